Source: an optimization exercise on an open RTL-to-GDS flow (aim: small area). Production flows keep margins and buffers that such runs may drop.
In this exercise RTL edits were held to simulation tests only and were not proved equivalent to the original.
Order is by start time. A run may have started before the one above it ended, and the first run may already hold edits.
The series may have gaps, and a smaller design here may also do less where the tests do not look.
Power is estimated from default activity; no workload was simulated.

`flow/run.sh`:
```
#!/bin/bash
# synth_recipe.tcl (not shown) runs the flow's synth.tcl, then flattens the netlist and writes it again
# the make line also repeats each setting of config.mk as NAME=value (left out here)
make -C /OpenROAD-flow-scripts/flow DESIGN_CONFIG=/design/flow/config.mk WORK_HOME=/design/flow/orfs CLKGATE_MAP_FILE= SYNTH_SCRIPT=/design/flow/synth_recipe.tcl finish
```
`flow/config.mk`:
```
export PLATFORM = sky130hd
export DESIGN_NAME = KFPS2IRKB
export DESIGN_NICKNAME = KFPS2IRKB
export VERILOG_FILES = /design/flow/design.v
export SDC_FILE = /design/flow/constraint.sdc
export NUM_CORES = 4
export LEC_CHECK = 0
export CAP_MARGIN = 20
export CORE_MARGIN = 2
export CORE_UTILIZATION = 40
export PLACE_DENSITY = 0.6
export SLEW_MARGIN = 20
```
`flow/constraint.sdc`:
```
create_clock -name core_clock -period 20.0 [get_ports {clock}]
set_input_delay 4.0000 -clock core_clock [delete_from_list [all_inputs] [get_ports {clock}]]
set_output_delay 4.0000 -clock core_clock [all_outputs]
set_load 0.01 [all_outputs]
```
`flow/design.v`:
```
module KFPS2KB_Shift_Register #(
    parameter over_time = 16'd1000
) (
    input   logic           clock,
    input   logic           reset,
    input   logic           device_clock,
    input   logic           device_data,
    output  logic   [7:0]   register,
    output  logic           recieved_flag,
    output  logic           error_flag
);
    typedef enum {READY, RECEIVING, STOPBIT} shit_state_t;
    logic           prev_device_clock;
    logic           device_clock_edge;
    logic   [8:0]   shift_register;
    logic   [3:0]   bit_count;
    logic           parity_bit;
    logic   [15:0]  receiving_time;
    logic           over_receiving_time;
    shit_state_t    next_state;
    shit_state_t    state;
    always_ff @(posedge clock, posedge reset) begin
        if (reset)
            prev_device_clock <= 1'b0;
        else
            prev_device_clock <= device_clock;
    end
    assign device_clock_edge = (prev_device_clock != device_clock) & (device_clock == 1'b0);
    always_ff @(posedge clock, posedge reset) begin
        if (reset)
            shift_register <= 9'b0_0000_0000;
        else if ((state == RECEIVING) & (device_clock_edge))
            shift_register <= {device_data, shift_register[8:1]};
        else
            shift_register <= shift_register;
    end
    always_ff @(posedge clock, posedge reset) begin
        if (reset)
            bit_count <= 4'b0000;
        else if (state == READY)
            bit_count <= 4'b0000;
        else if ((state == RECEIVING) & (device_clock_edge))
            bit_count <= bit_count + 4'b0001;
        else
            bit_count <= bit_count;
    end
    assign parity_bit = ~(shift_register[0]
                        + shift_register[1]
                        + shift_register[2]
                        + shift_register[3]
                        + shift_register[4]
                        + shift_register[5]
                        + shift_register[6]
                        + shift_register[7]);
    always_ff @(posedge clock, posedge reset) begin
        if (reset)
            receiving_time <= 16'h0000;
        else if (state == READY)
            receiving_time <= 16'h0000;
        else if (device_clock_edge)
            receiving_time <= 16'h0000;
        else if (over_receiving_time == 1'b0)
            receiving_time <= receiving_time + 16'h0001;
        else
            receiving_time <= receiving_time;
    end
    assign over_receiving_time = (receiving_time >= over_time) ? 1'b1 : 1'b0;
    always_ff @(posedge clock, posedge reset) begin
        if (reset) begin
            recieved_flag <= 1'b0;
            error_flag    <= 1'b0;
        end
        else if (over_receiving_time) begin
            recieved_flag <= 1'b0;
            error_flag    <= 1'b1;
        end
        else if (state == STOPBIT) begin
            if (device_clock_edge) begin
                if ((device_data == 1'b1) && (shift_register[8] == parity_bit)) begin
                    recieved_flag <= 1'b1;
                    error_flag    <= 1'b0;
                end
                else begin
                    recieved_flag <= 1'b0;
                    error_flag    <= 1'b1;
                end
            end
            else begin
                recieved_flag <= 1'b0;
                error_flag    <= 1'b0;
            end
        end
        else begin
            recieved_flag <= 1'b0;
            error_flag    <= 1'b0;
        end
    end
    always_ff @(posedge clock, posedge reset) begin
        if (reset)
            register <= 8'h00;
        else if ((state == STOPBIT) && (device_clock_edge))
            register <= shift_register[7:0];
        else
            register <= register;
    end
    always_comb begin
        next_state = READY;
        case (state)
            READY: begin
                if ((device_clock_edge) && (device_data == 1'b0))
                    next_state = RECEIVING;
                else
                    next_state = READY;
            end
            RECEIVING: begin
                if (bit_count >= 4'b1001)
                    next_state = STOPBIT;
                else
                    next_state = RECEIVING;
            end
            STOPBIT: begin
                if (device_clock_edge)
                    next_state = READY;
                else
                    next_state = STOPBIT;
            end
        endcase
        if (over_receiving_time)
            next_state = READY;
    end
    always_ff @(posedge clock, posedge reset) begin
        if (reset)
            state <= READY;
        else
            state <= next_state;
    end
endmodule
module KFPS2KB #(
    parameter over_time = 16'd1000
) (
    input   logic           clock,
    input   logic           reset,
    input   logic           device_clock,
    input   logic           device_data,
    output  logic           irq,
    output  logic   [7:0]   keycode,
    input   logic           clear_keycode
);
    logic   [7:0]   register;
    logic           recieved_flag;
    logic           error_flag;
    logic           break_flag;
    KFPS2KB_Shift_Register #(
        .over_time      (over_time)
    ) u_Shift_Register (
        .clock              (clock),
        .reset              (reset),
        .device_clock       (device_clock),
        .device_data        (device_data),
        .register           (register),
        .recieved_flag      (recieved_flag),
        .error_flag         (error_flag)
    );
    function logic [7:0] scancode_converter (input [7:0] code);
        casez (code)
            8'h00: scancode_converter = 8'hFF;
            8'h01: scancode_converter = 8'h43;   
            8'h02: scancode_converter = 8'h41;
            8'h03: scancode_converter = 8'h3F;   
            8'h04: scancode_converter = 8'h3D;   
            8'h05: scancode_converter = 8'h3B;   
            8'h06: scancode_converter = 8'h3C;   
            8'h07: scancode_converter = 8'h58;   
            8'h08: scancode_converter = 8'h64;
            8'h09: scancode_converter = 8'h44;   
            8'h0A: scancode_converter = 8'h42;   
            8'h0B: scancode_converter = 8'h40;   
            8'h0C: scancode_converter = 8'h3E;   
            8'h0D: scancode_converter = 8'h0F;   
            8'h0E: scancode_converter = 8'h29;   
            8'h0F: scancode_converter = 8'h59;
            8'h10: scancode_converter = 8'h65;
            8'h11: scancode_converter = 8'h38;   
            8'h12: scancode_converter = 8'h2A;   
            8'h13: scancode_converter = 8'h70;   
            8'h14: scancode_converter = 8'h1D;   
            8'h15: scancode_converter = 8'h10;   
            8'h16: scancode_converter = 8'h02;   
            8'h17: scancode_converter = 8'h5A;
            8'h18: scancode_converter = 8'h66;
            8'h19: scancode_converter = 8'h71;
            8'h1A: scancode_converter = 8'h2C;   
            8'h1B: scancode_converter = 8'h1F;   
            8'h1C: scancode_converter = 8'h1E;   
            8'h1D: scancode_converter = 8'h11;   
            8'h1E: scancode_converter = 8'h03;   
            8'h1F: scancode_converter = 8'h5B;   
            8'h20: scancode_converter = 8'h67;
            8'h21: scancode_converter = 8'h2E;   
            8'h22: scancode_converter = 8'h2D;   
            8'h23: scancode_converter = 8'h20;   
            8'h24: scancode_converter = 8'h12;   
            8'h25: scancode_converter = 8'h05;   
            8'h26: scancode_converter = 8'h04;   
            8'h27: scancode_converter = 8'h5C;   
            8'h28: scancode_converter = 8'h68;
            8'h29: scancode_converter = 8'h39;   
            8'h2A: scancode_converter = 8'h2F;   
            8'h2B: scancode_converter = 8'h21;   
            8'h2C: scancode_converter = 8'h14;   
            8'h2D: scancode_converter = 8'h13;   
            8'h2E: scancode_converter = 8'h06;   
            8'h2F: scancode_converter = 8'h5D;   
            8'h30: scancode_converter = 8'h69;
            8'h31: scancode_converter = 8'h31;   
            8'h32: scancode_converter = 8'h30;   
            8'h33: scancode_converter = 8'h23;   
            8'h34: scancode_converter = 8'h22;   
            8'h35: scancode_converter = 8'h15;   
            8'h36: scancode_converter = 8'h07;   
            8'h37: scancode_converter = 8'h5E;
            8'h38: scancode_converter = 8'h6A;
            8'h39: scancode_converter = 8'h72;
            8'h3A: scancode_converter = 8'h32;   
            8'h3B: scancode_converter = 8'h24;   
            8'h3C: scancode_converter = 8'h16;   
            8'h3D: scancode_converter = 8'h08;   
            8'h3E: scancode_converter = 8'h09;   
            8'h3F: scancode_converter = 8'h5F;
            8'h40: scancode_converter = 8'h6B;
            8'h41: scancode_converter = 8'h33;   
            8'h42: scancode_converter = 8'h25;   
            8'h43: scancode_converter = 8'h17;   
            8'h44: scancode_converter = 8'h18;   
            8'h45: scancode_converter = 8'h0B;   
            8'h46: scancode_converter = 8'h0A;   
            8'h47: scancode_converter = 8'h60;
            8'h48: scancode_converter = 8'h6C;
            8'h49: scancode_converter = 8'h34;   
            8'h4A: scancode_converter = 8'h35;   
            8'h4B: scancode_converter = 8'h26;   
            8'h4C: scancode_converter = 8'h27;   
            8'h4D: scancode_converter = 8'h19;   
            8'h4E: scancode_converter = 8'h0C;   
            8'h4F: scancode_converter = 8'h61;
            8'h50: scancode_converter = 8'h6D;
            8'h51: scancode_converter = 8'h7D;   
            8'h52: scancode_converter = 8'h28;   
            8'h53: scancode_converter = 8'h74;
            8'h54: scancode_converter = 8'h1A;   
            8'h55: scancode_converter = 8'h0D;   
            8'h56: scancode_converter = 8'h62;
            8'h57: scancode_converter = 8'h6E;
            8'h58: scancode_converter = 8'h3A;   
            8'h59: scancode_converter = 8'h36;   
            8'h5A: scancode_converter = 8'h1C;   
            8'h5B: scancode_converter = 8'h1B;   
            8'h5C: scancode_converter = 8'h75;
            8'h5D: scancode_converter = 8'h2B;   
            8'h5E: scancode_converter = 8'h63;
            8'h5F: scancode_converter = 8'h76;
            8'h60: scancode_converter = 8'h55;
            8'h61: scancode_converter = 8'h56;
            8'h62: scancode_converter = 8'h77;
            8'h63: scancode_converter = 8'h78;
            8'h64: scancode_converter = 8'h79;   
            8'h65: scancode_converter = 8'h7A;
            8'h66: scancode_converter = 8'h0E;   
            8'h67: scancode_converter = 8'h7B;   
            8'h68: scancode_converter = 8'h7C;
            8'h69: scancode_converter = 8'h4F;   
            8'h6A: scancode_converter = 8'h7D;
            8'h6B: scancode_converter = 8'h4B;   
            8'h6C: scancode_converter = 8'h47;   
            8'h6D: scancode_converter = 8'h7E;
            8'h6E: scancode_converter = 8'h7F;
            8'h6F: scancode_converter = 8'h6F;
            8'h70: scancode_converter = 8'h52;   
            8'h71: scancode_converter = 8'h53;   
            8'h72: scancode_converter = 8'h50;   
            8'h73: scancode_converter = 8'h4C;   
            8'h74: scancode_converter = 8'h4D;   
            8'h75: scancode_converter = 8'h48;   
            8'h76: scancode_converter = 8'h01;   
            8'h77: scancode_converter = 8'h45;   
            8'h78: scancode_converter = 8'h57;   
            8'h79: scancode_converter = 8'h4E;   
            8'h7A: scancode_converter = 8'h51;   
            8'h7B: scancode_converter = 8'h4A;   
            8'h7C: scancode_converter = 8'h37;   
            8'h7D: scancode_converter = 8'h49;   
            8'h7E: scancode_converter = 8'h46;   
            8'h7F: scancode_converter = 8'h54;
            8'h80: scancode_converter = 8'h81;
            8'h81: scancode_converter = 8'h82;
            8'h82: scancode_converter = 8'h83;
            8'h83: scancode_converter = 8'h41;   
            8'h84: scancode_converter = 8'h84;
            8'h85: scancode_converter = 8'h85;
            8'h86: scancode_converter = 8'h86;
            8'h87: scancode_converter = 8'h87;
            8'h88: scancode_converter = 8'h88;
            8'h89: scancode_converter = 8'h89;
            8'h8A: scancode_converter = 8'h8A;
            8'h8B: scancode_converter = 8'h8B;
            8'h8C: scancode_converter = 8'h8C;
            8'h8D: scancode_converter = 8'h8D;
            8'h8E: scancode_converter = 8'h8E;
            8'h8F: scancode_converter = 8'h8F;
            default:
                scancode_converter = code;
        endcase
    endfunction
    always_ff @(posedge clock, posedge reset) begin
        if (reset) begin
            irq         <= 1'b0;
            keycode     <= 8'h00;
            break_flag  <= 1'b0;
        end
        else if (clear_keycode) begin
            irq         <= 1'b0;
            keycode     <= 8'h00;
            break_flag  <= 1'b0;
        end
        else if (error_flag) begin
            irq         <= 1'b1;
            keycode     <= 8'hFF;
            break_flag  <= 1'b0;
        end
        else if (recieved_flag) begin
            if (irq == 1'b1) begin
                irq         <= 1'b1;
                keycode     <= 8'hFF;
                break_flag  <= 1'b0;
            end
            else if (register == 8'hF0) begin
                irq         <= 1'b0;
                keycode     <= 8'h00;
                break_flag  <= 1'b1;
            end
            else begin
                irq         <= 1'b1;
                keycode     <= scancode_converter(register) | (break_flag ? 8'h80 : 8'h00);
                break_flag  <= 1'b0;
            end
        end
        else begin
            irq         <= irq;
            keycode     <= keycode;
            break_flag  <= break_flag;
        end
    end
endmodule
module KFPS2IRKB #(
    parameter over_time         = 16'd10000,   
    parameter bit_phase_cycle   = 16'd22000-16'd1    
) (
    input   logic           clock,
    input   logic           reset,
    input   logic           device_clock,
    input   logic           device_data,
    output  logic           ir_signal
);
    logic           irq;
    logic   [7:0]   keycode;
    logic           clear_keycode;
    logic   [9:0]   shift_register;
    logic           shift;
    logic   [3:0]   send_count;
    logic           sending;
    logic   [1:0]   send_code;
    logic   [15:0]  phase_cycle_count;
    logic           bit_1_signal;
    logic           bit_0_signal;
    KFPS2KB #(
        .over_time          (over_time)
    ) u_KFPS2KB (
        .clock              (clock),
        .reset              (reset),
        .device_clock       (device_clock),
        .device_data        (device_data),
        .irq                (irq),
        .keycode            (keycode),
        .clear_keycode      (clear_keycode)
    );
    always_ff @(posedge clock, posedge reset) begin
        if (reset)
            shift_register      <= 10'b1111111111;
        else if (shift)
            shift_register      <= {1'b1, shift_register[9:1]};
        else if (~sending & irq)
            shift_register      <= {1'b1, keycode, 1'b1};
        else
            shift_register      <= shift_register;
    end
    always_ff @(posedge clock, posedge reset) begin
        if (reset) begin
            send_count          <= 4'd0;
            shift               <= 1'b0;
            clear_keycode       <= 1'b0;
        end
        else if (~|phase_cycle_count) begin
            if (|send_count) begin
                send_count      <= send_count - 4'd1;
                clear_keycode   <= 1'b0;
                shift           <= 1'b1;
            end
            else if (irq) begin
                send_count      <= 4'd10;
                clear_keycode   <= 1'b1;
                shift           <= 1'b0;
            end
            else begin
                send_count      <= send_count;
                clear_keycode   <= 1'b0;
                shift           <= 1'b0;
            end
        end
        else begin
            send_count          <= send_count;
            shift               <= 1'b0;
            clear_keycode       <= 1'b0;
        end
    end
    assign  sending     = |send_count;
    assign  send_code   = {sending, shift_register[0]};
    always_ff @(posedge clock, posedge reset) begin
        if (reset)
            phase_cycle_count   <= bit_phase_cycle;
        else if (~|phase_cycle_count)
            phase_cycle_count   <= bit_phase_cycle;
        else
            phase_cycle_count   <= phase_cycle_count - 1'd1;
    end
    always_ff @(posedge clock, posedge reset) begin
        if (reset)
            bit_1_signal        <= 1'b1;
        else if (phase_cycle_count == bit_phase_cycle)
            bit_1_signal        <= 1'b0;
        else if (phase_cycle_count == {1'b0, bit_phase_cycle[15:1]})
            bit_1_signal        <= 1'b1;
        else
            bit_1_signal        <= bit_1_signal;
    end
    assign  bit_0_signal = ~bit_1_signal;
    always_ff @(posedge clock, posedge reset) begin
        if (reset)
            ir_signal           <= 1'b1;
        else
            casez (send_code)
                2'b10:  ir_signal   <= bit_0_signal;
                2'b11:  ir_signal   <= bit_1_signal;
                default:ir_signal   <= 1'b1;
            endcase
    end
endmodule
```
==> flow_summary.toml, run 1 <==
[status]
status = "no timing/DRC/antenna violations"

[sta]
setup_tns_ps = 0
max-slew-margin-rel_pct = 32.7
fin_skew_ps = 9.85
period_share_pct = 27.4
period_minus_slack_ps = 5470
drv_slew = 0
finalSetupViolCount = 0
fin_hold_ws_ps = 472
setup_ws_ps = 14530
worstMarginPinSlew_ps = 984
hold_viol_final = 0
max_freq_mhz = 183
rsz0062_at_grt = "false"

[die]
core_area_mm2 = 0.0159
die_w_um = 132
rows = 46
ios = 5
die_area_mm2 = 0.0173
die_y_um = 132
start_util_pct = 41.0

[clock_tree]
ctsResizeCount = 0
numClockSinks = 85
post_cts_buffers = 0
cts_tree = "done"
numCtsBuffers = 9
cts_root_buffer = "clkbuf_16"
clock_path_buffers = 2
clk_pin_slew_ps = 60
htree_levels = 3
clkLatencyLatePin_ps = 330
hold_buffers = 0

[logic_synthesis]
ys_seq_area_share_pct = 33.1
synth_area_per_cell_um2 = 8.22
ys_types = 94
synth_top_flop_cell = "dfrtp_1"
syn-cell-area_mm2 = 0.00652
post-synth-top-count-cell = "nand2_1"
yosysTopAreaCellShare_pct = 24.2
syn_inst = 793
synth_edf_count = 0
synthTopCellsByCount = "nand2_1, nor2_1, dfrtp_1"
synth_area_leader_cell = "dfrtp_1"
synth_area_leaders = "dfrtp_1, dfstp_2, nand2_1, nor2_1, o21ai_0"
synth_seq_cells = 85
synth_nets = 806
async_reset_ff_share_pct = 100
yosysWarnings = 3

[cells_and_area]
finalNetCount = 777
n_antenna_cell = 0
multi_input_area_mm2 = 0.00397
fillCellCount = 1631
drive_above_1_share_pct = 13.4
seqCellArea_mm2 = 0.00216
syn2layout_area_growth_pct = 6.37

[pwr]
p_per_area_mw_per_mm2 = 66.7
leakage_nw = 2.69
ir_worst_vdd_v = 0.0000859
p_total_w = 0.000462

[setup_path]
ff2ff_path_depth = 9
cp_data_required_time_ps = 20220
cp.arrival_ps = 5690
crit_fanout = 16
cp_slowest_cell = "nor2b_2"
crit_path_end_kind = "flip-flop"
start_kind = "input pin"
crit_path_cell_trace = "clkdlybuf4s50_1, nand2b_1, nor2b_2, nand4_1, xor2_1, nor2_1"
path_class = "in -> reg"
max_stage_delay_ps = 580

[flow_run]
max_cap_viol_count = 0

[route]
drc = 0
routed_wl_um = 20200
drtAntennaViolNets = 0
drt_first_pass_iters = 5
wl_per_cell_um = 20.5
via_per_inst = 6.30
via_count = 6205
first_iter_violations = 719

[grt]
grt_pass1_vias = 5810
grt_pass1_wl_um = 31900
grt_max_degree = 85
globalRoute.totalOverflow = 0
grt_usage_pct = 23.0
antenna_found_initial = 0

[placed_design]
gp_congestion = 1.05
portBuffers = 4
dpl_worst_slack_ps = 13850
hpwl_um = 13900

[min_path]
hold_path_class = "reg -> reg"
holdPathStages = 1
-- path summary, 6_finish.rpt --
kind	from	endpoint	slack [ps]
worst max register to register	u_KFPS2KB.u_Shift_Register.register[6]	u_KFPS2KB.keycode[6]	16010
max in group asynchronous	reset	u_KFPS2KB.u_Shift_Register.register[2]	15150
min in group asynchronous	reset	ir_signal	4040
worst min-delay path	phase_cycle_count[0]	phase_cycle_count[0]	470
worst max-delay path	device_clock	u_KFPS2KB.u_Shift_Register.bit_count[3]	14530
worst min register to register	phase_cycle_count[0]	phase_cycle_count[0]	470
-- per-layer routing --
metal | global-route usage [%] | part of all wire (%) | vias up
li1 | - | - | 2827
met1 | 32.5 | 43 | 2932
met5 | 0 | 0 | -
met3 | 6.29 | 11 | 64
met4 | 9.30 | 3.5 | 0
met2 | 32.9 | 43 | 382
-- metrics by stage --
| stage | util [%] | area [µm²] | cells |
|---|---|---|---|
| 6_report | 43.6 | 6930 | 985 |
| 5_1_grt | 43.6 | 6930 | 985 |
| 4_1_cts | 43.6 | 6920 | 985 |
| 3_5_place_dp | 41.7 | 6620 | 969 |
| 3_3_place_gp | 41.7 | 6620 | 969 |
| 2_1_floorplan | - | 6520 | 793 |
-- power breakdown --
part / switching (W) / total, W / internal (W)
logic: 0.0000464 / 0.0000892 / 0.0000428
registers: 0.0000185 / 0.000206 / 0.000188
clock network: 0.0000665 / 0.000167 / 0.000100
total: 0.000131 / 0.000462 / 0.000331
-- layout by cell type (no fill, tap or decap), types with 10 or more instances in the layout --
cell and instances:
dfstp_2 22, nor2_1 82, o22ai_1 15, a21oi_1 44, o21ai_0 58, nor2b_1 13, xor2_1 20, nand3_1 35
dfrtp_1 62, nand2b_1 10, mux2_2 13, nand4_1 13, nor3_1 35, inv_1 16, nand2_1 88, xnor2_1 18
buf_4 16, a31oi_1 12
-- final cells by class --
cell class                      count  area share, %
Clock buffer                       11           3.50
Clock inverter                      5          0.830
Inverter                           18          0.993
Multi-Input combinational cell    629           57.2
Sequential cell                    85           31.1
Tap cell                          216           3.90
Timing Repair Buffer               21           2.47
-- cell families after synthesis --
kind of cell,after synthesis,share of synthesized area (%)
muxes,21,3.47
AOI/OAI and AO/OA,201,20.1
buffers and inverters,79,6.47
and+or+nand+nor,360,30.0
adders and majority gates,9,1.73
xor gates and xnor gates,38,5.11
DFF,85,33.1
-- worst max-delay path: cells and delay by family --
family,cells,cell delay (ps)
xor gates and xnor gates,1,180
buffers and inverters,1,410
and+or+nand+nor,4,1100
-- flip-flops by register name (all words and copies together), names as in the netlist --
| register | count |
|---|---|
| u_KFPS2KB.u_Shift_Register.receiving_time | 16 |
| u_KFPS2KB.u_Shift_Register.register | 8 |
| shift_register | 9 |
| shift | 1 |
| u_KFPS2KB.u_Shift_Register.state | 2 |
| u_KFPS2KB.irq | 1 |
| send_count | 4 |
| ir_signal | 1 |
| u_KFPS2KB.u_Shift_Register.recieved_flag | 1 |
| clear_keycode | 1 |
| u_KFPS2KB.u_Shift_Register.error_flag | 1 |
| u_KFPS2KB.break_flag | 1 |
| u_KFPS2KB.u_Shift_Register.prev_device_clock | 1 |
| u_KFPS2KB.keycode | 8 |
| bit_1_signal | 1 |
| u_KFPS2KB.u_Shift_Register.bit_count | 4 |
| phase_cycle_count | 16 |
| u_KFPS2KB.u_Shift_Register.shift_register | 9 |
==> inputs of run 2 (changes only) <==
--- a/flow/design.v
+++ b/flow/design.v
@@ -9,131 +9,72 @@
     output  logic           recieved_flag,
     output  logic           error_flag
 );
-    typedef enum {READY, RECEIVING, STOPBIT} shit_state_t;
+    function automatic integer log2ceil(input integer v);
+        integer i;
+        log2ceil = 0;
+        for (i = v - 1; i > 0; i = i >> 1)
+            log2ceil = log2ceil + 1;
+    endfunction
+    localparam logic [3:0] READY     = 4'd0;    
+    localparam logic [3:0] PARITY    = 4'd9;    
+    localparam logic [3:0] STOPBIT   = 4'd10;   
+    localparam logic [3:0] DONE_OK   = 4'd11;   
+    localparam logic [3:0] DONE_ERR  = 4'd12;   
+    localparam logic [3:0] DONE_ERR2 = 4'd13;   
     logic           prev_device_clock;
     logic           device_clock_edge;
-    logic   [8:0]   shift_register;
-    logic   [3:0]   bit_count;
-    logic           parity_bit;
-    logic   [15:0]  receiving_time;
+    logic   [7:0]   shift_register;
+    logic           parity;
+    logic   [3:0]   state;
+    logic           busy;            
+    logic           data_bit;        
+    logic   [log2ceil(over_time+2)-1:0] receiving_time;
     logic           over_receiving_time;
-    shit_state_t    next_state;
-    shit_state_t    state;
     always_ff @(posedge clock, posedge reset) begin
         if (reset)
             prev_device_clock <= 1'b0;
         else
             prev_device_clock <= device_clock;
     end
-    assign device_clock_edge = (prev_device_clock != device_clock) & (device_clock == 1'b0);
-    always_ff @(posedge clock, posedge reset) begin
-        if (reset)
-            shift_register <= 9'b0_0000_0000;
-        else if ((state == RECEIVING) & (device_clock_edge))
-            shift_register <= {device_data, shift_register[8:1]};
-        else
-            shift_register <= shift_register;
-    end
-    always_ff @(posedge clock, posedge reset) begin
-        if (reset)
-            bit_count <= 4'b0000;
-        else if (state == READY)
-            bit_count <= 4'b0000;
-        else if ((state == RECEIVING) & (device_clock_edge))
-            bit_count <= bit_count + 4'b0001;
+    assign device_clock_edge = prev_device_clock & ~device_clock;
+    assign busy     = (state != READY) && (state <= STOPBIT);
+    assign data_bit = (state != READY) && (state < PARITY);
+    always_ff @(posedge clock) begin
+        if (data_bit & device_clock_edge)
+            shift_register <= {device_data, shift_register[7:1]};
+    end
+    always_ff @(posedge clock) begin
+        if (device_clock_edge)
+            parity <= device_data ^ (parity & busy);
+    end
+    always_ff @(posedge clock) begin
+        if (~busy | device_clock_edge)
+            receiving_time <= '0;
         else
-            bit_count <= bit_count;
+            receiving_time <= receiving_time + 1'b1;
     end
-    assign parity_bit = ~(shift_register[0]
-                        + shift_register[1]
-                        + shift_register[2]
-                        + shift_register[3]
-                        + shift_register[4]
-                        + shift_register[5]
-                        + shift_register[6]
-                        + shift_register[7]);
+    assign over_receiving_time = busy & ((receiving_time & over_time) == over_time);
     always_ff @(posedge clock, posedge reset) begin
         if (reset)
-            receiving_time <= 16'h0000;
-        else if (state == READY)
-            receiving_time <= 16'h0000;
-        else if (device_clock_edge)
-            receiving_time <= 16'h0000;
-        else if (over_receiving_time == 1'b0)
-            receiving_time <= receiving_time + 16'h0001;
-        else
-            receiving_time <= receiving_time;
-    end
-    assign over_receiving_time = (receiving_time >= over_time) ? 1'b1 : 1'b0;
-    always_ff @(posedge clock, posedge reset) begin
-        if (reset) begin
-            recieved_flag <= 1'b0;
-            error_flag    <= 1'b0;
-        end
-        else if (over_receiving_time) begin
-            recieved_flag <= 1'b0;
-            error_flag    <= 1'b1;
-        end
-        else if (state == STOPBIT) begin
+            state <= READY;
+        else if (over_receiving_time)
+            state <= device_clock_edge ? DONE_ERR : DONE_ERR2;
+        else if (state == DONE_ERR2)
+            state <= DONE_ERR;
+        else if (busy) begin
             if (device_clock_edge) begin
-                if ((device_data == 1'b1) && (shift_register[8] == parity_bit)) begin
-                    recieved_flag <= 1'b1;
-                    error_flag    <= 1'b0;
-                end
-                else begin
-                    recieved_flag <= 1'b0;
-                    error_flag    <= 1'b1;
-                end
-            end
-            else begin
-                recieved_flag <= 1'b0;
-                error_flag    <= 1'b0;
-            end
-        end
-        else begin
-            recieved_flag <= 1'b0;
-            error_flag    <= 1'b0;
-        end
-    end
-    always_ff @(posedge clock, posedge reset) begin
-        if (reset)
-            register <= 8'h00;
-        else if ((state == STOPBIT) && (device_clock_edge))
-            register <= shift_register[7:0];
-        else
-            register <= register;
-    end
-    always_comb begin
-        next_state = READY;
-        case (state)
-            READY: begin
-                if ((device_clock_edge) && (device_data == 1'b0))
-                    next_state = RECEIVING;
-                else
-                    next_state = READY;
-            end
-            RECEIVING: begin
-                if (bit_count >= 4'b1001)
-                    next_state = STOPBIT;
-                else
-                    next_state = RECEIVING;
-            end
-            STOPBIT: begin
-                if (device_clock_edge)
-                    next_state = READY;
+                if (state == STOPBIT)
+                    state <= (device_data & parity) ? DONE_OK : DONE_ERR;
                 else
-                    next_state = STOPBIT;
+                    state <= state + 4'd1;
             end
-        endcase
-        if (over_receiving_time)
-            next_state = READY;
-    end
-    always_ff @(posedge clock, posedge reset) begin
-        if (reset)
-            state <= READY;
+        end
         else
-            state <= next_state;
+            state <= (device_clock_edge & ~device_data) ? 4'd1 : READY;
     end
+    assign register      = shift_register;
+    assign recieved_flag = (state == DONE_OK);
+    assign error_flag    = (state == DONE_ERR) | (state == DONE_ERR2);
 endmodule
 module KFPS2KB #(
     parameter over_time = 16'd1000
@@ -150,6 +91,8 @@
     logic           recieved_flag;
     logic           error_flag;
     logic           break_flag;
+    logic           is_break_prefix;
+    logic           set_ff;
     KFPS2KB_Shift_Register #(
         .over_time      (over_time)
     ) u_Shift_Register (
@@ -311,43 +254,30 @@
                 scancode_converter = code;
         endcase
     endfunction
+    assign is_break_prefix = (register == 8'hF0);
+    assign set_ff = error_flag | (recieved_flag & irq);
+    always_ff @(posedge clock) begin
+        if (irq)
+            keycode <= keycode | {8{set_ff}};
+        else
+            keycode <= scancode_converter(register) | {break_flag, 7'h00} | {8{error_flag}};
+    end
     always_ff @(posedge clock, posedge reset) begin
         if (reset) begin
             irq         <= 1'b0;
-            keycode     <= 8'h00;
             break_flag  <= 1'b0;
         end
         else if (clear_keycode) begin
             irq         <= 1'b0;
-            keycode     <= 8'h00;
             break_flag  <= 1'b0;
         end
         else if (error_flag) begin
             irq         <= 1'b1;
-            keycode     <= 8'hFF;
             break_flag  <= 1'b0;
         end
         else if (recieved_flag) begin
-            if (irq == 1'b1) begin
-                irq         <= 1'b1;
-                keycode     <= 8'hFF;
-                break_flag  <= 1'b0;
-            end
-            else if (register == 8'hF0) begin
-                irq         <= 1'b0;
-                keycode     <= 8'h00;
-                break_flag  <= 1'b1;
-            end
-            else begin
-                irq         <= 1'b1;
-                keycode     <= scancode_converter(register) | (break_flag ? 8'h80 : 8'h00);
-                break_flag  <= 1'b0;
-            end
-        end
-        else begin
-            irq         <= irq;
-            keycode     <= keycode;
-            break_flag  <= break_flag;
+            irq         <= irq | ~is_break_prefix;
+            break_flag  <= ~irq & is_break_prefix;
         end
     end
 endmodule
@@ -361,17 +291,27 @@
     input   logic           device_data,
     output  logic           ir_signal
 );
+    function automatic integer log2ceil(input integer v);
+        integer i;
+        log2ceil = 0;
+        for (i = v - 1; i > 0; i = i >> 1)
+            log2ceil = log2ceil + 1;
+    endfunction
+    localparam int HALF      = (bit_phase_cycle + 1) / 2;      
+    localparam int CW        = ((3 << (log2ceil(HALF) - 2)) + 1 >= HALF - 1) ? log2ceil(HALF) : log2ceil(HALF) + 1;
+    localparam int HALF_LAST = (1 << (CW - 1)) + (1 << (CW - 2)) + 1;
+    localparam int HALF_FIRST = HALF_LAST - (HALF - 1);
     logic           irq;
     logic   [7:0]   keycode;
     logic           clear_keycode;
     logic   [9:0]   shift_register;
-    logic           shift;
-    logic   [3:0]   send_count;
     logic           sending;
-    logic   [1:0]   send_code;
-    logic   [15:0]  phase_cycle_count;
-    logic           bit_1_signal;
-    logic           bit_0_signal;
+    logic           half;            
+    logic   [CW-1:0] half_count;
+    logic           half_top;        
+    logic           half_end;        
+    logic           phase_end;       
+    logic           phase_start;     
     KFPS2KB #(
         .over_time          (over_time)
     ) u_KFPS2KB (
@@ -383,74 +323,38 @@
         .keycode            (keycode),
         .clear_keycode      (clear_keycode)
     );
-    always_ff @(posedge clock, posedge reset) begin
-        if (reset)
-            shift_register      <= 10'b1111111111;
-        else if (shift)
-            shift_register      <= {1'b1, shift_register[9:1]};
-        else if (~sending & irq)
-            shift_register      <= {1'b1, keycode, 1'b1};
-        else
-            shift_register      <= shift_register;
-    end
+    assign half_top    = half_count[CW-1] & half_count[CW-2];
+    assign half_end    = half_top &  half_count[0];
+    assign phase_end   = half & half_top & ~half_count[0];
+    assign phase_start = half & half_end;
     always_ff @(posedge clock, posedge reset) begin
         if (reset) begin
-            send_count          <= 4'd0;
-            shift               <= 1'b0;
-            clear_keycode       <= 1'b0;
-        end
-        else if (~|phase_cycle_count) begin
-            if (|send_count) begin
-                send_count      <= send_count - 4'd1;
-                clear_keycode   <= 1'b0;
-                shift           <= 1'b1;
-            end
-            else if (irq) begin
-                send_count      <= 4'd10;
-                clear_keycode   <= 1'b1;
-                shift           <= 1'b0;
-            end
-            else begin
-                send_count      <= send_count;
-                clear_keycode   <= 1'b0;
-                shift           <= 1'b0;
-            end
+            half        <= 1'b1;
+            half_count  <= CW'(HALF_LAST);
         end
-        else begin
-            send_count          <= send_count;
-            shift               <= 1'b0;
-            clear_keycode       <= 1'b0;
+        else if (half_end) begin
+            half        <= ~half;
+            half_count  <= CW'(HALF_FIRST);
         end
-    end
-    assign  sending     = |send_count;
-    assign  send_code   = {sending, shift_register[0]};
-    always_ff @(posedge clock, posedge reset) begin
-        if (reset)
-            phase_cycle_count   <= bit_phase_cycle;
-        else if (~|phase_cycle_count)
-            phase_cycle_count   <= bit_phase_cycle;
         else
-            phase_cycle_count   <= phase_cycle_count - 1'd1;
+            half_count  <= half_count + 1'b1;
     end
+    assign sending = |shift_register;
+    assign clear_keycode = phase_start & shift_register[9];
     always_ff @(posedge clock, posedge reset) begin
         if (reset)
-            bit_1_signal        <= 1'b1;
-        else if (phase_cycle_count == bit_phase_cycle)
-            bit_1_signal        <= 1'b0;
-        else if (phase_cycle_count == {1'b0, bit_phase_cycle[15:1]})
-            bit_1_signal        <= 1'b1;
-        else
-            bit_1_signal        <= bit_1_signal;
+            shift_register  <= 10'b0;
+        else if (phase_end) begin
+            if (sending)
+                shift_register  <= {1'b0, shift_register[9:1]};
+            else if (irq)
+                shift_register  <= {1'b1, keycode, 1'b1};
+        end
     end
-    assign  bit_0_signal = ~bit_1_signal;
     always_ff @(posedge clock, posedge reset) begin
         if (reset)
-            ir_signal           <= 1'b1;
-        else
-            casez (send_code)
-                2'b10:  ir_signal   <= bit_0_signal;
-                2'b11:  ir_signal   <= bit_1_signal;
-                default:ir_signal   <= 1'b1;
-            endcase
+            ir_signal   <= 1'b1;
+        else if (~phase_start)
+            ir_signal   <= ~sending | ~(shift_register[0] ^ half);
     end
 endmodule
--- a/flow/config.mk
+++ b/flow/config.mk
@@ -5,6 +5,7 @@
 export SDC_FILE = /design/flow/constraint.sdc
 export NUM_CORES = 4
 export LEC_CHECK = 0
+export ABC_AREA = 1
 export CAP_MARGIN = 20
 export CORE_MARGIN = 2
 export CORE_UTILIZATION = 40
==> run 2 against run 1 <==
Die area shrank 20%. Power grew 0.23%. First-iteration DRC count grew 24%. Core utilization grew 0.88 points. Sequential power shrank 18%. Critical endpoint is now ir_signal. Worst hold slack lost 33 ps. Final area shrank 19%.
==> flow_summary.toml, run 2 <==
[status]
status = "no timing/DRC/antenna violations"

[logic_synthesis]
synth_area_leaders = "nand2_1, dfrtp_1, nor2_1, dfxtp_1, nand3_1"
synthTopCellsByCount = "nand2_1, nor2_1, inv_1"
post-synth-top-count-cell = "nand2_1"
synth_edf_count = 9
synth_area_per_cell_um2 = 6.03
syn_inst = 854
synth_nets = 864
synth_top_flop_cell = "dfrtp_1"
muxShareOfSynthArea_pct = 0
synth_compound_area_share_pct = 10.2
yosysWarnings = 3
syn-cell-area_mm2 = 0.00515
yosysTopAreaCellShare_pct = 19.1
synth_seq_cells = 64
synth_xor_area_share_pct = 1.36
async_reset_ff_share_pct = 51.6
synth_top_family_by_area = "simple AND/OR/NAND/NOR gates"
synth_simple_gate_area_share_pct = 48.5
ys_seq_area_share_pct = 30.0
synth_area_leader_cell = "nand2_1"
synthAdderAreaFrac_pct = 1.46
ys_types = 42

[setup_path]
reg2reg_to = "u_KFPS2KB.keycode[3]"
cp_num_buf_inv = 1
crit_path_cell_trace = "clkdlybuf4s50_1"
reg2reg_from = "u_KFPS2KB.u_Shift_Register.shift_register[1]"
cp.arrival_ps = 1380
crit_family = "buffers and inverters"
path_class = "reg -> out"
critPathLaunch = "ir_signal"
cp_data_required_time_ps = 16000
start_kind = "flip-flop"
cp_slowest_cell = "clkdlybuf4s50_1"
max_stage_delay_ps = 530
ff2ff_path_depth = 11
crit_fanout = 2
r2r_setup_slack_ps = 17250
crit_path_end_kind = "output pin"

[clock_tree]
hold_buffers = 0
cts_tree = "done"
cts_root_buffer = "clkbuf_16"
clkLatencyLatePin_ps = 330
clk_pin_slew_ps = 50
numClockSinks = 64
post_cts_buffers = 0
htree_levels = 3
ctsResizeCount = 0
numCtsBuffers = 9
clock_path_buffers = 2

[route]
drt_first_pass_iters = 7
first_iter_violations = 894
via_per_inst = 5.50
wl_per_cell_um = 17.0
via_count = 5673
drtAntennaViolNets = 0
routed_wl_um = 17600
drc = 0

[grt]
grt_pass1_wl_um = 27500
grt_pass1_vias = 5137
globalRoute.totalOverflow = 0
grt_max_degree = 34
antenna_found_initial = 0
grt_usage_pct = 25.7

[cells_and_area]
fillCellCount = 1344
layout_common_cells = "nand2_1, nor2_1, inv_1, nand3_1, o21ai_0"
syn2layout_area_growth_pct = 8.70
layout_commonest_cell = "nand2_1"
drive_above_1_share_pct = 8.72
n_antenna_cell = 0
reg_top3 = "half_count (14), u_KFPS2KB.u_Shift_Register.receiving_time (14), shift_register (10)"
fin_util_pct = 44.5
finalNetCount = 865
design_area_mm2 = 0.00560

[flow_run]
max_cap_viol_count = 0

[pwr]
p_per_area_mw_per_mm2 = 82.8
p_total_w = 0.000463
leakage_nw = 2.84
ir_worst_vdd_v = 0.0000656

[sta]
worstMarginPinSlew_ps = 862
fin_hold_ws_ps = 439
period_share_pct = 26.9
setup_tns_ps = 0
finalSetupViolCount = 0
drv_slew = 0
period_minus_slack_ps = 5380
max-slew-margin-rel_pct = 42.6
hold_viol_final = 0
rsz0062_at_grt = "false"
max_freq_mhz = 186
fin_skew_ps = 5.32

[min_path]
holdPathStages = 1
hp-start = "u_KFPS2KB.u_Shift_Register.receiving_time[0]"
hold_path_class = "reg -> reg"
hold_path_end = "u_KFPS2KB.u_Shift_Register.receiving_time[0]"

[die]
ios = 5
start_util_pct = 41.0
die_w_um = 117
die_y_um = 117
core_area_mm2 = 0.0126
die_area_mm2 = 0.0138
rows = 41

[placed_design]
place_area_mm2 = 0.00530
gp_congestion = 1.07
hpwl_um = 13500
portBuffers = 4
-- run 2: changes by cell type after synthesis, sizes merged, moves of 16 or more --
cell and delta:
inv +64, dfxtp +22, nand3 +30, dfrtp -35, xor2 -16, dfstp -17
nor2 +103, nand2 +193, nor3 -17, buf -20, clkbuf -24
-- run 2: logic make-up after synthesis --
| group | Yosys count |
|---|---|
| XOR/XNOR | 8 |
| AND/OR/NAND/NOR | 578 |
| buffers and inverters | 99 |
| adder cells (fa/ha/maj) | 6 |
| flip-flops | 64 |
| AO/OA/AOI/OAI | 99 |
-- run 2: report_power, final --
group / leakage [nW] / switching (W) / total [W] / internal (W)
sequential: 0.689 / 0.0000185 / 0.000169 / 0.000151
combinational: 2.01 / 0.000103 / 0.000146 / 0.0000428
clock: 0.145 / 0.0000540 / 0.000148 / 0.0000941
-- run 2: how the worst max path moves through the flow --
stage | cells past startpoint | to | slack (ps)
finish | 1 | ir_signal | 14620
global route | 4 | u_KFPS2KB.u_Shift_Register.shift_register[3] | 14550
CTS | 4 | u_KFPS2KB.u_Shift_Register.shift_register[1] | 14310
detailed placement | 4 | u_KFPS2KB.u_Shift_Register.shift_register[0] | 13930
global placement | 4 | u_KFPS2KB.u_Shift_Register.shift_register[3] | 14070
floorplan | 3 | u_KFPS2KB.u_Shift_Register.shift_register[0] | 14720
-- run 2: layer usage --
metal / track usage, % / vias up / wire length [µm]
met5: 0 / - / 0
met4: 13.7 / 0 / 1050
met3: 8.61 / 91 / 1890
met2: 35.3 / 322 / 6850
met1: 35.5 / 2501 / 7770
li1: - / 2759 / -
-- run 2: stage by stage --
| stage | std cells | setup slack, ps |
|---|---|---|
| after CTS | 1032 | 14310 |
| after floorplan | 854 | 14720 |
| after global placement | 1016 | 14070 |
| final | 1032 | 14620 |
| after detailed placement | 1016 | 13930 |
| after global routing | 1032 | 14550 |
-- run 2: final cells by class --
| type | count | area (µm²) | share of cell area [%] |
|---|---|---|---|
| Sequential cell | 64 | 1540 | 27.6 |
| Timing Repair Buffer | 7 | 62.6 | 1.12 |
| Clock inverter | 3 | 15.0 | 0.268 |
| Inverter | 82 | 313 | 5.59 |
| Tap cell | 172 | 215 | 3.85 |
| Multi-Input combinational cell | 691 | 3180 | 56.8 |
| Clock buffer | 13 | 272 | 4.85 |
==> inputs of run 3 (changes only) <==
==> flow/design.v (replaced) <==
module KFPS2KB_Shift_Register #(
    parameter over_time = 16'd1000
) (
    input   logic           clock,
    input   logic           reset,
    input   logic           device_clock,
    input   logic           device_data,
    output  logic   [7:0]   register,
    output  logic           recieved_flag,
    output  logic           error_flag
);
    function automatic logic [15:0] lfsr_taps(input integer w);
        case (w)
            3:  lfsr_taps = 16'h0006;
            4:  lfsr_taps = 16'h000C;
            5:  lfsr_taps = 16'h0014;
            6:  lfsr_taps = 16'h0030;
            7:  lfsr_taps = 16'h0060;
            8:  lfsr_taps = 16'h00B8;
            9:  lfsr_taps = 16'h0110;
            10: lfsr_taps = 16'h0240;
            11: lfsr_taps = 16'h0500;
            12: lfsr_taps = 16'h0829;
            13: lfsr_taps = 16'h100D;
            14: lfsr_taps = 16'h2015;
            15: lfsr_taps = 16'h6000;
            default: lfsr_taps = 16'hD008;
        endcase
    endfunction
    function automatic logic [15:0] lfsr_next(input logic [15:0] s, input integer w);
        logic [15:0] m;
        m = (16'h1 << w) - 16'h1;
        lfsr_next = {s[14:0], ~^(s & lfsr_taps(w))} & m;
    endfunction
    localparam logic [3:0] READY     = 4'd0;    
    localparam logic [3:0] PARITY    = 4'd9;    
    localparam logic [3:0] STOPBIT   = 4'd10;   
    localparam logic [3:0] DONE_OK   = 4'd11;   
    localparam logic [3:0] DONE_ERR  = 4'd12;   
    localparam logic [3:0] DONE_ERR2 = 4'd13;   
    logic           prev_device_clock;
    logic           device_clock_edge;
    logic   [7:0]   shift_register;
    logic           parity;
    logic   [3:0]   state;
    logic           busy;            
    logic           data_bit;        
    localparam int RW_GEN = 14;
    localparam int RW = RW_GEN;
    localparam logic [15:0] RT_OVER = 16'h3FE6;
    logic   [RW-1:0] receiving_time;     
    logic           over_receiving_time;
    always_ff @(posedge clock, posedge reset) begin
        if (reset)
            prev_device_clock <= 1'b0;
        else
            prev_device_clock <= device_clock;
    end
    assign device_clock_edge = prev_device_clock & ~device_clock;
    assign busy     = (state != READY) && (state <= STOPBIT);
    assign data_bit = (state != READY) && (state < PARITY);
    always_ff @(posedge clock) begin
        if (data_bit & device_clock_edge)
            shift_register <= {device_data, shift_register[7:1]};
    end
    always_ff @(posedge clock) begin
        if (device_clock_edge)
            parity <= device_data ^ (parity & busy);
    end
    always_ff @(posedge clock) begin
        if (~busy | device_clock_edge)
            receiving_time <= '0;
        else
            receiving_time <= RW'(lfsr_next(16'(receiving_time), RW));
    end
    assign over_receiving_time = busy & (receiving_time == RT_OVER[RW-1:0]);
    always_ff @(posedge clock, posedge reset) begin
        if (reset)
            state <= READY;
        else if (over_receiving_time)
            state <= device_clock_edge ? DONE_ERR : DONE_ERR2;
        else if (state == DONE_ERR2)
            state <= DONE_ERR;
        else if (busy) begin
            if (device_clock_edge) begin
                if (state == STOPBIT)
                    state <= (device_data & parity) ? DONE_OK : DONE_ERR;
                else
                    state <= state + 4'd1;
            end
        end
        else
            state <= (device_clock_edge & ~device_data) ? 4'd1 : READY;
    end
    assign register      = shift_register;
    assign recieved_flag = (state == DONE_OK);
    assign error_flag    = (state == DONE_ERR) | (state == DONE_ERR2);
endmodule
module KFPS2KB #(
    parameter over_time = 16'd1000
) (
    input   logic           clock,
    input   logic           reset,
    input   logic           device_clock,
    input   logic           device_data,
    output  logic           irq,
    output  logic   [7:0]   keycode,
    input   logic           clear_keycode
);
    logic   [7:0]   register;
    logic           recieved_flag;
    logic           error_flag;
    logic           break_flag;
    logic           is_break_prefix;
    logic           set_ff;
    KFPS2KB_Shift_Register #(
        .over_time      (over_time)
    ) u_Shift_Register (
        .clock              (clock),
        .reset              (reset),
        .device_clock       (device_clock),
        .device_data        (device_data),
        .register           (register),
        .recieved_flag      (recieved_flag),
        .error_flag         (error_flag)
    );
    logic   [7:0]   converted;
    KFPS2KB_table u_table (.a(register), .y(converted));
    assign is_break_prefix = (register == 8'hF0);
    assign set_ff = error_flag | (recieved_flag & irq);
    always_ff @(posedge clock) begin
        if (irq)
            keycode <= keycode | {8{set_ff}};
        else
            keycode <= converted | {break_flag, 7'h00} | {8{error_flag}};
    end
    always_ff @(posedge clock, posedge reset) begin
        if (reset) begin
            irq         <= 1'b0;
            break_flag  <= 1'b0;
        end
        else if (clear_keycode) begin
            irq         <= 1'b0;
            break_flag  <= 1'b0;
        end
        else if (error_flag) begin
            irq         <= 1'b1;
            break_flag  <= 1'b0;
        end
        else if (recieved_flag) begin
            irq         <= irq | ~is_break_prefix;
            break_flag  <= ~irq & is_break_prefix;
        end
    end
endmodule
module KFPS2KB_table(a, y);
  input [7:0] a;
  wire [7:0] a;
  output [7:0] y;
  wire [7:0] y;
  wire _000_;
  wire _001_;
  wire _002_;
  wire _003_;
  wire _004_;
  wire _005_;
  wire _006_;
  wire _007_;
  wire _008_;
  wire _009_;
  wire _010_;
  wire _011_;
  wire _012_;
  wire _013_;
  wire _014_;
  wire _015_;
  wire _016_;
  wire _017_;
  wire _018_;
  wire _019_;
  wire _020_;
  wire _021_;
  wire _022_;
  wire _023_;
  wire _024_;
  wire _025_;
  wire _026_;
  wire _027_;
  wire _028_;
  wire _029_;
  wire _030_;
  wire _031_;
  wire _032_;
  wire _033_;
  wire _034_;
  wire _035_;
  wire _036_;
  wire _037_;
  wire _038_;
  wire _039_;
  wire _040_;
  wire _041_;
  wire _042_;
  wire _043_;
  wire _044_;
  wire _045_;
  wire _046_;
  wire _047_;
  wire _048_;
  wire _049_;
  wire _050_;
  wire _051_;
  wire _052_;
  wire _053_;
  wire _054_;
  wire _055_;
  wire _056_;
  wire _057_;
  wire _058_;
  wire _059_;
  wire _060_;
  wire _061_;
  wire _062_;
  wire _063_;
  wire _064_;
  wire _065_;
  wire _066_;
  wire _067_;
  wire _068_;
  wire _069_;
  wire _070_;
  wire _071_;
  wire _072_;
  wire _073_;
  wire _074_;
  wire _075_;
  wire _076_;
  wire _077_;
  wire _078_;
  wire _079_;
  wire _080_;
  wire _081_;
  wire _082_;
  wire _083_;
  wire _084_;
  wire _085_;
  wire _086_;
  wire _087_;
  wire _088_;
  wire _089_;
  wire _090_;
  wire _091_;
  wire _092_;
  wire _093_;
  wire _094_;
  wire _095_;
  wire _096_;
  wire _097_;
  wire _098_;
  wire _099_;
  wire _100_;
  wire _101_;
  wire _102_;
  wire _103_;
  wire _104_;
  wire _105_;
  wire _106_;
  wire _107_;
  wire _108_;
  wire _109_;
  wire _110_;
  wire _111_;
  wire _112_;
  wire _113_;
  wire _114_;
  wire _115_;
  wire _116_;
  wire _117_;
  wire _118_;
  wire _119_;
  wire _120_;
  wire _121_;
  wire _122_;
  wire _123_;
  wire _124_;
  wire _125_;
  wire _126_;
  wire _127_;
  wire _128_;
  wire _129_;
  wire _130_;
  wire _131_;
  wire _132_;
  wire _133_;
  wire _134_;
  wire _135_;
  wire _136_;
  wire _137_;
  wire _138_;
  wire _139_;
  wire _140_;
  wire _141_;
  wire _142_;
  wire _143_;
  wire _144_;
  wire _145_;
  wire _146_;
  wire _147_;
  wire _148_;
  wire _149_;
  wire _150_;
  wire _151_;
  wire _152_;
  wire _153_;
  wire _154_;
  wire _155_;
  wire _156_;
  wire _157_;
  wire _158_;
  wire _159_;
  wire _160_;
  wire _161_;
  wire _162_;
  wire _163_;
  wire _164_;
  wire _165_;
  wire _166_;
  wire _167_;
  wire _168_;
  wire _169_;
  wire _170_;
  wire _171_;
  wire _172_;
  wire _173_;
  wire _174_;
  wire _175_;
  wire _176_;
  wire _177_;
  wire _178_;
  wire _179_;
  wire _180_;
  wire _181_;
  wire _182_;
  wire _183_;
  wire _184_;
  wire _185_;
  wire _186_;
  wire _187_;
  wire _188_;
  wire _189_;
  wire _190_;
  wire _191_;
  wire _192_;
  wire _193_;
  wire _194_;
  wire _195_;
  wire _196_;
  wire _197_;
  wire _198_;
  wire _199_;
  wire _200_;
  wire _201_;
  wire _202_;
  wire _203_;
  wire _204_;
  wire _205_;
  wire _206_;
  wire _207_;
  wire _208_;
  wire _209_;
  wire _210_;
  wire _211_;
  wire _212_;
  wire _213_;
  wire _214_;
  wire _215_;
  wire _216_;
  wire _217_;
  wire _218_;
  wire _219_;
  wire _220_;
  wire _221_;
  wire _222_;
  wire _223_;
  wire _224_;
  wire _225_;
  wire _226_;
  wire _227_;
  wire _228_;
  wire _229_;
  wire _230_;
  wire _231_;
  wire _232_;
  wire _233_;
  wire _234_;
  wire _235_;
  wire _236_;
  wire _237_;
  wire _238_;
  wire _239_;
  wire _240_;
  wire _241_;
  wire _242_;
  wire _243_;
  wire _244_;
  wire _245_;
  wire _246_;
  wire _247_;
  wire _248_;
  wire _249_;
  wire _250_;
  wire _251_;
  wire _252_;
  wire _253_;
  wire _254_;
  wire _255_;
  wire _256_;
  wire _257_;
  wire _258_;
  wire _259_;
  wire _260_;
  wire _261_;
  wire _262_;
  wire _263_;
  wire _264_;
  wire _265_;
  wire _266_;
  wire _267_;
  wire _268_;
  wire _269_;
  wire _270_;
  wire _271_;
  wire _272_;
  wire _273_;
  wire _274_;
  wire _275_;
  wire _276_;
  wire _277_;
  wire _278_;
  wire _279_;
  wire _280_;
  wire _281_;
  wire _282_;
  wire _283_;
  wire _284_;
  wire _285_;
  wire _286_;
  wire _287_;
  wire _288_;
  wire _289_;
  wire _290_;
  wire _291_;
  wire _292_;
  wire _293_;
  wire _294_;
  assign _068_ = a[7] | a[5];
  assign _079_ = ~(a[1] | a[2]);
  assign _090_ = ~_079_;
  assign _100_ = a[1] & a[2];
  assign _111_ = ~a[0];
  assign _122_ = _100_ & ~(_111_);
  assign _133_ = _090_ & ~(_122_);
  assign _144_ = a[0] & ~(a[1]);
  assign _154_ = ~(_133_ | _144_);
  assign _165_ = a[3] & ~(a[2]);
  assign _176_ = ~_165_;
  assign _186_ = ~_100_;
  assign _197_ = a[0] & a[2];
  assign _208_ = a[3] & ~(_197_);
  assign _219_ = _186_ & ~(_208_);
  assign _228_ = ~a[2];
  assign _229_ = a[1] & ~(a[0]);
  assign _230_ = _228_ & ~(_229_);
  assign _231_ = _219_ & ~(_230_);
  assign _232_ = _176_ & ~(_231_);
  assign _233_ = a[4] ? _232_ : _154_;
  assign _234_ = ~(a[0] | a[2]);
  assign _235_ = a[3] & ~(_234_);
  assign _236_ = ~(a[0] | a[1]);
  assign _237_ = a[0] & a[1];
  assign _238_ = ~(_236_ | _237_);
  assign _239_ = _235_ & ~(_238_);
  assign _240_ = _176_ & ~(_239_);
  assign _241_ = _090_ & ~(_240_);
  assign _242_ = ~a[3];
  assign _243_ = _238_ & ~(a[2]);
  assign _244_ = a[2] & ~(_238_);
  assign _245_ = ~(_243_ | _244_);
  assign _246_ = _242_ & ~(_245_);
  assign _247_ = ~(_241_ | _246_);
  assign _248_ = _247_ & ~(a[2]);
  assign _249_ = ~(_248_ | _122_);
  assign _250_ = ~(_249_ & a[4]);
  assign _251_ = _133_ & ~(_234_);
  assign _252_ = _165_ | a[4];
  assign _253_ = _251_ & ~(_252_);
  assign _254_ = _250_ & ~(_253_);
  assign _255_ = ~a[6];
  assign _256_ = _255_ ? _254_ : _233_;
  assign _257_ = _068_ | _256_;
  assign _258_ = _237_ & ~(a[2]);
  assign _259_ = _258_ | a[6];
  assign _260_ = a[3] & ~(a[4]);
  assign _261_ = ~_260_;
  assign _262_ = _229_ & ~(_228_);
  assign _263_ = _261_ | _262_;
  assign _264_ = _238_ & ~(_263_);
  assign _265_ = _259_ | _264_;
  assign _266_ = _265_ | _249_;
  assign _267_ = a[7] | ~(a[5]);
  assign _268_ = _236_ & ~(_228_);
  assign _269_ = a[4] & a[3];
  assign _270_ = ~_269_;
  assign _271_ = _268_ & ~(_270_);
  assign _272_ = _271_ | _255_;
  assign _273_ = _262_ & ~(a[3]);
  assign _274_ = ~(_272_ | _273_);
  assign _275_ = _267_ | _274_;
  assign _276_ = _266_ & ~(_275_);
  assign _277_ = a[6] | ~(a[7]);
  assign _278_ = ~(a[4] | a[3]);
  assign _279_ = _278_ & ~(a[5]);
  assign _280_ = _279_ & _258_;
  assign _281_ = ~(_277_ | _280_);
  assign _282_ = _276_ | _281_;
  assign y[6] = _257_ & ~(_282_);
  assign _283_ = _268_ | _242_;
  assign _284_ = ~_234_;
  assign _285_ = _079_ | a[3];
  assign _286_ = _284_ & ~(_285_);
  assign _287_ = _283_ & ~(_286_);
  assign _288_ = _287_ | ~(_253_);
  assign _289_ = a[2] & ~(a[1]);
  assign _290_ = a[1] & ~(a[2]);
  assign _291_ = a[3] ? _290_ : _289_;
  assign _292_ = ~a[4];
  assign _293_ = _291_ & ~(_292_);
  assign _294_ = _288_ & ~(_293_);
  assign _000_ = _294_ | _255_;
  assign _001_ = a[0] & a[3];
  assign _002_ = _001_ | a[4];
  assign _003_ = _165_ & a[1];
  assign _004_ = _002_ | _003_;
  assign _005_ = _246_ & ~(_236_);
  assign _006_ = _004_ | _005_;
  assign _007_ = a[4] & ~(a[2]);
  assign _008_ = _251_ & ~(_270_);
  assign _009_ = _007_ & ~(_008_);
  assign _010_ = _009_ | a[6];
  assign _011_ = _006_ & ~(_010_);
  assign _012_ = _011_ | _068_;
  assign _013_ = _000_ & ~(_012_);
  assign _014_ = ~a[7];
  assign _015_ = a[0] ? _228_ : _289_;
  assign _016_ = _260_ & ~(_015_);
  assign _017_ = _016_ | _272_;
  assign _018_ = _273_ | a[4];
  assign _019_ = ~(_018_ | _285_);
  assign _020_ = _017_ | _019_;
  assign _021_ = ~(_236_ & _242_);
  assign _022_ = _021_ | _292_;
  assign _023_ = a[6] | ~(a[2]);
  assign _024_ = _022_ & ~(_023_);
  assign _025_ = _020_ & ~(_024_);
  assign _026_ = _014_ & ~(_025_);
  assign _027_ = a[5] & ~(_026_);
  assign y[5] = _013_ | _027_;
  assign _028_ = _244_ | a[4];
  assign _029_ = ~a[5];
  assign _030_ = _243_ | a[3];
  assign _031_ = _029_ & ~(_030_);
  assign _032_ = _028_ | _031_;
  assign _033_ = _229_ & ~(a[2]);
  assign _034_ = _242_ & ~(_033_);
  assign _035_ = _034_ & ~(_244_);
  assign _036_ = _035_ | _029_;
  assign _037_ = _144_ & ~(_036_);
  assign _038_ = _032_ | _037_;
  assign _039_ = _038_ & ~(a[6]);
  assign _040_ = _245_ & ~(_242_);
  assign _041_ = _040_ | _029_;
  assign _042_ = ~(_030_ | _197_);
  assign _043_ = _041_ | _042_;
  assign _044_ = _111_ & ~(_289_);
  assign _045_ = _029_ & ~(_044_);
  assign _046_ = _045_ | _292_;
  assign _047_ = _043_ & ~(_046_);
  assign _048_ = _039_ & ~(_047_);
  assign _049_ = _240_ | _292_;
  assign _050_ = _015_ & ~(a[3]);
  assign _051_ = _050_ | _264_;
  assign _052_ = _049_ & ~(_051_);
  assign _053_ = _284_ & ~(_240_);
  assign _054_ = _053_ | _018_;
  assign _055_ = ~(_269_ & a[0]);
  assign _056_ = _055_ & ~(_286_);
  assign _057_ = _056_ | ~(_186_);
  assign _058_ = ~(_285_ | _238_);
  assign _059_ = a[4] & ~(_058_);
  assign _060_ = _262_ | ~(_059_);
  assign _061_ = _057_ & ~(_060_);
  assign _062_ = _054_ & ~(_061_);
  assign _063_ = a[5] ? _062_ : _052_;
  assign _064_ = a[6] & ~(_063_);
  assign _065_ = _048_ | _064_;
  assign y[4] = a[7] ? a[4] : _065_;
  assign _066_ = _003_ | _292_;
  assign _067_ = _228_ ? _236_ : _144_;
  assign _069_ = _066_ | _067_;
  assign _070_ = _069_ | _246_;
  assign _071_ = ~_237_;
  assign _072_ = _228_ & ~(_236_);
  assign _073_ = _071_ & ~(_072_);
  assign _074_ = _073_ & ~(_239_);
  assign _075_ = _292_ & ~(_074_);
  assign _076_ = _070_ & ~(_075_);
  assign _077_ = _076_ | a[5];
  assign _078_ = _057_ & ~(_029_);
  assign _080_ = _292_ & ~(_287_);
  assign _081_ = _078_ & ~(_080_);
  assign _082_ = _077_ & ~(_081_);
  assign _083_ = _075_ | _080_;
  assign _084_ = _083_ & ~(_251_);
  assign _085_ = _084_ | _029_;
  assign _086_ = _111_ & ~(_285_);
  assign _087_ = _086_ | _292_;
  assign _088_ = _087_ | _015_;
  assign _089_ = _294_ & ~(_088_);
  assign _091_ = _085_ | _089_;
  assign _092_ = _247_ | _292_;
  assign _093_ = ~(_252_ | _243_);
  assign _094_ = _093_ | a[5];
  assign _095_ = _092_ & ~(_094_);
  assign _096_ = _091_ & ~(_095_);
  assign _097_ = _255_ ? _096_ : _082_;
  assign y[3] = a[7] ? a[3] : _097_;
  assign _098_ = ~(_286_ | _258_);
  assign _099_ = _098_ | _018_;
  assign _101_ = ~_290_;
  assign _102_ = _100_ & ~(_242_);
  assign _103_ = ~(_102_ | _208_);
  assign _104_ = _101_ & ~(_103_);
  assign _105_ = _059_ & ~(_104_);
  assign _106_ = _105_ | _255_;
  assign _107_ = _099_ & ~(_106_);
  assign _108_ = _107_ | _029_;
  assign _109_ = ~(_033_ | _240_);
  assign _110_ = ~(_285_ | _268_);
  assign _112_ = ~(_109_ | _110_);
  assign _113_ = _112_ | _009_;
  assign _114_ = a[3] & ~(a[1]);
  assign _115_ = ~_114_;
  assign _116_ = _284_ & ~(_058_);
  assign _117_ = _116_ | _005_;
  assign _118_ = _115_ & ~(_117_);
  assign _119_ = _118_ | _292_;
  assign _120_ = _113_ | _119_;
  assign _121_ = ~(_268_ | _258_);
  assign _123_ = _121_ & _278_;
  assign _124_ = _230_ | _144_;
  assign _125_ = _260_ & ~(_124_);
  assign _126_ = _123_ | _125_;
  assign _127_ = _120_ & ~(_126_);
  assign _128_ = _255_ & ~(_127_);
  assign _129_ = _108_ | _128_;
  assign _130_ = _087_ | _040_;
  assign _131_ = _101_ & ~(_208_);
  assign _132_ = _292_ & ~(_131_);
  assign _134_ = _130_ & ~(_132_);
  assign _135_ = _134_ | _255_;
  assign _136_ = _114_ | a[4];
  assign _137_ = _136_ | _042_;
  assign _138_ = ~(_066_ | _236_);
  assign _139_ = _138_ | a[6];
  assign _140_ = _137_ & ~(_139_);
  assign _141_ = _140_ | a[5];
  assign _142_ = _135_ & ~(_141_);
  assign _143_ = _129_ & ~(_142_);
  assign y[2] = a[7] ? a[2] : _143_;
  assign _145_ = ~(a[2] | a[6]);
  assign _146_ = ~(_145_ & _279_);
  assign _147_ = _146_ ? a[1] : _238_;
  assign _148_ = a[4] | ~(a[5]);
  assign _149_ = _148_ | _117_;
  assign _150_ = _121_ | _242_;
  assign _151_ = a[5] | a[4];
  assign _152_ = _035_ | _151_;
  assign _153_ = _150_ & ~(_152_);
  assign _155_ = a[2] & ~(_144_);
  assign _156_ = _242_ & ~(_155_);
  assign _157_ = _156_ | a[5];
  assign _158_ = _186_ & ~(_230_);
  assign _159_ = _158_ & _208_;
  assign _160_ = _157_ | _159_;
  assign _161_ = _235_ & ~(_197_);
  assign _162_ = _090_ & ~(_161_);
  assign _163_ = a[5] & ~(_162_);
  assign _164_ = _163_ | _292_;
  assign _166_ = _160_ & ~(_164_);
  assign _167_ = _153_ | _166_;
  assign _168_ = _149_ & ~(_167_);
  assign _169_ = _168_ | _255_;
  assign _170_ = _115_ & ~(_162_);
  assign _171_ = _170_ | _219_;
  assign _172_ = ~(_059_ & a[5]);
  assign _173_ = _171_ & ~(_172_);
  assign _174_ = ~(_148_ | _112_);
  assign _175_ = _173_ | _174_;
  assign _177_ = _119_ | _144_;
  assign _178_ = _158_ & ~(_261_);
  assign _179_ = _178_ | a[5];
  assign _180_ = _177_ & ~(_179_);
  assign _181_ = _175_ | _180_;
  assign _182_ = _124_ & _279_;
  assign _183_ = _182_ | a[6];
  assign _184_ = _181_ & ~(_183_);
  assign _185_ = _169_ & ~(_184_);
  assign y[1] = _014_ ? _185_ : _147_;
  assign _187_ = _290_ & ~(_292_);
  assign _188_ = _156_ & ~(_187_);
  assign _189_ = ~(_263_ | _230_);
  assign _190_ = _188_ | _189_;
  assign _191_ = ~(_190_ | _008_);
  assign _192_ = _235_ & ~(_289_);
  assign _193_ = _192_ | _292_;
  assign _194_ = _079_ & ~(_111_);
  assign _195_ = _156_ & ~(_194_);
  assign _196_ = _193_ | _195_;
  assign _198_ = _260_ & ~(_067_);
  assign _199_ = _196_ & ~(_198_);
  assign _200_ = _228_ ? a[0] : _238_;
  assign _201_ = _278_ & ~(_200_);
  assign _202_ = _199_ & ~(_201_);
  assign _203_ = a[5] ? _202_ : _191_;
  assign _204_ = a[6] & ~(_203_);
  assign _205_ = _204_ | a[7];
  assign _206_ = _151_ | _219_;
  assign _207_ = _001_ | a[5];
  assign _209_ = _021_ & ~(_207_);
  assign _210_ = _036_ & ~(_209_);
  assign _211_ = a[4] & ~(_210_);
  assign _212_ = _206_ & ~(_211_);
  assign _213_ = _212_ | _102_;
  assign _214_ = ~(_195_ & _071_);
  assign _215_ = _004_ | _029_;
  assign _216_ = _214_ & ~(_215_);
  assign _217_ = _216_ | a[6];
  assign _218_ = _213_ & ~(_217_);
  assign _220_ = _205_ | _218_;
  assign _221_ = _146_ | _144_;
  assign _222_ = _146_ & ~(_111_);
  assign _223_ = _222_ | _014_;
  assign _224_ = _221_ & ~(_223_);
  assign y[0] = _220_ & ~(_224_);
  assign _225_ = _236_ & ~(_146_);
  assign _226_ = _225_ | a[7];
  assign _227_ = _280_ & ~(_277_);
  assign y[7] = _226_ & ~(_227_);
endmodule
module KFPS2IRKB #(
    parameter over_time         = 16'd10000,   
    parameter bit_phase_cycle   = 16'd22000-16'd1    
) (
    input   logic           clock,
    input   logic           reset,
    input   logic           device_clock,
    input   logic           device_data,
    output  logic           ir_signal
);
    function automatic logic [15:0] lfsr_taps(input integer w);
        case (w)
            3:  lfsr_taps = 16'h0006;
            4:  lfsr_taps = 16'h000C;
            5:  lfsr_taps = 16'h0014;
            6:  lfsr_taps = 16'h0030;
            7:  lfsr_taps = 16'h0060;
            8:  lfsr_taps = 16'h00B8;
            9:  lfsr_taps = 16'h0110;
            10: lfsr_taps = 16'h0240;
            11: lfsr_taps = 16'h0500;
            12: lfsr_taps = 16'h0829;
            13: lfsr_taps = 16'h100D;
            14: lfsr_taps = 16'h2015;
            15: lfsr_taps = 16'h6000;
            default: lfsr_taps = 16'hD008;
        endcase
    endfunction
    function automatic logic [15:0] lfsr_next(input logic [15:0] s, input integer w);
        logic [15:0] m;
        m = (16'h1 << w) - 16'h1;
        lfsr_next = {s[14:0], ~^(s & lfsr_taps(w))} & m;
    endfunction
    localparam int HALF      = (bit_phase_cycle + 1) / 2;      
    localparam int CW_GEN = 14;
    localparam int CW        = CW_GEN;
    localparam logic [15:0] HALF_LAST = 16'h2D1D;
    localparam logic [15:0] HALF_PREV = 16'h368E;
    logic           irq;
    logic   [7:0]   keycode;
    logic           clear_keycode;
    logic   [9:0]   shift_register;
    logic           sending;
    logic           half;            
    logic   [CW-1:0] half_count;
    logic           half_end;        
    logic           phase_end;       
    logic           phase_start;     
    KFPS2KB #(
        .over_time          (over_time)
    ) u_KFPS2KB (
        .clock              (clock),
        .reset              (reset),
        .device_clock       (device_clock),
        .device_data        (device_data),
        .irq                (irq),
        .keycode            (keycode),
        .clear_keycode      (clear_keycode)
    );
    assign half_end    = (half_count == HALF_LAST[CW-1:0]);
    assign phase_end   = half & (half_count == HALF_PREV[CW-1:0]);
    assign phase_start = half & half_end;
    always_ff @(posedge clock, posedge reset) begin
        if (reset) begin
            half        <= 1'b1;
            half_count  <= HALF_LAST[CW-1:0];
        end
        else if (half_end) begin
            half        <= ~half;
            half_count  <= '0;
        end
        else
            half_count  <= CW'(lfsr_next(16'(half_count), CW));
    end
    assign sending = |shift_register;
    assign clear_keycode = phase_start & shift_register[9];
    always_ff @(posedge clock, posedge reset) begin
        if (reset)
            shift_register  <= 10'b0;
        else if (phase_end) begin
            if (sending)
                shift_register  <= {1'b0, shift_register[9:1]};
            else if (irq)
                shift_register  <= {1'b1, keycode, 1'b1};
        end
    end
    always_ff @(posedge clock, posedge reset) begin
        if (reset)
            ir_signal   <= 1'b1;
        else if (~phase_start)
            ir_signal   <= ~sending | ~(shift_register[0] ^ half);
    end
endmodule
==> flow/flow/run.sh (new file) <==
#!/bin/bash
# Own flow: the standard synthesis, then the combinational logic between
# the registers is mapped again with a stronger, area-oriented ABC script
# (the registers stay as they are: same instances, names and cell types),
# checked for equivalence with the standard netlist, then the standard
# layout from the floorplan on. Each tool writes its own log here.
set -euo pipefail
HERE=$(pwd)
R=$HERE/orfs/results/$FLOW_PLATFORM/KFPS2IRKB/base
LIB=$FLOW_HOME/platforms/$FLOW_PLATFORM/lib/sky130_fd_sc_hd__tt_025C_1v80.lib
TOP=$FLOW_TOP

bash standard.sh synth > standard_synth.log 2>&1
cp $R/1_2_yosys.v $R/1_2_yosys.std.v

# 1. standard netlist -> generic logic, registers kept as cells
cat > reopt_flat.ys <<EOS
read_liberty -ignore_miss_func $LIB
select -set seq =A:blackbox %% sky130_fd_sc_hd__df* sky130_fd_sc_hd__edf* sky130_fd_sc_hd__sdf* sky130_fd_sc_hd__sedf* sky130_fd_sc_hd__dl* sky130_fd_sc_hd__lpflow* sky130_fd_sc_hd__probe* sky130_fd_sc_hd__conb* %u
delete @seq
write_verilog -noattr comb_models.v
design -reset
read_liberty -lib $LIB
read_verilog -overwrite comb_models.v
read_verilog $R/1_2_yosys.std.v
hierarchy -top $TOP
flatten
proc
techmap
opt -fast
opt_clean -purge
write_verilog -noattr reopt_flat.v
EOS
yosys -s reopt_flat.ys > reopt_flat.log 2>&1

# 2. map the logic again for area
cat > reopt_map.ys <<EOS
read_liberty -lib $LIB
read_verilog reopt_flat.v
hierarchy -top $TOP
proc
techmap
opt -fast
abc -liberty $LIB -dont_use *probe* -dont_use *lpflow* -script $HERE/flow/area.abc
opt_clean -purge
hilomap -singleton -hicell sky130_fd_sc_hd__conb_1 HI -locell sky130_fd_sc_hd__conb_1 LO
opt_clean -purge
stat -liberty $LIB
check -assert -mapped
write_verilog -noattr -nohex -nodec reopt.v
EOS
yosys -s reopt_map.ys > reopt_map.log 2>&1

# 3. prove the new netlist equals the standard one (registers paired by name)
cat > reopt_equiv.ys <<EOS
read_liberty -ignore_miss_func $LIB
read_verilog $R/1_2_yosys.std.v
rename $TOP gold
read_verilog reopt.v
rename $TOP gate
hierarchy -check
flatten gold gate
proc
async2sync
rename -hide w:_*
opt_clean
equiv_make gold gate equiv
hierarchy -top equiv
equiv_simple -seq 2
equiv_induct -seq 2
equiv_status -assert
EOS
if yosys -s reopt_equiv.ys > reopt_equiv.log 2>&1; then
  cp reopt.v $R/1_2_yosys.v
  rm -f $R/1_synth.odb $R/1_synth.sdc
else
  echo "equivalence check failed; keeping the standard netlist" >> reopt_equiv.log
fi

bash standard.sh finish > standard_finish.log 2>&1
==> flow/flow/area.abc (new file) <==
strash
&get -n; &fraig -x; &put
dc2
balance; rewrite; refactor; balance; rewrite; rewrite -z; balance; refactor -z; rewrite -z; balance
balance -l; resub -K 6 -l; rewrite -l; resub -K 6 -N 2 -l; refactor -l; resub -K 8 -l; balance -l; resub -K 8 -N 2 -l; rewrite -l; resub -K 10 -l; rewrite -z -l; resub -K 10 -N 2 -l; balance -l; resub -K 12 -l; refactor -z -l; resub -K 12 -N 2 -l; rewrite -z -l; balance -l
dch -f
map -a
topo
==> flow/standard.sh (new file) <==
#!/bin/bash
# synth_recipe.tcl (not shown) runs the flow's synth.tcl, then flattens the netlist and writes it again
# the make line also repeats each setting of config.mk as NAME=value (left out here)
make -C /OpenROAD-flow-scripts/flow DESIGN_CONFIG=/design/flow/config.mk WORK_HOME=/design/flow/orfs CLKGATE_MAP_FILE= SYNTH_SCRIPT=/design/flow/synth_recipe.tcl "${@:-finish}"
--- a/flow/config.mk
+++ b/flow/config.mk
@@ -9,5 +9,6 @@
 export CAP_MARGIN = 20
 export CORE_MARGIN = 2
 export CORE_UTILIZATION = 40
+export CTS_BUF_LIST = sky130_fd_sc_hd__clkbuf_4
 export PLACE_DENSITY = 0.6
 export SLEW_MARGIN = 20
removed: flow/run.sh
==> run 3 against run 2 <==
Register-to-register slack lost 660 ps. Sequential share of layout area increased by 14 points. Die area fell by 32%. Setup slack got worse by 82 ps. Non-clock buffer count unchanged. Combinational power fell by 75%. Highest routed layer unchanged.
==> flow_summary.toml, run 3 <==
[sta]
setup_ws_ps = 14540
period_share_pct = 27.3
drv_slew = 0
rsz0062_at_grt = "false"
finalSetupViolCount = 0
worstMarginPinSlew_ps = 859
hold_viol_final = 0
max-slew-margin-rel_pct = 42.7
period_minus_slack_ps = 5460
setup_tns_ps = 0
max_freq_mhz = 183
fin_skew_ps = 19.5

[logic_synthesis]
synth_nets = 473
syn_inst = 469
yosysWarnings = 3
syn-cell-area_mm2 = 0.00342
synth_area_per_cell_um2 = 7.30

[min_path]
hp-start = "half_count[5]"
hold_path_class = "reg -> reg"

[clock_tree]
ctsResizeCount = 0
hold_buffers = 0
post_cts_buffers = 0
numCtsBuffers = 9
htree_levels = 3
cts_root_buffer = "clkbuf_4"
clock_path_buffers = 2
clkLatencyLatePin_ps = 400
clk_pin_slew_ps = 110
cts_tree = "done"
numClockSinks = 64

[setup_path]
crit_fanout = 2
reg2reg_from = "u_KFPS2KB.u_Shift_Register.shift_register[2]"
crit_family = "flip-flops"
start_kind = "flip-flop"
cp_num_buf_inv = 1
crit_path_end_kind = "output pin"
cp_slowest_cell = "dfstp_2"
cp_data_required_time_ps = 16000
path_class = "reg -> out"
max_stage_delay_ps = 550
crit_path_cell_trace = "clkdlybuf4s50_1"
critPathLaunch = "ir_signal"
cp.arrival_ps = 1460

[placed_design]
dpl_worst_slack_ps = 14360
portBuffers = 4
hpwl_um = 6350
place_area_mm2 = 0.00362
gp_congestion = 0.998

[die]
core_area_mm2 = 0.00826
die_area_mm2 = 0.00931
rows = 33
ios = 5
die_y_um = 96.5
die_w_um = 96.5
start_util_pct = 41.5

[cells_and_area]
syn2layout_area_growth_pct = 9.72
layout_common_cells = "nor2_1, clkinv_1, a21oi_1, nand2_1, o21ai_0"
reg_top3 = "half_count (14), u_KFPS2KB.u_Shift_Register.receiving_time (14), shift_register (10)"
fillCellCount = 842
finalNetCount = 491
n_antenna_cell = 0
drive_above_1_share_pct = 6.10
design_area_mm2 = 0.00376
layout_commonest_cell = "nor2_1"

[grt]
antenna_found_initial = 0
grt_max_degree = 34
globalRoute.totalOverflow = 0
grt_usage_pct = 20.9
grt_pass1_wl_um = 15000
grt_pass1_vias = 3168

[route]
drtAntennaViolNets = 0
wl_per_cell_um = 14.9
drt_first_pass_iters = 6
first_iter_violations = 374
via_per_inst = 5.72
drc = 0
routed_wl_um = 8920
via_count = 3412

[pwr]
leakage_nw = 1.38
power.share.sequential_pct = 53.4
p_sw_share_pct = 28.7
intPower_w = 0.000190
combPwrFrac_pct = 13.9
p_sw_w = 0.0000766
p_clk_share_pct = 32.7
p_per_area_mw_per_mm2 = 71.0
ir_worst_vdd_v = 0.0000622

[flow_run]
max_cap_viol_count = 0

[status]
status = "no timing/DRC/antenna violations"
[run 3: stage by stage]
step	hold WS [ps]	util, %	total power (W)	instances
floorplan	354	-	0.000170	469
global placement	358	43.8	0.000182	581
detailed placement	365	43.8	0.000181	581
CTS	389	45.5	0.000270	597
global route	414	45.5	0.000281	597
finish	386	45.5	0.000267	597
[run 3: worst paths after layout]
kind	slack (ps)	depth (start not counted)	to
setup / recovery	14540	1	ir_signal
hold / removal	390	0	half_count[6]
setup reg to reg	16590	11	u_KFPS2KB.keycode[0]
hold reg to reg	390	0	half_count[6]
max in group asynchronous	15680	3	half_count[13]
min in group asynchronous	3980	3	u_KFPS2KB.u_Shift_Register.prev_device_clock
[run 3: final cells by class]
type	instances	area [µm²]	area share [%]
Clock buffer	11	82.6	2.20
Clock inverter	5	56.3	1.50
Sequential cell	64	1550	41.2
Timing Repair Buffer	7	62.6	1.67
Inverter	71	267	7.10
Multi-Input combinational cell	334	1610	42.8
Tap cell	105	131	3.50
[run 3: power groups by stage]
stage | Sequential, W | Clock (W) | Combinational, W
floorplan | 0.000143 | 0 | 0.0000270
global placement | 0.000145 | 0 | 0.0000366
detailed placement | 0.000145 | 0 | 0.0000362
CTS | 0.000142 | 0.0000910 | 0.0000364
global route | 0.000143 | 0.0000958 | 0.0000419
finish | 0.000143 | 0.0000873 | 0.0000370
[run 3: metal layers]
metal  vias up  routed length [µm]  track usage [%]
met5         -                   0                0
met4         0                 386             10.3
met3        51                 752             4.65
met1      1533                3920             29.1
met2       182                3870             30.7
li1       1646                   -                -
==> inputs of run 4 (changes only) <==
==> flow/flow/area.abc (replaced) <==
strash
&get -n; &fraig -x; &put
dc2
balance; rewrite; refactor; balance; rewrite; rewrite -z; balance; refactor -z; rewrite -z; balance
balance -l; resub -K 6 -l; rewrite -l; resub -K 6 -N 2 -l; refactor -l; resub -K 8 -l; balance -l; resub -K 8 -N 2 -l; rewrite -l; resub -K 10 -l; rewrite -z -l; resub -K 10 -N 2 -l; balance -l; resub -K 12 -l; refactor -z -l; resub -K 12 -N 2 -l; rewrite -z -l; balance -l
&get -n
&deepsyn -T 120
&put
&get -n
&dch -f
&nf -p -R 1000 -F 8 -A 4 -C 32
&put
topo
==> run 4 against run 3 <==
Worst hold slack got worse by 5.6 ps. Die area decreased by 2.7%. First-iteration DRC count up 5.6%. Largest power group unchanged. Synthesized cell count down 19%. Setup slack lost 62 ps. Clock-buffer cell count stayed put. Largest cell class unchanged. Clock skew shrank 3.4 ps. Still clean. Clock power increased by 16%. Power rose by 38%. Final area is 0.60% lower. Critical path depth is 3 higher. Synthesized area is 2.8% lower. Critical path type is now in -> reg.
==> flow_summary.toml, run 4 <==
[status]
status = "no timing/DRC/antenna violations"

[pwr]
p_sw_w = 0.000132
ir_worst_vdd_v = 0.0000541
combPwrFrac_pct = 29.1
power.share.sequential_pct = 43.6
leakage_nw = 1.48
p_sw_share_pct = 36.0
p_clk_share_pct = 27.3
p_per_area_mw_per_mm2 = 98.6
intPower_w = 0.000236
p_total_w = 0.000368

[route]
routed_wl_um = 8350
drtAntennaViolNets = 0
wl_per_cell_um = 16.2
via_count = 3051
drc = 0
drt_first_pass_iters = 5
first_iter_violations = 395
via_per_inst = 5.94

[placed_design]
gp_congestion = 0.895
place_area_mm2 = 0.00356
hpwl_um = 5560
portBuffers = 4

[setup_path]
cp.arrival_ps = 5650
critPathLaunch = "device_clock"
crit_path_end_kind = "flip-flop"
crit_fanout = 17
path_class = "in -> reg"
r2r_setup_slack_ps = 16260
cp_data_required_time_ps = 20120
ff2ff_path_depth = 16
critPathCapture = "u_KFPS2KB.u_Shift_Register.shift_register[3]"
reg2reg_from = "u_KFPS2KB.u_Shift_Register.shift_register[1]"
reg2reg_to = "u_KFPS2KB.keycode[4]"
start_kind = "input pin"

[sta]
fin_skew_ps = 16.2
max-slew-margin-rel_pct = 45.2
setup_tns_ps = 0
drv_slew = 0
finalSetupViolCount = 0
hold_viol_final = 0
period_minus_slack_ps = 5520
max_freq_mhz = 181
worstMarginPinSlew_ps = 819
rsz0062_at_grt = "false"
period_share_pct = 27.6
fin_hold_ws_ps = 380

[grt]
antenna_found_initial = 0
grt_pass1_wl_um = 14100
grt_usage_pct = 20.0
grt_pass1_vias = 2772
globalRoute.totalOverflow = 0
grt_max_degree = 33

[die]
ios = 5
rows = 33
core_area_mm2 = 0.00813
die_area_mm2 = 0.00906
start_util_pct = 40.9
die_w_um = 95.2
die_y_um = 95.2

[cells_and_area]
fillCellCount = 768
fin_util_pct = 45.9
layout_commonest_cell = "nor2_1"
finalNetCount = 408
design_area_mm2 = 0.00373
n_antenna_cell = 0
drive_above_1_share_pct = 8.80
syn2layout_area_growth_pct = 12.2
layout_common_cells = "nor2_1, nand2_1, a21oi_1, o21ai_0, dfrtp_1"
reg_top3 = "half_count (14), u_KFPS2KB.u_Shift_Register.receiving_time (14), shift_register (10)"

[clock_tree]
ctsResizeCount = 0
numClockSinks = 64
clock_path_buffers = 2
clk_pin_slew_ps = 100
hold_buffers = 0
post_cts_buffers = 0
cts_tree = "done"
cts_root_buffer = "clkbuf_4"
clkLatencyLatePin_ps = 420
numCtsBuffers = 9
htree_levels = 3

[flow_run]
max_cap_viol_count = 0

[logic_synthesis]
syn_inst = 380
synth_area_per_cell_um2 = 8.76
yosysWarnings = 3
syn-cell-area_mm2 = 0.00333
synth_nets = 384

[min_path]
hold_path_class = "reg -> reg"
[run 4: critical path, cell delays in order]
cell and delay [ps]:
clkdlybuf4s50_1 410, nand2b_1 370, nor3_1 590, clkbuf_2 280
[run 4: final cells by class]
class / count / area (µm²) / area share [%]
multi-input cells: 306 / 1750 / 46.8
flip-flops and latches: 64 / 1550 / 41.5
well taps: 105 / 131 / 3.52
repair buffers: 13 / 105 / 2.82
clock buffers: 11 / 82.6 / 2.21
clock inverters: 5 / 81.3 / 2.18
inverters: 10 / 37.5 / 1.01
[run 4: per-layer routing]
metal / GRT usage [%] / up-vias / part of all wire (%)
met5: 0 / - / 0
met4: 6.76 / 0 / 2.1
met3: 5.61 / 20 / 7.8
met2: 27.3 / 145 / 42
met1: 30.0 / 1400 / 48
li1: - / 1486 / -
[run 4: power groups by stage]
stage | sequential [W] | combinational [W] | clock (W)
after CTS | 0.000160 | 0.000104 | 0.000103
final | 0.000160 | 0.000107 | 0.000101
after detailed placement | 0.000163 | 0.000103 | 0
after floorplan | 0.000165 | 0.0000716 | 0
after global routing | 0.000163 | 0.000119 | 0.000110
after global placement | 0.000163 | 0.000104 | 0
[run 4: stage by stage]
stage / instances / setup WS (ps)
after global routing: 514 / 14380
final: 514 / 14480
after global placement: 497 / 13940
after detailed placement: 497 / 13860
after CTS: 513 / 14320
after floorplan: 380 / 14640
[run 4: how the worst min path moves through the flow]
stage	from	to	slack, ps	cells past startpoint
finish	half_count[6]	half_count[7]	380	0
global route	half_count[1]	half_count[2]	390	0
CTS	half_count[6]	half_count[7]	380	0
detailed placement	half_count[6]	half_count[7]	370	0
global placement	half_count[6]	half_count[7]	360	0
floorplan	half_count[6]	half_count[7]	350	0
==> inputs of run 5 (changes only) <==
--- a/flow/config.mk
+++ b/flow/config.mk
@@ -9,6 +9,6 @@
 export CAP_MARGIN = 20
 export CORE_MARGIN = 2
 export CORE_UTILIZATION = 40
-export CTS_BUF_LIST = sky130_fd_sc_hd__clkbuf_4
+export CTS_BUF_LIST = sky130_fd_sc_hd__clkbuf_8
 export PLACE_DENSITY = 0.6
 export SLEW_MARGIN = 20
==> run 5 against run 4 <==
Final cell count stayed put. Fmax fell by 1.5%. Largest cell class unchanged. Wire length down 0.22%. Clock skew down 4.2 ps. Final area up 1.3%.
==> flow_summary.toml, run 5 <==
[placed_design]
hpwl_um = 5560
gp_congestion = 0.895
portBuffers = 4
dp_cells = 497

[die]
die_w_um = 95.2
core_area_mm2 = 0.00813
ios = 5
rows = 33
start_util_pct = 40.9
die_y_um = 95.2
die_area_mm2 = 0.00906

[setup_path]
crit_fanout = 17
path_class = "in -> reg"
reg2reg_from = "u_KFPS2KB.u_Shift_Register.shift_register[1]"
max_stage_delay_ps = 580
start_kind = "input pin"
r2r_setup_slack_ps = 16340
crit_path_end_kind = "flip-flop"
cp_data_required_time_ps = 20040
cp.arrival_ps = 5650
cp_slowest_cell = "nor3_1"
ff2ff_path_depth = 16
crit_path_cell_trace = "clkdlybuf4s50_1, nand2b_1, nor3_1, clkbuf_2"
reg2reg_to = "u_KFPS2KB.keycode[4]"

[pwr]
ir_worst_vdd_v = 0.0000582
leakage_nw = 1.50
p_total_w = 0.000386
p_per_area_mw_per_mm2 = 102

[sta]
rsz0062_at_grt = "false"
finalSetupViolCount = 0
hold_viol_final = 0
period_share_pct = 28.0
fin_skew_ps = 12.0
max-slew-margin-rel_pct = 44.5
drv_slew = 0
worstMarginPinSlew_ps = 830
period_minus_slack_ps = 5610
max_freq_mhz = 178
setup_tns_ps = 0

[min_path]
hp-start = "half_count[6]"
holdPathStages = 0
hold_path_class = "reg -> reg"
hold_path_end = "half_count[7]"

[route]
via_count = 3019
via_per_inst = 5.87
first_iter_violations = 445
wl_per_cell_um = 16.2
drt_first_pass_iters = 5
routed_wl_um = 8330
drc = 0
drtAntennaViolNets = 0

[grt]
grt_pass1_vias = 2754
grt_usage_pct = 19.8
globalRoute.totalOverflow = 0
antenna_found_initial = 0
grt_max_degree = 33
grt_pass1_wl_um = 14000

[clock_tree]
post_cts_buffers = 0
clkLatencyLatePin_ps = 340
cts_tree = "done"
ctsResizeCount = 0
htree_levels = 3
clk_pin_slew_ps = 60
numCtsBuffers = 9
clock_path_buffers = 2
cts_root_buffer = "clkbuf_8"
numClockSinks = 64
hold_buffers = 0

[cells_and_area]
n_antenna_cell = 0
fin_util_pct = 46.5
drive_above_1_share_pct = 8.31
reg_top3 = "half_count (14), u_KFPS2KB.u_Shift_Register.receiving_time (14), shift_register (10)"
layout_commonest_cell = "nor2_1"
finalNetCount = 408
layout_common_cells = "nor2_1, nand2_1, a21oi_1, o21ai_0, dfrtp_1"
syn2layout_area_growth_pct = 13.7
final_cells = 514

[status]
status = "no timing/DRC/antenna violations"

[logic_synthesis]
yosysWarnings = 3
synth_area_per_cell_um2 = 8.76
synth_nets = 384
syn_inst = 380
syn-cell-area_mm2 = 0.00333

[flow_run]
max_cap_viol_count = 0
run 5: how the worst max path moves through the flow:
stage	startpoint	endpoint	slack, ps
2_1_floorplan	device_clock	u_KFPS2KB.u_Shift_Register.shift_register[0]	14640
3_3_place_gp	device_clock	u_KFPS2KB.u_Shift_Register.shift_register[1]	13940
3_5_place_dp	device_clock	u_KFPS2KB.u_Shift_Register.shift_register[1]	13860
4_1_cts	device_clock	u_KFPS2KB.u_Shift_Register.shift_register[1]	14230
5_1_grt	device_clock	u_KFPS2KB.u_Shift_Register.shift_register[2]	14270
6_report	device_clock	u_KFPS2KB.u_Shift_Register.shift_register[3]	14390
run 5: layer usage:
metal | wire [µm] | vias to the layer above | global-route usage, %
met3 | 712 | 15 | 5.06
met1 | 3970 | 1372 | 30.2
met2 | 3520 | 160 | 27.2
met4 | 131 | 0 | 6.16
met5 | 0 | - | 0
li1 | - | 1472 | -
run 5: critical path: cells and delay by family:
family / cells / cell delay (ps)
and+or+nand+nor: 2 / 950
buffers and inverters: 2 / 690
run 5: area by class of cell:
class                           count  area, µm²
Clock buffer                        9        124
Clock inverter                      7       88.8
Fill cell                         765       4350
Inverter                           10       37.5
Multi-Input combinational cell    306       1750
Sequential cell                    64       1550
Tap cell                          105        131
Timing Repair Buffer               13        105
run 5: through the flow:
step                      hold WS [ps]  setup WS (ps)  area (µm²)
final                              372          14390        3780
after floorplan                    355          14640        3330
after detailed placement           365          13860        3560
after global routing               395          14270        3780
after global placement             357          13940        3560
after CTS                          375          14230        3780
run 5: report_power, final:
group	internal, W	total (W)	switching [W]
combinational	0.0000370	0.000107	0.0000700
clock	0.0000692	0.000118	0.0000490
sequential	0.000145	0.000161	0.0000154
total	0.000252	0.000386	0.000134
==> inputs of run 6 (changes only) <==
--- a/flow/config.mk
+++ b/flow/config.mk
@@ -6,9 +6,11 @@
 export NUM_CORES = 4
 export LEC_CHECK = 0
 export ABC_AREA = 1
-export CAP_MARGIN = 20
+export CAP_MARGIN = 0
 export CORE_MARGIN = 2
 export CORE_UTILIZATION = 40
 export CTS_BUF_LIST = sky130_fd_sc_hd__clkbuf_8
+export CTS_CLUSTER_DIAMETER = 500
+export CTS_CLUSTER_SIZE = 100
 export PLACE_DENSITY = 0.6
-export SLEW_MARGIN = 20
+export SLEW_MARGIN = 0
==> run 6 against run 5 <==
Still clean on timing, DRC and antenna. Wire length down 3.9%. Worst hold slack better by 8.2 ps. Register-to-register slack better by 250 ps. Synthesized area down 0.38%. Non-clock buffer count fell by 3.
==> flow_summary.toml, run 6 <==
[status]
status = "no timing/DRC/antenna violations"

[logic_synthesis]
synth_nets = 369
synth_area_per_cell_um2 = 9.08
syn_inst = 365
yosysWarnings = 3
syn-cell-area_mm2 = 0.00331

[setup_path]
crit_fanout = 16
cp_data_required_time_ps = 19940
critPathLaunch = "device_clock"
start_kind = "input pin"
critPathCapture = "u_KFPS2KB.u_Shift_Register.shift_register[4]"
path_class = "in -> reg"
ff2ff_path_depth = 11
crit_path_end_kind = "flip-flop"
cp.arrival_ps = 5660
r2r_setup_slack_ps = 16590
reg2reg_from = "u_KFPS2KB.u_Shift_Register.shift_register[3]"
reg2reg_to = "u_KFPS2KB.break_flag"

[grt]
met2_usage_pct = 27.6
grt_pass1_vias = 2684
antenna_found_initial = 0
use_met1_pct = 27.1
grt_use_met3_pct = 4.58
grt_max_degree = 39
globalRoute.totalOverflow = 0
grt_usage_pct = 18.8
top_usage_layer = "met2"
grt_pass1_wl_um = 13300

[clock_tree]
htree_levels = 3
cts_tree = "done"
numCtsBuffers = 9
post_cts_buffers = 0
hold_buffers = 0
numClockSinks = 64
clkLatencyLatePin_ps = 330
ctsResizeCount = 0
clk_pin_slew_ps = 60
cts_root_buffer = "clkbuf_8"
clock_path_buffers = 2

[placed_design]
portBuffers = 4
gp_congestion = 0.961
hpwl_um = 5460

[sta]
period_minus_slack_ps = 5710
fin_skew_ps = 10.9
worstMarginPinSlew_ps = 1010
max-slew-margin-rel_pct = 32.4
drv_slew = 0
hold_viol_final = 0
finalSetupViolCount = 0
period_share_pct = 28.6
max_freq_mhz = 175
setup_tns_ps = 0
rsz0062_at_grt = "false"

[die]
start_util_pct = 40.7
rows = 33
die_w_um = 95.0
ios = 5
core_area_mm2 = 0.00813
die_area_mm2 = 0.00903
die_y_um = 95.0

[cells_and_area]
fin_util_pct = 45.6
fillCellCount = 776
layout_common_cells = "nand2_1, nor2_1, nor2b_1, a21oi_1, dfrtp_1"
n_antenna_cell = 0
reg_top3 = "half_count (14), u_KFPS2KB.u_Shift_Register.receiving_time (14), shift_register (10)"
drive_above_1_share_pct = 7.67
finalNetCount = 390
syn2layout_area_growth_pct = 11.9

[route]
via_count = 2964
via_per_inst = 5.98
wl_per_cell_um = 16.2
drc = 0
drtAntennaViolNets = 0
drt_first_pass_iters = 5
routed_wl_um = 8010
first_iter_violations = 232

[flow_run]
max_cap_viol_count = 0

[pwr]
p_per_area_mw_per_mm2 = 105
ir_worst_vdd_v = 0.0000426
leakage_nw = 1.44

[min_path]
hp-start = "half_count[6]"
hold_path_class = "reg -> reg"
-- run 6: worst min-delay path by stage --
stage,endpoint,slack (ps),depth (start not counted)
CTS,half_count[7],380,0
detailed placement,half_count[7],370,0
finish,half_count[7],380,0
global placement,half_count[7],360,0
global route,half_count[7],400,0
floorplan,half_count[7],350,0
-- run 6: power by group --
group | leakage (nW) | internal [W] | switching [W] | total [W]
clock | 0.0977 | 0.0000504 | 0.0000456 | 0.0000960
sequential | 0.667 | 0.000154 | 0.0000256 | 0.000180
combinational | 0.675 | 0.0000439 | 0.0000686 | 0.000113
-- run 6: area by class of cell --
cell class                 count  area (µm²)  share of cell area, %
clock buffer                  11         151                   4.08
clock inverter                 5        25.0                  0.675
inverter                       7        26.3                  0.709
multi-input combinational    294        1740                   46.9
sequential                    64        1550                   41.8
tap                          105         131                   3.54
timing repair buffer          10        85.1                   2.29
-- run 6: routing by layer --
metal,wire length (µm),vias up
met3,526,12
met4,102,0
met1,3750,1397
met2,3640,116
li1,-,1439
met5,0,-
-- run 6: worst max-delay path: stages --
cell             delay (ps)
clkdlybuf4s50_1         400
nand2b_1                370
nor3_1                  880
-- run 6: per-stage QoR --
stage | instances | instance area (µm²) | total power (W) | worst slack (ps) | hold slack [ps]
floorplan | 365 | 3310 | 0.000259 | 14660 | 355
global placement | 480 | 3530 | 0.000293 | 13980 | 360
detailed placement | 480 | 3530 | 0.000292 | 13930 | 368
CTS | 496 | 3710 | 0.000390 | 14270 | 383
global route | 496 | 3710 | 0.000415 | 14110 | 396
finish | 496 | 3710 | 0.000389 | 14290 | 380
==> inputs of run 7 (changes only) <==
--- a/flow/config.mk
+++ b/flow/config.mk
@@ -9,7 +9,7 @@
 export CAP_MARGIN = 0
 export CORE_MARGIN = 2
 export CORE_UTILIZATION = 40
-export CTS_BUF_LIST = sky130_fd_sc_hd__clkbuf_8
+export CTS_BUF_LIST = sky130_fd_sc_hd__clkbuf_16
 export CTS_CLUSTER_DIAMETER = 500
 export CTS_CLUSTER_SIZE = 100
 export PLACE_DENSITY = 0.6
==> run 7 against run 6 <==
Still clean on timing, DRC and antenna. Global-route usage is 0.26 points higher. Sequential power hardly changed. Critical path depth stayed put. Combinational power hardly changed. Flip-flop and latch count stayed put. Core utilization is 1.0 points higher. Fmax is 0.27% lower. Wire length is 2.0% higher. Worst hold slack worse by 2.5 ps. Critical endpoint unchanged. Largest power group unchanged.
==> flow_summary.toml, run 7 <==
[route]
first_iter_violations = 245
wl_per_cell_um = 16.5
via_count = 2992
drc = 0
via_per_inst = 6.03
drtAntennaViolNets = 0
drt_first_pass_iters = 5
routed_wl_um = 8170

[sta]
max-slew-margin-rel_pct = 32.2
worstMarginPinSlew_ps = 1020
drv_slew = 0
finalSetupViolCount = 0
setup_tns_ps = 0
period_minus_slack_ps = 5730
max_freq_mhz = 175
fin_skew_ps = 6.22
setup_ws_ps = 14270
period_share_pct = 28.6
hold_viol_final = 0
rsz0062_at_grt = "false"

[placed_design]
dp_cells = 480
portBuffers = 4
hpwl_um = 5460
place_area_mm2 = 0.00353
gp_congestion = 0.961
dpl_worst_slack_ps = 13930

[clock_tree]
numCtsBuffers = 9
ctsResizeCount = 0
cts_tree = "done"
cts_root_buffer = "clkbuf_16"
clkLatencyLatePin_ps = 320
numClockSinks = 64
clk_pin_slew_ps = 50
post_cts_buffers = 0
clock_path_buffers = 2
htree_levels = 3
hold_buffers = 0

[grt]
globalRoute.totalOverflow = 0
use_met1_pct = 27.4
grt_usage_pct = 19.1
grt_pass1_wl_um = 13500
grt_max_degree = 39
grt_pass1_vias = 2699
antenna_found_initial = 0
met2_usage_pct = 28.3
grt_use_met3_pct = 5.30
top_usage_layer = "met2"

[setup_path]
cp_data_required_time_ps = 19940
start_kind = "input pin"
crit_fanout = 16
crit_path_end_kind = "flip-flop"
path_class = "in -> reg"
cp.arrival_ps = 5670

[pwr]
leakage_nw = 1.47
ir_worst_vdd_v = 0.0000453
p_clk_share_pct = 31.1
intPower_w = 0.000280
p_sw_share_pct = 34.4
p_sw_w = 0.000147
p_total_w = 0.000426
combPwrFrac_pct = 26.6
power.share.sequential_pct = 42.3
p_per_area_mw_per_mm2 = 113

[die]
die_w_um = 95.0
ios = 5
die_y_um = 95.0
rows = 33
die_area_mm2 = 0.00903
core_area_mm2 = 0.00813
start_util_pct = 40.7

[cells_and_area]
drive_above_1_share_pct = 7.16
final_cells = 496
syn2layout_area_growth_pct = 14.3
design_area_mm2 = 0.00379
reg_top3 = "half_count (14), u_KFPS2KB.u_Shift_Register.receiving_time (14), shift_register (10)"
finalNetCount = 390
layout_common_cells = "nand2_1, nor2_1, nor2b_1, a21oi_1, dfrtp_1"
n_antenna_cell = 0

[flow_run]
max_cap_viol_count = 0

[logic_synthesis]
synth_area_per_cell_um2 = 9.08
syn_inst = 365
yosysWarnings = 3
syn-cell-area_mm2 = 0.00331
synth_nets = 369

[min_path]
hold_path_class = "reg -> reg"

[status]
status = "no timing/DRC/antenna violations"
run 7: layout make-up:
class,count,area (µm²)
fill,771,4350
multi-input combinational,294,1740
sequential,64,1550
clock buffer,9,225
tap,105,131
timing repair buffer,10,85.1
clock inverter,7,32.5
inverter,7,26.3
run 7: path summary, 6_finish.rpt:
check / slack (ps) / startpoint / endpoint / depth (start not counted)
min in group asynchronous: 4060 / reset / u_KFPS2KB.u_Shift_Register.prev_device_clock / 3
worst max register to register: 16580 / u_KFPS2KB.u_Shift_Register.shift_register[3] / u_KFPS2KB.break_flag / 11
worst max-delay path: 14270 / device_clock / u_KFPS2KB.u_Shift_Register.shift_register[4] / 3
max in group asynchronous: 15610 / reset / half_count[13] / 3
worst min-delay path: 380 / half_count[6] / half_count[7] / 0
worst min register to register: 380 / half_count[6] / half_count[7] / 0
run 7: per-layer routing:
| layer | vias to the layer above | routed length (µm) |
|---|---|---|
| li1 | 1439 | - |
| met1 | 1399 | 3710 |
| met2 | 143 | 3740 |
| met3 | 11 | 623 |
| met4 | 0 | 97 |
| met5 | - | 0 |
run 7: worst max-delay path, stage by stage:
cell and delay (ps):
clkdlybuf4s50_1 400, nand2b_1 370, nor3_1 890
run 7: through the flow:
stage                     util (%)  hold WS, ps
after floorplan                  -          355
after global placement        43.4          360
after detailed placement      43.4          368
after CTS                     46.6          379
after global routing          46.6          392
final                         46.6          377
run 7: power by group through the flow:
stage / logic (W) / clock network [W] / registers (W)
finish: 0.000113 / 0.000133 / 0.000180
global route: 0.000127 / 0.000142 / 0.000183
CTS: 0.000111 / 0.000136 / 0.000180
detailed placement: 0.000110 / 0 / 0.000182
global placement: 0.000111 / 0 / 0.000182
floorplan: 0.0000801 / 0 / 0.000178

## static timing again, ports no longer ideal
How much do the figures lean on ideal ports? The routed layouts below were timed once more, with nothing changed but the port constraints.
Step 1, drivers: a clkbuf_16 drives clock and a buf_2 each remaining input, both assumed.
Step 2 times the ports against the registers' clock, not the clock port: input delays grow and output delays shrink by t, the midpoint of the rising clock arrivals with the driver on.
a / b / c = ideal ports / drivers / drivers and shift; a / b = the first two.
run | t, ns | slack for setup (ns) | worst setup path after step 2 | slew at the worst register clock pin (ns)
run 1 | 0.363 | 14.528 / 14.540 / 14.177 | input to register | 0.06 / 0.06
run 2 | 0.369 | 14.620 / 14.575 / 14.325 | input to register | 0.05 / 0.05
run 3 | 0.417 | 14.538 / 14.509 / 14.353 | input to register | 0.11 / 0.11
run 4 | 0.437 | 14.476 / 14.483 / 14.046 | input to register | 0.11 / 0.11
run 5 | 0.361 | 14.393 / 14.402 / 14.041 | input to register | 0.07 / 0.07
run 6 | 0.353 | 14.287 / 14.292 / 13.939 | input to register | 0.07 / 0.07
run 7 | 0.352 | 14.272 / 14.282 / 13.929 | input to register | 0.05 / 0.05
After both steps setup and hold are still met in every run listed. For run 4, which loses most, drivers alone change the setup slack by +0.007 ns; drivers and shift together by -0.430 ns.
